From an optimization exercise on the open Yosys and OpenROAD flow, aimed at small area; shortcuts taken in it are not production practice. The RTL was checked by simulation tests, not by an equivalence proof against the original design. Runs are listed by start time; runs that overlapped did not see each other's results, and the first one shown may already differ from the original design. The series may have gaps, and a smaller design here may also do less where the tests do not look. Power is estimated from default activity; no workload was simulated.

## flow/design.v

```verilog
module MUXI(input [32-1:0] sel, input [32*24-1:0] d, output reg [24-1:0] y);
	integer i;
	always @* begin
		y = {24{1'b0}};
		for (i = 0; i < 32; i = i + 1)
			y = y | (d[i*24 +: 24] & {24{sel[i]}});
	end
endmodule
module MUXR(input [35-1:0] sel, input [35*32-1:0] d, output reg [32-1:0] y);
	integer i;
	always @* begin
		y = {32{1'b0}};
		for (i = 0; i < 35; i = i + 1)
			y = y | (d[i*32 +: 32] & {32{sel[i]}});
	end
endmodule
module MUXD(input [33-1:0] sel, input [33*32-1:0] d, output reg [32-1:0] y);
	integer i;
	always @* begin
		y = {32{1'b0}};
		for (i = 0; i < 33; i = i + 1)
			y = y | (d[i*32 +: 32] & {32{sel[i]}});
	end
endmodule
module MULTI_CYCLE_RISC_V#(parameter INSTRUCTION_ADDR_SIZE = 5, DATA_LEN = 32)(input clk, input rst, input ins_write,input [(2**INSTRUCTION_ADDR_SIZE)-1:0] instruction_in, output [DATA_LEN-1:0] res);
	integer k;
	wire [6:0] in_op = instruction_in[6:0];
	wire [9:0] in_fn = {instruction_in[31:25], instruction_in[14:12]};
	wire in_r  = (in_op == 7'd51);
	wire in_ld = (in_op == 7'd3);
	wire in_st = (in_op == 7'd35);
	wire in_bq = (in_op == 7'd99);
	reg [2:0] in_aop;
	always @* begin
		case (in_fn)
			10'b0000000000: in_aop = 3'b000;
			10'b0100000000: in_aop = 3'b001;
			10'b0000000111: in_aop = 3'b010;
			10'b0000000110: in_aop = 3'b011;
			default:        in_aop = 3'b100;
		endcase
	end
	wire [1:0] in_typ = in_ld ? 2'b01 : in_st ? 2'b10 : in_bq ? 2'b11 : 2'b00;
	wire [6:0] in_hi  = (in_ld | in_st) ? instruction_in[31:25] : in_r ? {3'b000, 1'b1, in_aop} : 7'd0;
	wire [23:0] in_word = {in_typ, in_hi, instruction_in[24:20], instruction_in[19:15], instruction_in[11:7]};
	reg [23:0] imem [0:31];
	reg [4:0] imem_wptr;
	reg imem_wrap;
	reg [4:0] pc;
	always @(posedge clk or negedge rst) begin
		if (~rst) begin
			imem_wptr <= 5'd0;
			imem_wrap <= 1'b0;
		end else if (ins_write) begin
			imem_wptr <= imem_wptr + 1'b1;
			if (imem_wptr == 5'd31) imem_wrap <= 1'b1;
		end
	end
	always @(posedge clk) begin
		if (ins_write) imem[imem_wptr] <= in_word;
	end
	wire fetch_ok = ~ins_write & (imem_wrap | (pc < imem_wptr));
	reg [31:0] fetch_sel;
	reg [767:0] fetch_d;
	wire [23:0] fetch;
	always @* begin
		for (k = 0; k < 32; k = k + 1) begin
			fetch_sel[k] = fetch_ok && (pc == k);
			fetch_d[k*24 +: 24] = imem[k];
		end
	end
	MUXI fetch_mux(.sel(fetch_sel), .d(fetch_d), .y(fetch));
	reg [23:0] ifid_w;
	reg [4:0] ifid_ptr;
	reg [1:0] pstate;
	reg [4:0] idex_rs1, idex_rs2, idex_rd;
	reg [6:0] idex_hi;
	reg [2:0] idex_aop;
	reg idex_imm_ld, idex_imm_st, idex_imm_z;
	reg idex_mr, idex_mw, idex_rw, idex_m2r;
	reg idex_beq, idex_pred, idex_dz;
	reg [31:0] exmem_alu;
	reg [4:0] exmem_rd;
	reg exmem_rw, exmem_m2r, exmem_mr, exmem_z;
	reg exmem_upd, exmem_taken, exmem_misp;
	reg [31:0] memwb_val;
	reg [4:0] memwb_rd;
	reg memwb_rw, memwb_z;
	reg [31:0] wb_data;
	reg [4:0] wb_addr;
	reg wb_en;
	wire [1:0] d_typ = ifid_w[23:22];
	wire [6:0] d_hi  = ifid_w[21:15];
	wire [4:0] d_rs2 = ifid_w[14:10];
	wire [4:0] d_rs1 = ifid_w[9:5];
	wire [4:0] d_rd  = ifid_w[4:0];
	wire d_ld = (d_typ == 2'b01);
	wire d_st = (d_typ == 2'b10);
	wire d_bq = (d_typ == 2'b11);
	wire d_r  = (d_typ == 2'b00) & d_hi[3];
	wire d_df = (d_typ == 2'b00) & ~d_hi[3];
	wire stall = idex_mr & ((idex_rd == d_rs1) | (idex_rd == d_rs2));
	wire flush = exmem_misp;
	wire take_status = ~pstate[1] & d_bq;
	wire pc_src = d_bq & (flush ? exmem_taken : ~pstate[1]);
	wire [4:0] new_pc = {ifid_ptr[4:1] + d_rd[4:1], ifid_ptr[0]};
	wire [4:0] next_pc = pc_src ? new_pc : pc + 1'b1;
	always @(posedge clk or negedge rst) begin
		if (~rst) pc <= 5'd0;
		else if (ins_write) pc <= 5'd0;
		else if (~stall) pc <= next_pc;
	end
	always @(posedge clk or negedge rst) begin
		if (~rst) begin
			ifid_w <= 24'd0;
			ifid_ptr <= 5'd0;
		end else if (flush) begin
			ifid_w <= 24'd0;
		end else if (~stall) begin
			ifid_w <= fetch;
			ifid_ptr <= pc;
		end
	end
	always @(posedge clk or negedge rst) begin
		if (~rst) pstate <= 2'b01;
		else if (exmem_upd) begin
			if (exmem_taken) pstate <= (pstate == 2'b00) ? 2'b00 : pstate - 1'b1;
			else pstate <= (pstate == 2'b11) ? 2'b11 : pstate + 1'b1;
		end
	end
	always @(posedge clk) begin
		idex_rs1 <= d_rs1;
		idex_rs2 <= d_rs2;
		idex_rd <= d_rd;
		idex_hi <= d_hi;
	end
	wire ctl = ~flush & ~stall;
	always @(posedge clk or negedge rst) begin
		if (~rst) begin
			idex_aop <= 3'd0;
			idex_imm_ld <= 1'b0;
			idex_imm_st <= 1'b0;
			idex_imm_z <= 1'b0;
			idex_mr <= 1'b0;
			idex_mw <= 1'b0;
			idex_rw <= 1'b0;
			idex_m2r <= 1'b0;
			idex_beq <= 1'b0;
			idex_pred <= 1'b0;
			idex_dz <= 1'b1;
		end else begin
			idex_aop <= ~ctl ? 3'b000 : d_bq ? 3'b001 : d_r ? d_hi[2:0] : 3'b000;
			idex_imm_ld <= ctl & d_ld;
			idex_imm_st <= ctl & d_st;
			idex_imm_z <= ctl & d_df;
			idex_mr <= ctl & d_ld;
			idex_mw <= ctl & d_st;
			idex_rw <= ctl & (d_ld | d_r | d_df);
			idex_m2r <= ctl & (d_ld | d_df);
			idex_beq <= ~flush & d_bq;
			idex_pred <= take_status;
			idex_dz <= flush;
		end
	end
	reg [31:0] rf [0:31];
	reg [31:0] rf_v;
	always @(posedge clk) begin
		if (wb_en) rf[wb_addr] <= wb_data;
	end
	always @(posedge clk or negedge rst) begin
		if (~rst) rf_v <= 32'd0;
		else if (wb_en) rf_v[wb_addr] <= 1'b1;
	end
	wire exmem_fw = exmem_rw & (exmem_rd != 5'd0);
	wire memwb_fw = memwb_rw & (memwb_rd != 5'd0);
	wire fa_ex = exmem_fw & (exmem_rd == idex_rs1);
	wire fa_wb = ~fa_ex & memwb_fw & (memwb_rd == idex_rs1);
	wire fb_ex = exmem_fw & (exmem_rd == idex_rs2);
	wire fb_wb = ~fb_ex & memwb_fw & (memwb_rd == idex_rs2);
	wire rd_a = ~idex_dz & ~fa_ex & ~fa_wb;
	wire rd_b = ~idex_dz & ~fb_ex & ~fb_wb;
	reg [34:0] sel_a, sel_b;
	reg [1119:0] rf_d_a, rf_d_b;
	always @* begin
		for (k = 0; k < 32; k = k + 1) begin
			sel_a[k] = rd_a && (idex_rs1 == k) && rf_v[k];
			sel_b[k] = rd_b && (idex_rs2 == k) && rf_v[k];
			rf_d_a[k*32 +: 32] = rf[k];
			rf_d_b[k*32 +: 32] = rf[k];
		end
		sel_a[32] = fa_ex;
		sel_a[33] = fa_wb;
		sel_a[34] = rd_a & ~rf_v[idex_rs1];
		sel_b[32] = fb_ex;
		sel_b[33] = fb_wb;
		sel_b[34] = rd_b & ~rf_v[idex_rs2];
		rf_d_a[1024 +: 96] = {27'd0, idex_rs1, memwb_val, exmem_alu};
		rf_d_b[1024 +: 96] = {27'd0, idex_rs2, memwb_val, exmem_alu};
	end
	wire [31:0] op_a, op_b2;
	MUXR rf_mux_a(.sel(sel_a), .d(rf_d_a), .y(op_a));
	MUXR rf_mux_b(.sel(sel_b), .d(rf_d_b), .y(op_b2));
	wire [31:0] op_b = idex_imm_ld ? {20'd0, idex_hi, idex_rs2} :
	                   idex_imm_st ? {20'd0, idex_hi, idex_rd} :
	                   idex_imm_z ? 32'd0 : op_b2;
	reg [31:0] alu;
	always @* begin
		case (idex_aop)
			3'b000: alu = op_a + op_b;
			3'b001: alu = op_a - op_b;
			3'b010: alu = op_a & op_b;
			3'b011: alu = op_a | op_b;
			default: alu = 32'd0;
		endcase
	end
	wire [31:0] zx = op_a ^ op_b2;
	wire [31:0] zo = {op_a[30:0] | op_b2[30:0], 1'b0};
	wire alu_zero = ~|(zx ^ (zo & {32{~idex_aop[0]}}));
	reg [31:0] dmem [0:31];
	reg [31:0] dmem_v;
	wire st_en = idex_mw & ~flush;
	always @(posedge clk) begin
		if (st_en) dmem[alu[4:0]] <= op_b2;
	end
	always @(posedge clk or negedge rst) begin
		if (~rst) dmem_v <= 32'd0;
		else if (st_en) dmem_v[alu[4:0]] <= 1'b1;
	end
	always @(posedge clk) begin
		exmem_alu <= alu;
		exmem_rd <= idex_rd;
	end
	always @(posedge clk or negedge rst) begin
		if (~rst) begin
			exmem_rw <= 1'b0;
			exmem_m2r <= 1'b0;
			exmem_mr <= 1'b0;
			exmem_z <= 1'b1;
			exmem_upd <= 1'b0;
			exmem_taken <= 1'b0;
			exmem_misp <= 1'b0;
		end else begin
			exmem_rw <= ~flush & idex_rw;
			exmem_m2r <= ~flush & idex_m2r;
			exmem_mr <= ~flush & idex_mr;
			exmem_z <= flush;
			exmem_upd <= ~flush & idex_beq;
			exmem_taken <= ~flush & idex_beq & alu_zero;
			exmem_misp <= ~flush & idex_beq & (idex_pred ^ alu_zero);
		end
	end
	reg [32:0] mem_sel;
	reg [1055:0] mem_d;
	wire [31:0] mem_val;
	always @* begin
		for (k = 0; k < 32; k = k + 1) begin
			mem_sel[k] = exmem_m2r && exmem_mr && (exmem_alu[4:0] == k) && dmem_v[k];
			mem_d[k*32 +: 32] = dmem[k];
		end
		mem_sel[32] = ~exmem_m2r & ~exmem_z;
		mem_d[1024 +: 32] = exmem_alu;
	end
	MUXD mem_mux(.sel(mem_sel), .d(mem_d), .y(mem_val));
	always @(posedge clk) begin
		memwb_val <= mem_val;
		memwb_rd <= exmem_rd;
	end
	always @(posedge clk or negedge rst) begin
		if (~rst) begin
			memwb_rw <= 1'b0;
			memwb_z <= 1'b1;
		end else begin
			memwb_rw <= exmem_rw;
			memwb_z <= 1'b0;
		end
	end
	assign res = memwb_val & {32{~ins_write & ~memwb_z}};
	always @(posedge clk) begin
		wb_data <= memwb_val;
		wb_addr <= memwb_rd;
	end
	always @(posedge clk or negedge rst) begin
		if (~rst) wb_en <= 1'b0;
		else wb_en <= memwb_rw & ~ins_write;
	end
endmodule
```

## flow/constraint.sdc

```tcl
create_clock -name core_clock -period 10.0 [get_ports {clk}]
set_input_delay 2.0000 -clock core_clock [delete_from_list [all_inputs] [get_ports {clk}]]
set_output_delay 2.0000 -clock core_clock [all_outputs]
set_load 0.01 [all_outputs]
```

## flow/standard.sh

```bash
#!/bin/bash
# synth_recipe.tcl (not shown) runs the flow's synth.tcl, then flattens the netlist and writes it again
# the make line also repeats each setting of config.mk as NAME=value (left out here)
make -C /OpenROAD-flow-scripts/flow DESIGN_CONFIG=/design/flow/config.mk WORK_HOME=/design/flow/orfs CLKGATE_MAP_FILE= SYNTH_SCRIPT=/design/flow/synth_recipe.tcl "${@:-finish}"
```

## flow/config.mk

```make
export PLATFORM = sky130hd
export DESIGN_NAME = MULTI_CYCLE_RISC_V
export DESIGN_NICKNAME = MULTI_CYCLE_RISC_V
export VERILOG_FILES = /design/flow/design.v
export SDC_FILE = /design/flow/constraint.sdc
export NUM_CORES = 8
export LEC_CHECK = 0
export CAP_MARGIN = 20
export CORE_MARGIN = 2
export CORE_UTILIZATION = 60
export PLACE_DENSITY = 0.7
export SLEW_MARGIN = 20
```

## flow/flow/subst.py

```python
#!/usr/bin/env python3
"""Replace the behavioural read multiplexers in the design with structural ones.
usage: subst.py IN.v OUT.v   (muxgen.py must sit beside this script)"""
import re, sys, os
sys.path.insert(0, os.path.dirname(os.path.abspath(__file__)))
from muxgen import gen
MUXES = {'MUXI': (32, 24, {}), 'MUXR': (35, 32, {34: 5}), 'MUXD': (33, 32, {})}
src = open(sys.argv[1]).read()
for name, (n, w, nar) in MUXES.items():
    pat = re.compile(r'^\s*module\s+' + name + r'\b.*?^\s*endmodule\b', re.S | re.M)
    found = pat.findall(src)
    if len(found) != 1:
        sys.exit(f'module {name} found {len(found)} times')
    src = pat.sub('', src)
    src += '\n' + gen(name, n, w, nar)
    print(f'replaced {name} ({n} x {w}, narrow {nar})')
open(sys.argv[2], 'w').write(src)
```

## flow/flow/muxgen.py

```python
#!/usr/bin/env python3
"""Structural one-hot AND-OR multiplexer in sky130_fd_sc_hd cells.

y[b] = OR over i of (sel[i] & d[i*W + b]).  Same ports as the behavioural module.
usage: muxgen.py NAME N W [K:WIDTH ...]
  K:WIDTH marks input K as only WIDTH bits wide (its higher bits are zero and skipped).
"""
import sys

P = 'sky130_fd_sc_hd__'


def split(n, most):
    """Split n items into ceil(n/most) nearly equal chunks."""
    c = (n + most - 1) // most
    return [n // c + (1 if x < n % c else 0) for x in range(c)]


def gen(name, n, w, narrow):
    out = [f'module {name}(input [{n-1}:0] sel, input [{n*w-1}:0] d, output [{w-1}:0] y);']
    cnt = [0]

    def inst(cell, pins):
        cnt[0] += 1
        ps = ', '.join(f'.{p}({s})' for p, s in pins)
        out.append(f'  {P}{cell} u{cnt[0]} ({ps});')

    def wire(nm):
        out.append(f'  wire {nm};')
        return nm

    for b in range(w):
        idx = [i for i in range(n) if not (i in narrow and b >= narrow[i])]
        # first level: groups of up to 3 AND pairs, active-low outputs
        sizes = split(len(idx), 3)
        lows = []
        k = 0
        for gi, sz in enumerate(sizes):
            g = idx[k:k + sz]
            k += sz
            o = wire(f'g{b}_{gi}')
            if sz == 3:
                inst('a222oi_1', [('A1', f'sel[{g[0]}]'), ('A2', f'd[{g[0]*w+b}]'),
                                  ('B1', f'sel[{g[1]}]'), ('B2', f'd[{g[1]*w+b}]'),
                                  ('C1', f'sel[{g[2]}]'), ('C2', f'd[{g[2]*w+b}]'), ('Y', o)])
            elif sz == 2:
                inst('a22oi_1', [('A1', f'sel[{g[0]}]'), ('A2', f'd[{g[0]*w+b}]'),
                                 ('B1', f'sel[{g[1]}]'), ('B2', f'd[{g[1]*w+b}]'), ('Y', o)])
            else:
                inst('nand2_1', [('A', f'sel[{g[0]}]'), ('B', f'd[{g[0]*w+b}]'), ('Y', o)])
            lows.append(o)
        # second level: NAND of up to 4 active-low terms gives active-high ORs
        highs = []
        k = 0
        for j, sz in enumerate(split(len(lows), 4)):
            chunk = lows[k:k + sz]
            k += sz
            o = wire(f'h{b}_{j}')
            if sz == 1:
                inst('inv_1', [('A', chunk[0]), ('Y', o)])
            else:
                inst({2: 'nand2_1', 3: 'nand3_1', 4: 'nand4_1'}[sz], list(zip('ABCD', chunk)) + [('Y', o)])
            highs.append(o)
        assert len(highs) <= 4
        if len(highs) == 1:
            out.append(f'  assign y[{b}] = {highs[0]};')
        else:
            inst({2: 'or2_1', 3: 'or3_1', 4: 'or4_1'}[len(highs)], list(zip('ABCD', highs)) + [('X', f'y[{b}]')])
    out.append('endmodule')
    return '\n'.join(out) + '\n'


if __name__ == '__main__':
    nar = {}
    for a in sys.argv[4:]:
        k, v = a.split(':')
        nar[int(k)] = int(v)
    sys.stdout.write(gen(sys.argv[1], int(sys.argv[2]), int(sys.argv[3]), nar))
```

## flow/flow/run.sh

```bash
#!/bin/bash
# Own layout flow: the standard ORFS flow, except that
#  - the one-hot read multiplexers (modules MUXI, MUXR, MUXD) are given as
#    structural sky130 cells before synthesis, so that ABC does not remap them;
#  - clock tree synthesis uses larger sink clusters and no dummy loads.
set -euo pipefail
python3 flow/subst.py design.v design_mapped.v > subst.log 2>&1
bash standard.sh VERILOG_FILES="$PWD/design_mapped.v" \
  CTS_ARGS="-sink_clustering_enable -repair_clock_nets -sink_clustering_size 32 -sink_clustering_max_diameter 65 -dont_use_dummy_load" \
  finish > standard.log 2>&1
```

==> flow_metrics.tcl, run 1 <==
set metrics [dict create \
    nNetsFinal 6992 \
    coreArea_sq_um 193000 \
    hold_buffers 0 \
    via_per_inst 7.97 \
    async_flop_share_pct 4.10 \
    dieWidth_um 445 \
    clock-root-buffer "clkbuf_16" \
    final_common_cell "edfxtp_1" \
    syn-num-nets 6563 \
    synth_seq_area_share_pct 77.6 \
    floorplan.die_area_sq_um 198000 \
    cts_tree "done" \
    grt_pass1_wl_um 515000 \
    p_sw_mw 15.8 \
    synth_top_area_share_pct 72.6 \
    clk_pin_slew_ns 0.11 \
    vdd_drop_max_uv 488 \
    report.final.hold_viol_count 0 \
    synth.distinct_cells 94 \
    fin_area_sq_um 127000 \
    wl_per_cell_um 38.9 \
    startpoint_type "register" \
    fin_cells 9402 \
    wirelength_um 365000 \
    hpwlAfterDp_um 227000 \
    dpl_worst_slack_ns 0.729 \
    port_buffers 66 \
    synth_edf_count 2816 \
    num-fill-cells 13000 \
    clk-insertion-delay-late_ns 0.86 \
    rows 161 \
    start_util_pct 60.4 \
    multiInputGateArea_sq_um 26200 \
    post-route-drc-count 0 \
    drt_iter0_markers 18400 \
    drv_slew 0 \
    pwr-share-seq_pct 47.5 \
    synth_cells 6439 \
    cap_violations 0 \
    seqCellArea_sq_um 90400 \
    skew_ns 0.0846 \
    fin_util_pct 65.8 \
    htreeDepth 4 \
    cts_sinks 3075 \
    swShare_pct 39.0 \
    die_h_um 445 \
    layout_common_cells "edfxtp_1 (2816), a222oi_1 (1242), nand4_1 (314)" \
    ys_ff_latch 3075 \
    io_pins 67 \
    clock_path_buffers 3 \
    fin_crit_ns 9.73 \
    place_area_sq_um 123000 \
    worstSetupPathType "register to register" \
    drt_first_pass_iters 15 \
    p_int_mw 24.7 \
    status "timing/DRC/antenna clean" \
    grt_pass1_vias 71500 \
    p_leak_nw 41.0 \
    synth_area_leaders "edfxtp_1 (73%), a222oi_1 (11%), dfrtp_1 (2.6%), dfxtp_1 (2.3%), nand4_1 (1.7%)" \
    relSlewSlack_pct 17.9 \
    gp_congestion 0.980 \
    yosysWarnings 1 \
    setup_tns_ns 0 \
    tightest_slew_ns 1.23 \
    antenna_left 0 \
    path_max_fanout 34 \
    hold_class "register to register" \
    synth.avg_cell_area_sq_um 18.1 \
    dr_total_vias 75000 \
    cellPowerDensity_nw_per_um2 319 \
    comb_power_share_pct 36.4 \
    synth_ff_type "edfxtp_1" \
    cts_setup_buffers 0 \
    grt_overflow 0 \
    grt_max_degree 83 \
    cp.arrival_ns 10.45 \
    gr-usage-all-layers_pct 36.3 \
    rsz0062_at_grt "false" \
    p_clk_share_pct 16.1 \
    cts_buffers 155 \
    worst_slack_ns 0.272 \
    dp_cells 9234 \
    cp.required_ns 10.72 \
    fin_crit_sh_pct 97.3 \
    cp-end-kind "register" \
    cts_resized 0 \
    area_growth_pct 8.84 \
    antenna_found_initial 31 \
    drive_above_1_share_pct 9.70 \
    finalSetupViolations 0 \
    syn-cell-area_sq_um 117000 \
    synth_top_area_cell "edfxtp_1" \
    fmaxAchievable_ghz 0.103 \
]
cells in the mapped netlist, drive strengths merged (20+ instances only):
cell and instances:
xor2 39, mux4 20, edfxtp 2816, maj3 22, a211oi 23, and3 108
dfxtp 133, nor2b 32, ha 87, and2 54, clkbuf 57, a222oi 1242
nand3 86, xnor2 50, a21o 38, a21oi 73, nand4 314, nor2 223
a22o 29, dfrtp 123, a22oi 155, nand2 121, o21ai 68, inv 98
o31ai 20, nor3 28, or3 131, o21bai 35
registers in the layout (all words and copies together), names as in the netlist, 7 cells and up:
name       count
dmem        1024
rf          1024
imem         768
dmem_v        32
exmem_alu     32
memwb_val     32
rf_v          32
wb_data       32
ifid_w        24
idex_hi        7
cells by family after synthesis:
group | after synthesis | share of synthesized area, %
other | 1 | 0.00322
and+or+nand+nor | 1179 | 5.57
adders and majority gates | 111 | 1.16
buffers and inverters | 173 | 0.571
xor gates and xnor gates | 89 | 0.682
muxes | 27 | 0.447
DFF | 3075 | 77.6
AOI/OAI and AO/OA | 1784 | 14.0
critical path: stages (launching register included):
cell and delay, ns:
dfxtp_1 0.37, or4_1 0.51, o21ai_0 0.34, nor4_2 0.12, or3_1 0.41, or2_2 0.35
nor3_1 0.27, and3_1 0.95, buf_4 0.39, a222oi_1 0.14, nand4_1 0.26, or3_1 0.23
buf_4 0.41, or3b_1 0.42, a31o_2 0.29, and4_1 0.30, a21oi_1 0.73, xor2_1 0.15
ha_1 0.47, nand4_1 0.22, or4_1 0.55, a211oi_1 0.24, nand3b_1 0.28, o31ai_1 0.16
a31oi_1 0.43, a211oi_1 0.18, a311o_1 0.38
power groups by stage:
stage	clock network (mW)	registers, mW	logic, mW
2_1_floorplan	0	18.7	8.46
3_3_place_gp	0	19.4	14.0
3_5_place_dp	0	19.5	14.2
4_1_cts	6.54	19.2	14.2
5_1_grt	6.93	19.4	15.5
6_report	6.50	19.2	14.7
cell type report:
type | count | area share (%)
clock buffer | 155 | 3.06
multi-input combinational | 3191 | 20.7
inverter | 99 | 0.295
tap | 2526 | 2.49
sequential | 3075 | 71.3
antenna | 10 | 0.0197
timing repair buffer | 346 | 2.19
routing by layer:
layer	share of wire [%]	vias to the layer above	global-route usage [%]
met4	6.8	18	20.2
met5	0.033	-	0
met2	45	6494	54.2
li1	-	30100	-
met1	35	37400	50.2
met3	14	986	8.04
per-stage QoR:
| step | power, mW | hold WS [ns] |
|---|---|---|
| final | 40.5 | 0.386 |
| after global routing | 41.8 | 0.408 |
| after CTS | 40.0 | 0.384 |
| after detailed placement | 33.7 | 0.367 |
| after global placement | 33.4 | 0.363 |
| after floorplan | 27.2 | 0.348 |
worst paths after layout:
kind	end	start	cells after the start	slack, ns
min in group asynchronous	rf_v[19]	rst	1	1.08
setup reg to reg	exmem_alu[30]	exmem_rd[1]	26	0.27
max in group asynchronous	dmem_v[26]	rst	2	7.78
setup / recovery	exmem_alu[30]	exmem_rd[1]	26	0.27
hold reg to reg	wb_addr[0]	memwb_rd[0]	0	0.39
hold / removal	wb_addr[0]	memwb_rd[0]	0	0.39
==> run 2: changes to the inputs <==
==> flow/flow/run.sh (replaced) <==
#!/bin/bash
# Own layout flow: the standard ORFS flow, except that
#  - the one-hot read multiplexers (modules MUXI, MUXR, MUXD) are given as
#    structural sky130 cells before synthesis, so that ABC does not remap them;
#  - clock tree synthesis uses clkbuf_8 buffers, its own sink clusters and no dummy loads.
set -euo pipefail
python3 flow/subst.py design.v design_mapped.v > subst.log 2>&1
bash standard.sh VERILOG_FILES="$PWD/design_mapped.v" \
  CTS_ARGS="-sink_clustering_enable -repair_clock_nets -sink_clustering_size 20 -sink_clustering_max_diameter 60 -dont_use_dummy_load -buf_list sky130_fd_sc_hd__clkbuf_8" \
  finish > standard.log 2>&1
==> run 2 against run 1 <==
Synthesized cell count did not move. Wire length barely moved. Combinational power barely moved. Highest routed layer unchanged.
==> flow_metrics.tcl, run 2 <==
set metrics [dict create \
    status "timing/DRC/antenna clean" \
    cp.required_ns 10.88 \
    clk_pin_slew_ns 0.12 \
    p_leak_nw 40.5 \
    final_common_cell "edfxtp_1" \
    worstSetupPathType "register to register" \
    io_pins 67 \
    min_from "ifid_w[0]" \
    max_stage_delay_ns 0.95 \
    drt_iter0_markers 18400 \
    htreeDepth 4 \
    grt_max_degree 83 \
    worst_hold_slack_ns 0.401 \
    gp_congestion 0.980 \
    startpoint_type "register" \
    layout_common_cells "edfxtp_1 (2816), a222oi_1 (1242), nand4_1 (314)" \
    antenna_found_initial 27 \
    skew_ns 0.145 \
    syn-cell-area_sq_um 117000 \
    synth_edf_count 2816 \
    finalSetupViolations 0 \
    synth.most_common_cell "edfxtp_1" \
    netlist_top_cells_count "edfxtp_1 (2816), a222oi_1 (1242), nand4_1 (314), nor2_1 (223), a22oi_1 (155)" \
    cts_tree "done" \
    hpwlAfterDp_um 227000 \
    reg2reg_from "exmem_rd[1]" \
    post-route-drc-count 0 \
    path_max_fanout 34 \
    tightest_slew_ns 1.17 \
    report.final.hold_viol_count 0 \
    synth.avg_cell_area_sq_um 18.1 \
    drv_slew 0 \
    grt_pass1_wl_um 516000 \
    gr-usage-all-layers_pct 36.3 \
    fin_crit_ns 9.70 \
    multiInputGateArea_sq_um 26200 \
    fin_cells 9442 \
    cellPowerDensity_nw_per_um2 313 \
    cp.arrival_ns 10.59 \
    coreArea_sq_um 193000 \
    async_flop_share_pct 4.10 \
    dr_total_vias 75100 \
    hold_class "register to register" \
    yosysWarnings 1 \
    clock_path_buffers 3 \
    seqCellArea_sq_um 90400 \
    clock-root-buffer "clkbuf_8" \
    rows 161 \
    cp-startpoint "exmem_rd[1]" \
    synth.distinct_cells 94 \
    synth_area_leaders "edfxtp_1 (73%), a222oi_1 (11%), dfrtp_1 (2.6%), dfxtp_1 (2.3%), nand4_1 (1.7%)" \
    grt_overflow 0 \
    cp-end-kind "register" \
    ys_ff_latch 3075 \
    vdd_drop_max_uv 465 \
    dieWidth_um 445 \
    wl_per_cell_um 38.7 \
    dp_cells 9234 \
    wirelength_um 366000 \
    relSlewSlack_pct 21.7 \
    cts_sinks 3075 \
    nNetsFinal 7030 \
    cts_buffers 193 \
    grt_pass1_vias 71600 \
    synth_cells 6439 \
    area_growth_pct 7.79 \
    cap_violations 0 \
    port_buffers 66 \
    fmaxAchievable_ghz 0.103 \
    drt_first_pass_iters 15 \
    synth_top_area_cell "edfxtp_1" \
    floorplan.die_area_sq_um 198000 \
    synth_seq_area_share_pct 77.6 \
    setup_tns_ns 0 \
    drive_above_1_share_pct 10.2 \
    via_per_inst 7.95 \
    antenna_left 0 \
    fin_crit_sh_pct 97.0 \
    start_util_pct 60.4 \
    synth_top_area_share_pct 72.6 \
    syn-num-nets 6563 \
    die_h_um 445 \
    clk-insertion-delay-late_ns 1.06 \
    rsz0062_at_grt "false" \
    slowest_stage "and3_1" \
    synth_ff_type "edfxtp_1" \
    num-fill-cells 13100 \
]
[run 2: changes by cell type in the layout (fill, tap and decap cells not counted), moves of 2 or more]
cell and change:
diode_2 +2, dfxtp_1 -2, clkbuf_16 -155, clkbuf_8 +193, dfxtp_2 +2
[run 2: cell type report]
cell class | count | share of cell area, %
Tap cell | 2526 | 2.52
Antenna cell | 12 | 0.0239
Sequential cell | 3075 | 72.0
Inverter | 99 | 0.298
Clock buffer | 193 | 2.12
Multi-Input combinational cell | 3191 | 20.9
Timing Repair Buffer | 346 | 2.20
[run 2: stage by stage]
stage / util, % / cell area [sq um] / setup WS (ns) / power (mW)
after global placement: 63.7 / 123000 / 1.02 / 33.4
after detailed placement: 63.7 / 123000 / 0.729 / 33.7
final: 65.1 / 126000 / 0.298 / 39.3
after CTS: 65.1 / 125000 / 0.686 / 38.8
after floorplan: - / 117000 / 0.0818 / 27.2
after global routing: 65.1 / 126000 / 0.174 / 40.6
[run 2: worst paths after layout]
| path | to | slack, ns | cells past startpoint |
|---|---|---|---|
| max | exmem_alu[30] | 0.30 | 26 |
| max in group asynchronous | dmem_v[27] | 7.94 | 2 |
| max reg2reg | exmem_alu[30] | 0.30 | 26 |
| min in group asynchronous | rf_v[19] | 0.88 | 1 |
| min reg2reg | idex_rd[0] | 0.40 | 0 |
| min | idex_rd[0] | 0.40 | 0 |
[run 2: what timing repair did]
action                                 in CTS  in global routing
endpoints found under the hold margin       0                  0
gates resized for setup                     0                  1
hold buffers                                0                  0
setup buffers                               0                  0
setup endpoints to repair                   0                  1
[run 2: cells by family after synthesis]
| kind of cell | count (synthesis) | share of synthesized area [%] |
|---|---|---|
| DFF | 3075 | 77.6 |
| AOI/OAI and AO/OA | 1784 | 14.0 |
| adders and majority gates | 111 | 1.16 |
| xor gates and xnor gates | 89 | 0.682 |
| buffers and inverters | 173 | 0.571 |
| other | 1 | 0.00322 |
| and+or+nand+nor | 1179 | 5.57 |
| muxes | 27 | 0.447 |
[run 2: routing by layer]
metal | vias up | GRT usage [%] | part of all wire, %
met5 | - | 0 | 0.016
met4 | 8 | 20.0 | 6.6
met3 | 1028 | 7.46 | 14
met2 | 6484 | 54.2 | 45
met1 | 37400 | 50.7 | 35
li1 | 30100 | - | -
[run 2: power breakdown]
| group | internal, mW | switching, mW |
|---|---|---|
| clock network | 1.73 | 3.65 |
| registers | 17.7 | 1.50 |
| logic | 4.19 | 10.5 |
[run 2: worst max-delay path: cells and delay by family, from the launching register on]
kind	cells	cell delay (ns)
adders and majority gates	1	0.47
AOI/OAI and AO/OA	9	2.90
DFF	1	0.36
buffers and inverters	2	0.86
xor gates and xnor gates	1	0.15
and+or+nand+nor	13	4.77
==> run 3: changes to the inputs <==
--- a/flow/flow/run.sh
+++ b/flow/flow/run.sh
@@ -7,4 +7,4 @@
 python3 flow/subst.py design.v design_mapped.v > subst.log 2>&1
 bash standard.sh VERILOG_FILES="$PWD/design_mapped.v" \
-  CTS_ARGS="-sink_clustering_enable -repair_clock_nets -sink_clustering_size 20 -sink_clustering_max_diameter 60 -dont_use_dummy_load -buf_list sky130_fd_sc_hd__clkbuf_8" \
+  CTS_ARGS="-sink_clustering_enable -repair_clock_nets -sink_clustering_size 18 -sink_clustering_max_diameter 55 -dont_use_dummy_load -buf_list sky130_fd_sc_hd__clkbuf_8" \
   finish > standard.log 2>&1
==> run 3 against run 2 <==
Synthesized cell count unchanged. Synthesized area stayed put. Sequential share of layout area decreased by 0.17 points. Wire length grew 0.17%. Cell count up 0.23%. Sequential power is essentially flat. Critical path depth unchanged. First-iteration DRC count rose by 2.3%. Via count increased by 0.22%. Flip-flop and latch count stayed put. Hold slack worse by 0.0050 ns.
==> flow_metrics.tcl, run 3 <==
set metrics [dict create \
    synth.most_common_cell "edfxtp_1" \
    skew_ns 0.113 \
    synth_top_area_share_pct 72.6 \
    status "timing/DRC/antenna clean" \
    cts_sinks 3075 \
    synth_area_leaders "edfxtp_1 (73%), a222oi_1 (11%), dfrtp_1 (2.6%), dfxtp_1 (2.3%), nand4_1 (1.7%)" \
    antenna_left 0 \
    worstSetupPathType "register to register" \
    gp_congestion 0.980 \
    fin_total_pwr_mw 39.6 \
    cts_buffers 213 \
    post-route-drc-count 0 \
    dr_total_vias 75200 \
    clk-insertion-delay-late_ns 1.04 \
    layout_common_cells "edfxtp_1 (2816), a222oi_1 (1242), nand4_1 (314)" \
    num-fill-cells 13100 \
    clock_path_buffers 3 \
    cellPowerDensity_nw_per_um2 314 \
    syn-num-nets 6563 \
    synth_ff_type "edfxtp_1" \
    synth_cells 6439 \
    coreArea_sq_um 193000 \
    report.final.hold_viol_count 0 \
    vdd_drop_max_uv 524 \
    start_util_pct 60.4 \
    htreeDepth 4 \
    grt_overflow 0 \
    via_per_inst 7.95 \
    dp_cells 9234 \
    gr-usage-all-layers_pct 36.4 \
    grt_max_degree 83 \
    clk_pin_slew_ns 0.10 \
    fin_crit_sh_pct 96.7 \
    rows 161 \
    multiInputGateArea_sq_um 26200 \
    rsz0062_at_grt "false" \
    synth_edf_count 2816 \
    drt_first_pass_iters 13 \
    grt_pass1_vias 71900 \
    drt_iter0_markers 18800 \
    clock-root-buffer "clkbuf_8" \
    dieWidth_um 445 \
    synth_seq_area_share_pct 77.6 \
    nNetsFinal 7051 \
    synth.distinct_cells 94 \
    relSlewSlack_pct 21.9 \
    grt_pass1_wl_um 517000 \
    floorplan.die_area_sq_um 198000 \
    hpwlAfterDp_um 227000 \
    fin_area_sq_um 126000 \
    p_leak_nw 40.6 \
    path_max_fanout 34 \
    cp-end-kind "register" \
    async_flop_share_pct 4.10 \
    yosysWarnings 1 \
    drv_slew 0 \
    die_h_um 445 \
    fin_cells 9464 \
    antenna_found_initial 32 \
    synth_top_area_cell "edfxtp_1" \
    fmaxAchievable_ghz 0.103 \
    seqCellArea_sq_um 90400 \
    area_growth_pct 8.05 \
    cts_setup_buffers 0 \
    drive_above_1_share_pct 10.5 \
    startpoint_type "register" \
    hold_class "register to register" \
    netlist_top_cells_count "edfxtp_1 (2816), a222oi_1 (1242), nand4_1 (314), nor2_1 (223), a22oi_1 (155)" \
    cts_tree "done" \
    syn-cell-area_sq_um 117000 \
    wl_per_cell_um 38.7 \
    cap_violations 0 \
    cp.required_ns 10.91 \
    synth.avg_cell_area_sq_um 18.1 \
    io_pins 67 \
    fin_crit_ns 9.67 \
    finalSetupViolations 0 \
    port_buffers 66 \
    ys_ff_latch 3075 \
    hold_buffers 0 \
    final_common_cell "edfxtp_1" \
    tightest_slew_ns 1.17 \
    setup_tns_ns 0 \
    place_area_sq_um 123000 \
    cp.arrival_ns 10.58 \
    wirelength_um 366000 \
    cts_resized 0 \
]
-- run 3: worst paths after layout --
kind                             start             to  slack, ns  cells past startpoint
setup reg to reg           exmem_rd[1]  exmem_alu[30]       0.33                     26
hold reg to reg              ifid_w[0]     idex_rd[0]       0.40                      0
hold / removal               ifid_w[0]     idex_rd[0]       0.40                      0
max in group asynchronous          rst     dmem_v[24]       7.96                      2
setup / recovery           exmem_rd[1]  exmem_alu[30]       0.33                     26
min in group asynchronous          rst       rf_v[16]       0.87                      1
-- run 3: worst max-delay path: stages, from the launching register on --
cell	delay (ns)
dfxtp_1	0.36
or4_1	0.51
o21ai_0	0.34
nor4_2	0.11
or3_1	0.41
or2_2	0.35
nor3_1	0.27
and3_1	0.98
buf_4	0.39
a222oi_1	0.12
nand4_1	0.21
or3_1	0.22
buf_4	0.41
or3b_1	0.42
a31o_2	0.28
and4_1	0.31
a21oi_1	0.74
xor2_1	0.15
ha_1	0.47
nand4_1	0.22
or4_1	0.55
a211oi_1	0.25
nand3b_1	0.29
o31ai_1	0.16
a31oi_1	0.43
a211oi_1	0.18
a311o_1	0.38
-- run 3: report_power, final --
part,internal (mW),switching [mW]
clock network,1.90,3.71
registers,17.7,1.50
logic,4.19,10.5
total,23.8,15.7
-- run 3: cells by family (layout without fill, tap and decap cells) --
family,Yosys count,in the layout,share of synthesized area (%)
DFF,3075,3075,77.6
AOI/OAI and AO/OA,1784,1784,14.0
other,1,14,0.00322
adders and majority gates,111,111,1.16
muxes,27,27,0.447
xor gates and xnor gates,89,89,0.682
and+or+nand+nor,1179,1179,5.57
buffers and inverters,173,659,0.571
-- run 3: cell type report --
cell class	count	share of cell area, %
multi-input cells	3191	20.8
well taps	2526	2.51
repair buffers	347	2.21
inverters	99	0.297
flip-flops and latches	3075	71.8
clock buffers	213	2.33
diodes	13	0.0258
-- run 3: through the flow --
stage | util (%) | hold WS (ns) | setup WS, ns
after floorplan | - | 0.348 | 0.0818
after global placement | 63.7 | 0.363 | 1.02
after detailed placement | 63.7 | 0.367 | 0.729
after CTS | 65.2 | 0.392 | 0.740
after global routing | 65.3 | 0.407 | 0.0270
final | 65.3 | 0.396 | 0.330
-- run 3: per-layer routing --
layer,GRT usage [%],share of wire (%),up-vias
met1,50.5,35,37500
li1,-,-,30200
met4,20.3,6.7,20
met5,0,0.040,-
met3,7.90,13,1039
met2,54.3,45,6446
==> run 4: changes to the inputs <==
--- a/flow/design.v
+++ b/flow/design.v
@@ -172,10 +172,24 @@
 		else if (wb_en) rf_v[wb_addr] <= 1'b1;
 	end
+	reg fa_ex_r, fa_wb_r, fb_ex_r, fb_wb_r;
+	wire idex_fw = ~flush & idex_rw & (idex_rd != 5'd0);
 	wire exmem_fw = exmem_rw & (exmem_rd != 5'd0);
-	wire memwb_fw = memwb_rw & (memwb_rd != 5'd0);
-	wire fa_ex = exmem_fw & (exmem_rd == idex_rs1);
-	wire fa_wb = ~fa_ex & memwb_fw & (memwb_rd == idex_rs1);
-	wire fb_ex = exmem_fw & (exmem_rd == idex_rs2);
-	wire fb_wb = ~fb_ex & memwb_fw & (memwb_rd == idex_rs2);
+	always @(posedge clk or negedge rst) begin
+		if (~rst) begin
+			fa_ex_r <= 1'b0;
+			fa_wb_r <= 1'b0;
+			fb_ex_r <= 1'b0;
+			fb_wb_r <= 1'b0;
+		end else begin
+			fa_ex_r <= idex_fw & (idex_rd == d_rs1);
+			fa_wb_r <= exmem_fw & (exmem_rd == d_rs1);
+			fb_ex_r <= idex_fw & (idex_rd == d_rs2);
+			fb_wb_r <= exmem_fw & (exmem_rd == d_rs2);
+		end
+	end
+	wire fa_ex = fa_ex_r;
+	wire fa_wb = ~fa_ex_r & fa_wb_r;
+	wire fb_ex = fb_ex_r;
+	wire fb_wb = ~fb_ex_r & fb_wb_r;
 	wire rd_a = ~idex_dz & ~fa_ex & ~fa_wb;
 	wire rd_b = ~idex_dz & ~fb_ex & ~fb_wb;
--- a/flow/flow/run.sh
+++ b/flow/flow/run.sh
@@ -7,4 +7,4 @@
 python3 flow/subst.py design.v design_mapped.v > subst.log 2>&1
 bash standard.sh VERILOG_FILES="$PWD/design_mapped.v" \
-  CTS_ARGS="-sink_clustering_enable -repair_clock_nets -sink_clustering_size 18 -sink_clustering_max_diameter 55 -dont_use_dummy_load -buf_list sky130_fd_sc_hd__clkbuf_8" \
+  CTS_ARGS="-sink_clustering_enable -repair_clock_nets -sink_clustering_size 20 -sink_clustering_max_diameter 60 -dont_use_dummy_load -buf_list sky130_fd_sc_hd__clkbuf_8" \
   finish > standard.log 2>&1
==> run 4 against run 3 <==
Still clean on timing, DRC and antenna. Sequential power rose by 2%. Non-clock buffer count rose by 4. Core utilization fell by 0.22 points. Critical path type unchanged. Critical endpoint is now exmem_alu[29].
==> flow_metrics.tcl, run 4 <==
set metrics [dict create \
    vdd_drop_max_uv 932 \
    synth_ff_type "edfxtp_1" \
    async_flop_share_pct 4.22 \
    io_pins 67 \
    cap_violations 0 \
    synth_cells 6561 \
    clk_pin_slew_ns 0.10 \
    ys_ff_latch 3079 \
    cts_tree "done" \
    start_util_pct 60.2 \
    synth.avg_cell_area_sq_um 17.8 \
    via_per_inst 8.01 \
    p_leak_nw 40.9 \
    reg2reg_slack_ns 1.37 \
    floorplan.die_area_sq_um 199000 \
    die_h_um 446 \
    post-route-drc-count 0 \
    gp_congestion 1.01 \
    drv_slew 0 \
    synth.most_common_cell "edfxtp_1" \
    synth_seq_area_share_pct 77.4 \
    place_area_sq_um 123000 \
    final_common_cell "edfxtp_1" \
    antenna_left 0 \
    status "timing/DRC/antenna clean" \
    clk-insertion-delay-late_ns 1.05 \
    coreArea_sq_um 194000 \
    cts_buffers 196 \
    fin_cells 9599 \
    nNetsFinal 7152 \
    fin_crit_ns 8.63 \
    path_max_fanout 20 \
    clock_path_buffers 3 \
    grt_max_degree 72 \
    synth_top_area_cell "edfxtp_1" \
    cp-startpoint "idex_rs2[0]" \
    drive_above_1_share_pct 10.4 \
    hold_buffers 0 \
    layout_common_cells "edfxtp_1 (2816), a222oi_1 (1243), nand4_1 (315)" \
    port_buffers 66 \
    cp-end-kind "register" \
    dr_total_vias 76900 \
    netlist_top_cells_count "edfxtp_1 (2816), a222oi_1 (1243), nand4_1 (315), nor2_1 (232), a22oi_1 (158)" \
    wl_per_cell_um 39.9 \
    syn-num-nets 6685 \
    tightest_slew_ns 1.21 \
    setup_tns_ns 0 \
    startpoint_type "register" \
    yosysWarnings 1 \
    dp_cells 9360 \
    report.final.hold_viol_count 0 \
    cp.required_ns 10.95 \
    clock-root-buffer "clkbuf_8" \
    crit_end "exmem_alu[29]" \
    fin_util_pct 65.1 \
    grt_pass1_wl_um 532000 \
    reg2reg_from "idex_rs2[0]" \
    antenna_found_initial 42 \
    cellPowerDensity_nw_per_um2 332 \
    fmaxAchievable_ghz 0.116 \
    synth_top_area_share_pct 72.3 \
    reg2reg_to "exmem_alu[29]" \
    cts_sinks 3079 \
    gr-usage-all-layers_pct 37.8 \
    fin_area_sq_um 127000 \
    rows 162 \
    rsz0062_at_grt "false" \
    reg2reg_depth 22 \
    grt_overflow 0 \
    htreeDepth 4 \
    hpwlAfterDp_um 237000 \
    area_growth_pct 8.15 \
    drt_first_pass_iters 22 \
    num-fill-cells 13100 \
    synth_edf_count 2816 \
    synth_area_leaders "edfxtp_1 (72%), a222oi_1 (11%), dfrtp_1 (2.7%), dfxtp_1 (2.3%), nand4_1 (1.7%)" \
    wirelength_um 383000 \
    cts_setup_buffers 0 \
    finalSetupViolations 0 \
    skew_ns 0.127 \
    cts_resized 0 \
    syn-cell-area_sq_um 117000 \
    fin_crit_sh_pct 86.3 \
    grt_pass1_vias 73200 \
    relSlewSlack_pct 19.3 \
    cp.arrival_ns 9.58 \
    worstSetupPathType "register to register" \
    worst_hold_slack_ns 0.262 \
    dieWidth_um 446 \
    synth.distinct_cells 88 \
    hold_class "register to register" \
    drt_iter0_markers 19600 \
]
-- run 4: changes by cell type in the layout (fill, tap and decap cells not counted), moves of 12 or more --
cell,before,now
a21oi_1,68,81
buf_16,0,15
clkbuf_8,213,196
nand2b_1,15,34
diode_2,13,31
nand3_1,85,109
buf_4,274,260
nor2_1,92,104
o21bai_1,35,6
o21ai_0,64,92
and3_2,4,16
mux4_2,20,4
-- run 4: layout make-up --
class | instances | area [sq um] | area share (%)
antenna | 31 | 77.6 | 0.0613
multi-input combinational | 3291 | 26500 | 20.9
tap | 2542 | 3180 | 2.51
timing repair buffer | 351 | 3150 | 2.49
clock buffer | 196 | 2700 | 2.13
inverter | 109 | 409 | 0.323
sequential | 3079 | 90500 | 71.5
-- run 4: per-layer routing --
| metal | vias to the layer above | track usage (%) | routed length, um |
|---|---|---|---|
| met4 | 22 | 19.8 | 23900 |
| li1 | 30600 | - | - |
| met1 | 38300 | 50.8 | 132000 |
| met2 | 6779 | 56.8 | 171000 |
| met3 | 1184 | 10.5 | 55900 |
| met5 | - | 0 | 142 |
-- run 4: critical path: stages, from the launching register on --
cell	delay [ns]
dfxtp_1	0.91
nor3_1	0.27
and3_1	0.68
buf_4	0.42
a222oi_1	0.36
nand4_1	0.30
or3_1	0.60
nor3b_1	0.22
o21a_1	0.25
nor4_1	0.72
nand4b_1	0.50
nor2_1	0.51
nor2_1	0.21
a21oi_1	0.30
ha_1	0.38
a21o_1	0.24
a221o_1	0.34
a21oi_1	0.20
inv_1	0.07
a211oi_1	0.42
o31ai_1	0.20
a311o_1	0.39
o211ai_1	0.08
-- run 4: logic make-up (layout without fill, tap and decap cells) --
| family | Yosys count | in the layout | share of synthesized area [%] |
|---|---|---|---|
| flops | 3079 | 3079 | 77.4 |
| compound gates | 1834 | 1834 | 14.2 |
| simple gates | 1249 | 1249 | 5.83 |
| buf+inv | 191 | 656 | 0.636 |
| fa+ha+maj | 102 | 102 | 1.08 |
| xor+xnor | 75 | 75 | 0.568 |
| mux | 30 | 30 | 0.310 |
| other cells | 1 | 32 | 0.00321 |
-- run 4: through the flow --
stage / setup slack, ns / total power, mW
after global routing: 0.941 / 43.3
after CTS: 1.66 / 41.3
after floorplan: 1.88 / 28.3
after global placement: 1.70 / 35.7
final: 1.37 / 42.0
after detailed placement: 1.70 / 36.1
-- run 4: report_power, final --
part           internal, mW  leakage (nW)  switching (mW)
Sequential             18.0          28.6            1.54
Combinational          4.56          10.9            12.5
Clock                  1.75          1.41            3.64
-- run 4: how the worst min path moves through the flow --
| stage | to | start | depth (start not counted) |
|---|---|---|---|
| 2_1_floorplan | wb_addr[0] | memwb_rd[0] | 0 |
| 3_3_place_gp | wb_addr[2] | memwb_rd[2] | 0 |
| 3_5_place_dp | wb_addr[0] | memwb_rd[0] | 0 |
| 4_1_cts | wb_addr[4] | memwb_rd[4] | 0 |
| 5_1_grt | wb_addr[4] | memwb_rd[4] | 0 |
| 6_report | wb_addr[4] | memwb_rd[4] | 0 |
==> run 5: changes to the inputs <==
--- a/flow/design.v
+++ b/flow/design.v
@@ -218,9 +218,11 @@
 	                   idex_imm_st ? {20'd0, idex_hi, idex_rd} :
 	                   idex_imm_z ? 32'd0 : op_b2;
+	wire sub = idex_aop[0];
+	wire [31:0] bx = op_b ^ {32{sub}};
+	wire [32:0] sum33 = {op_a, sub} + {bx, sub};
 	reg [31:0] alu;
 	always @* begin
 		case (idex_aop)
-			3'b000: alu = op_a + op_b;
-			3'b001: alu = op_a - op_b;
+			3'b000, 3'b001: alu = sum33[32:1];
 			3'b010: alu = op_a & op_b;
 			3'b011: alu = op_a | op_b;
@@ -228,7 +230,7 @@
 		endcase
 	end
-	wire [31:0] zx = op_a ^ op_b2;
-	wire [31:0] zo = {op_a[30:0] | op_b2[30:0], 1'b0};
-	wire alu_zero = ~|(zx ^ (zo & {32{~idex_aop[0]}}));
+	wire [31:0] zp = op_a ^ bx;
+	wire [31:0] zo = op_a | bx;
+	wire alu_zero = sub ? &zp : ~|(zp ^ {zo[30:0], 1'b0});
 	reg [31:0] dmem [0:31];
 	reg [31:0] dmem_v;
--- a/flow/flow/run.sh
+++ b/flow/flow/run.sh
@@ -7,4 +7,4 @@
 python3 flow/subst.py design.v design_mapped.v > subst.log 2>&1
 bash standard.sh VERILOG_FILES="$PWD/design_mapped.v" \
-  CTS_ARGS="-sink_clustering_enable -repair_clock_nets -sink_clustering_size 20 -sink_clustering_max_diameter 60 -dont_use_dummy_load -buf_list sky130_fd_sc_hd__clkbuf_8" \
+  CTS_ARGS="-sink_clustering_enable -repair_clock_nets -sink_clustering_size 18 -sink_clustering_max_diameter 55 -dont_use_dummy_load -buf_list sky130_fd_sc_hd__clkbuf_8" \
   finish > standard.log 2>&1
==> run 5 against run 4 <==
Synthesized area shrank 0.63%. Via count shrank 3.2%. Critical path depth shrank 2. Design area shrank 0.84%. Hold slack gained 0.069 ns. Sequential share of layout area grew 0.59 points. Flip-flop and latch count is the same. Setup slack gained 0.028 ns. Clock skew shrank 0.017 ns. Combinational power shrank 29%. Register-to-register slack gained 0.03 ns. Core utilization grew 0.058 points. Critical path type unchanged. Largest power group unchanged.
==> flow_metrics.tcl, run 5 <==
set metrics [dict create \
    htreeDepth 4 \
    area_growth_pct 7.92 \
    hold_buffers 0 \
    fin_crit_ns 8.60 \
    synth.distinct_cells 86 \
    coreArea_sq_um 193000 \
    synth_area_leaders "edfxtp_1 (73%), a222oi_1 (11%), dfrtp_1 (2.7%), dfxtp_1 (2.3%), nand4_1 (1.8%)" \
    start_util_pct 60.4 \
    wirelength_um 369000 \
    relSlewSlack_pct 13.5 \
    io_pins 67 \
    ys_ff_latch 3079 \
    finalSetupViolations 0 \
    netlist_top_cells_count "edfxtp_1 (2816), a222oi_1 (1242), nand4_1 (328), nor2_1 (176), a22oi_1 (147)" \
    cp-end-kind "register" \
    drt_iter0_markers 18400 \
    syn-num-nets 6524 \
    cellPowerDensity_nw_per_um2 288 \
    final_common_cell "edfxtp_1" \
    cts_sinks 3079 \
    cp-startpoint "fb_ex_r" \
    clock-root-buffer "clkbuf_8" \
    async_flop_share_pct 4.22 \
    vdd_drop_max_uv 734 \
    setup_tns_ns 0 \
    synth_top_area_share_pct 72.7 \
    grt_pass1_vias 70400 \
    reg2reg_from "fb_ex_r" \
    synth.avg_cell_area_sq_um 18.2 \
    holdPathStages 0 \
    reg2reg_slack_ns 1.40 \
    dr_total_vias 74500 \
    gp_congestion 0.980 \
    synth_edf_count 2816 \
    drive_above_1_share_pct 10.6 \
    cap_violations 0 \
    skew_ns 0.110 \
    antenna_left 0 \
    fin_total_pwr_mw 36.2 \
    reg2reg_to "dmem[2][20]" \
    yosysWarnings 1 \
    syn-cell-area_sq_um 116000 \
    die_h_um 444 \
    report.final.hold_viol_count 0 \
    synth_top_area_cell "edfxtp_1" \
    drt_first_pass_iters 17 \
    rsz0062_at_grt "false" \
    cp.required_ns 10.63 \
    synth_cells 6399 \
    grt_overflow 0 \
    worstSetupPathType "register to register" \
    clock_path_buffers 3 \
    wl_per_cell_um 39.1 \
    fmaxAchievable_ghz 0.116 \
    port_buffers 66 \
    cts_resized 0 \
    dieWidth_um 444 \
    hold_class "register to register" \
    antenna_found_initial 53 \
    cts_buffers 211 \
    reg2reg_depth 20 \
    clk-insertion-delay-late_ns 1.07 \
    synth.most_common_cell "edfxtp_1" \
    startpoint_type "register" \
    cts_setup_buffers 0 \
    layout_common_cells "edfxtp_1 (2816), a222oi_1 (1242), nand4_1 (328)" \
    rows 161 \
    tightest_slew_ns 1.30 \
    cp.arrival_ns 9.23 \
    drv_slew 0 \
    clk_pin_slew_ns 0.09 \
    gr-usage-all-layers_pct 36.5 \
    status "timing/DRC/antenna clean" \
    floorplan.die_area_sq_um 197000 \
    grt_pass1_wl_um 512000 \
    p_leak_nw 40.7 \
    path_max_fanout 34 \
    via_per_inst 7.90 \
    hpwlAfterDp_um 230000 \
    nNetsFinal 6996 \
    synth_ff_type "edfxtp_1" \
    post-route-drc-count 0 \
    cts_tree "done" \
    crit_end "dmem[2][20]" \
    grt_max_degree 79 \
    synth_seq_area_share_pct 77.8 \
    fin_crit_sh_pct 86.0 \
]
run 5: changes by cell type in the layout (fill, tap and decap cells not counted), sizes merged, moves of 13 or more:
cell,delta
clkbuf,+15
o21ai,-48
nand4,+13
xor2,+19
nor3,+14
maj3,+13
nand3,-16
a31o,-31
o21bai,+29
nor2,-56
a21oi,-17
xnor2,+30
run 5: area by class of cell:
cell class,instances,area [sq um]
Sequential cell,3079,90500
Fill cell,13100,67100
Multi-Input combinational cell,3135,25700
Tap cell,2526,3160
Clock buffer,211,2900
Timing Repair Buffer,347,2770
Inverter,97,364
Antenna cell,27,67.6
run 5: worst min path at each step:
stage                 from          to  slack [ns]
2_1_floorplan  memwb_rd[0]  wb_addr[0]        0.31
3_3_place_gp   memwb_rd[3]  wb_addr[3]        0.31
3_5_place_dp   memwb_rd[0]  wb_addr[0]        0.31
4_1_cts        memwb_rd[0]  wb_addr[0]        0.34
5_1_grt        memwb_rd[3]  wb_addr[3]        0.35
6_report       memwb_rd[3]  wb_addr[3]        0.33
run 5: cell families after synthesis:
family	synth area share, %
flip-flops	77.8
buffers and inverters	0.615
other	0.00323
AO/OA/AOI/OAI	13.6
adder cells (fa/ha/maj)	1.20
AND/OR/NAND/NOR	5.50
multiplexers	0.312
XOR/XNOR	0.950
run 5: where the power goes:
part / leakage [nW] / internal [mW] / total, mW / switching, mW
Sequential: 28.6 / 17.3 / 18.6 / 1.27
Clock: 1.52 / 1.88 / 5.58 / 3.70
Combinational: 10.6 / 2.90 / 12.0 / 9.07
Total: 40.7 / 22.1 / 36.2 / 14.0
run 5: critical path, cell delays in order, from the launching register on:
cell      delay, ns
dfrtp_1        0.37
buf_4          0.28
nor3_1         0.55
nand2_1        0.21
nor2_1         0.27
and3_1         1.07
a222oi_1       0.28
nand4_1        0.28
or3_1          0.28
buf_4          0.42
or3b_2         0.49
a21oi_1        0.25
xnor2_1        0.19
ha_1           0.28
a21oi_1        0.38
or3_1          0.17
nand4_1        0.10
o21ai_2        0.49
nand4_1        0.68
nor2_4         0.81
buf_4          0.36
run 5: metal layers:
layer	GRT usage, %	routed length [um]	up-vias
met3	8.50	51200	1044
met4	19.7	25000	26
li1	-	-	29800
met2	55.5	165000	6253
met1	49.6	127000	37300
met5	0	184	-
run 5: per-stage QoR:
stage                     std cells  cell area [sq um]  hold slack [ns]  setup slack (ns)  util, %
after floorplan                6399             116000            0.310             0.480        -
after global placement         9181             122000            0.311              1.82     63.6
after detailed placement       9184             123000            0.312              1.67     63.6
after CTS                      9395             125000            0.335              1.61     65.1
after global routing           9406             125000            0.354              1.12     65.1
final                          9422             125000            0.332              1.40     65.1
==> run 6: changes to the inputs <==
--- a/flow/design.v
+++ b/flow/design.v
@@ -114,12 +114,13 @@
 		if (~rst) begin
 			ifid_w <= 24'd0;
-			ifid_ptr <= 5'd0;
 		end else if (flush) begin
 			ifid_w <= 24'd0;
 		end else if (~stall) begin
 			ifid_w <= fetch;
-			ifid_ptr <= pc;
 		end
 	end
+	always @(posedge clk) begin
+		if (~flush & ~stall) ifid_ptr <= pc;
+	end
 	always @(posedge clk or negedge rst) begin
 		if (~rst) pstate <= 2'b01;
@@ -129,5 +130,8 @@
 		end
 	end
+	wire ctl = ~flush & ~stall;
 	always @(posedge clk) begin
+		idex_aop <= ~ctl ? 3'b000 : d_bq ? 3'b001 : d_r ? d_hi[2:0] : 3'b000;
+		idex_pred <= take_status;
 		idex_rs1 <= d_rs1;
 		idex_rs2 <= d_rs2;
@@ -135,8 +139,6 @@
 		idex_hi <= d_hi;
 	end
-	wire ctl = ~flush & ~stall;
 	always @(posedge clk or negedge rst) begin
 		if (~rst) begin
-			idex_aop <= 3'd0;
 			idex_imm_ld <= 1'b0;
 			idex_imm_st <= 1'b0;
@@ -147,8 +149,6 @@
 			idex_m2r <= 1'b0;
 			idex_beq <= 1'b0;
-			idex_pred <= 1'b0;
 			idex_dz <= 1'b1;
 		end else begin
-			idex_aop <= ~ctl ? 3'b000 : d_bq ? 3'b001 : d_r ? d_hi[2:0] : 3'b000;
 			idex_imm_ld <= ctl & d_ld;
 			idex_imm_st <= ctl & d_st;
@@ -159,5 +159,4 @@
 			idex_m2r <= ctl & (d_ld | d_df);
 			idex_beq <= ~flush & d_bq;
-			idex_pred <= take_status;
 			idex_dz <= flush;
 		end
@@ -205,8 +204,8 @@
 		sel_a[32] = fa_ex;
 		sel_a[33] = fa_wb;
-		sel_a[34] = rd_a & ~rf_v[idex_rs1];
+		sel_a[34] = rd_a & ~|sel_a[31:0];
 		sel_b[32] = fb_ex;
 		sel_b[33] = fb_wb;
-		sel_b[34] = rd_b & ~rf_v[idex_rs2];
+		sel_b[34] = rd_b & ~|sel_b[31:0];
 		rf_d_a[1024 +: 96] = {27'd0, idex_rs1, memwb_val, exmem_alu};
 		rf_d_b[1024 +: 96] = {27'd0, idex_rs2, memwb_val, exmem_alu};
@@ -244,4 +243,5 @@
 	end
 	always @(posedge clk) begin
+		exmem_taken <= idex_beq & alu_zero;
 		exmem_alu <= alu;
 		exmem_rd <= idex_rd;
@@ -254,5 +254,4 @@
 			exmem_z <= 1'b1;
 			exmem_upd <= 1'b0;
-			exmem_taken <= 1'b0;
 			exmem_misp <= 1'b0;
 		end else begin
@@ -262,5 +261,4 @@
 			exmem_z <= flush;
 			exmem_upd <= ~flush & idex_beq;
-			exmem_taken <= ~flush & idex_beq & alu_zero;
 			exmem_misp <= ~flush & idex_beq & (idex_pred ^ alu_zero);
 		end
==> run 6 against run 5 <==
Still clean. Clock skew increased by 0.016 ns. Flip-flop and latch count unchanged. Total power increased by 1.1%. Largest cell class unchanged.
==> flow_metrics.tcl, run 6 <==
set metrics [dict create \
    skew_ns 0.126 \
    vdd_drop_max_uv 415 \
    nNetsFinal 7018 \
    crit_chain "nor3_1 -> nand2_1 -> nor3_1 -> and3_1 -> nor4_1 -> nand4b_1 -> a2111oi_0 -> buf_4 -> a22oi_1 -> nand4_1 -> or3_1 -> buf_4 -> a221oi_1 -> or2_2 -> xnor2_1 -> inv_1 -> ha_1 -> nand2_1 -> a21o_1 -> a21boi_0 -> o32a_1 -> and2_1 -> nand2_1 -> nor2_4" \
    synth_top_area_share_pct 73.0 \
    area_growth_pct 8.42 \
    reg2reg_from "fb_ex_r" \
    p_sw_mw 14.1 \
    fmaxAchievable_ghz 0.116 \
    setup_tns_ns 0 \
    hold_buffers 0 \
    cp_top_family "simple AND/OR/NAND/NOR gates" \
    via_per_inst 7.93 \
    grt_pass1_wl_um 519000 \
    fin_crit_ns 8.60 \
    clk_pin_slew_ns 0.10 \
    synth.most_common_cell "edfxtp_1" \
    synth.avg_cell_area_sq_um 18.1 \
    tightest_slew_ns 1.14 \
    num-fill-cells 13000 \
    syn-num-nets 6520 \
    cts_sinks 3079 \
    pwr-share-seq_pct 50.9 \
    wl_per_cell_um 39.3 \
    report.final.hold_viol_count 0 \
    die_h_um 444 \
    synth_cells 6395 \
    floorplan.die_area_sq_um 197000 \
    cts_tree "done" \
    path_common_cell "nand2_1" \
    antenna_found_initial 43 \
    cts_setup_buffers 0 \
    path_max_fanout 33 \
    start_util_pct 60.3 \
    cellPowerDensity_nw_per_um2 291 \
    slowest_stage "nor2_4" \
    clk-insertion-delay-late_ns 1.09 \
    cp.depth 24 \
    worstSetupPathType "register to register" \
    cts_buffers 212 \
    p_leak_nw 40.7 \
    gr-usage-all-layers_pct 37.0 \
    path_buf_inv 3 \
    clock-root-buffer "clkbuf_8" \
    drt_iter0_markers 19700 \
    async_flop_share_pct 3.90 \
    fin_total_pwr_mw 36.6 \
    p_clk_share_pct 15.2 \
    cp-end-kind "register" \
    layout_common_cells "edfxtp_1 (2821), a222oi_1 (1242), nand4_1 (321)" \
    cp.arrival_ns 9.28 \
    synth_area_leaders "edfxtp_1 (73%), a222oi_1 (11%), dfrtp_1 (2.5%), dfxtp_1 (2.4%), nand4_1 (1.7%)" \
    cts_resized 0 \
    synth_edf_count 2821 \
    swShare_pct 38.7 \
    hold_class "register to register" \
    coreArea_sq_um 192000 \
    cap_violations 0 \
    post-route-drc-count 0 \
    yosysWarnings 1 \
    clock_path_buffers 3 \
    p_int_mw 22.4 \
    htreeDepth 4 \
    comb_power_share_pct 33.9 \
    min_from "memwb_rd[3]" \
    startpoint_type "register" \
    dpl_worst_slack_ns 1.40 \
    rsz0062_at_grt "false" \
    ys_ff_latch 3079 \
    drv_slew 0 \
    drive_above_1_share_pct 10.5 \
    max_stage_delay_ns 0.94 \
    synth_top_area_cell "edfxtp_1" \
    netlist_top_cells_count "edfxtp_1 (2821), a222oi_1 (1242), nand4_1 (321), nor2_1 (220), a22oi_1 (148)" \
    io_pins 67 \
    grt_pass1_vias 70700 \
    final_common_cell "edfxtp_1" \
    reg2reg_depth 24 \
    gp_congestion 1.01 \
    syn-cell-area_sq_um 116000 \
    synth.distinct_cells 85 \
    antenna_left 0 \
    fin_cells 9463 \
    holdPathStages 0 \
    grt_overflow 0 \
    dieWidth_um 444 \
    dr_total_vias 75000 \
    synth_seq_area_share_pct 78.0 \
    cp-startpoint "fb_ex_r" \
    rows 161 \
    drt_first_pass_iters 22 \
    port_buffers 66 \
    synth_ff_type "edfxtp_1" \
    fin_crit_sh_pct 86.0 \
    worst_slack_ns 1.40 \
    finalSetupViolations 0 \
    status "timing/DRC/antenna clean" \
    relSlewSlack_pct 23.9 \
    reg2reg_slack_ns 1.40 \
    cp.required_ns 10.68 \
    grt_max_degree 80 \
    wirelength_um 372000 \
    dp_cells 9193 \
    hpwlAfterDp_um 231000 \
]
run 6: per-stage QoR:
step / hold slack [ns] / cell area, sq um / util (%)
6_report: 0.335 / 126000 / 65.4
5_1_grt: 0.347 / 126000 / 65.4
4_1_cts: 0.336 / 125000 / 65.2
3_5_place_dp: 0.312 / 122000 / 63.7
3_3_place_gp: 0.312 / 122000 / 63.6
2_1_floorplan: 0.310 / 116000 / -
run 6: cells by family after synthesis:
logic type | Yosys count | share of synthesized area [%]
muxes | 12 | 0.127
other | 1 | 0.00323
buffers and inverters | 180 | 0.590
AOI/OAI and AO/OA | 1708 | 13.6
DFF | 3079 | 78.0
xor gates and xnor gates | 117 | 0.899
and+or+nand+nor | 1185 | 5.60
adders and majority gates | 113 | 1.18
run 6: worst register-to-register path, stage by stage (launching register included):
cell and delay (ns):
dfrtp_1 0.39, nor3_1 0.67, nand2_1 0.23, nor3_1 0.65, and3_1 0.55, nor4_1 0.12, nand4b_1 0.15, a2111oi_0 0.10
buf_4 0.23, a22oi_1 0.14, nand4_1 0.11, or3_1 0.42, buf_4 0.30, a221oi_1 0.37, or2_2 0.19, xnor2_1 0.14
inv_1 0.07, ha_1 0.45, nand2_1 0.17, a21o_1 0.18, a21boi_0 0.22, o32a_1 0.85, and2_1 0.30, nand2_1 0.31
nor2_4 0.95
run 6: metal layers:
layer / share of wire [%] / GRT usage (%) / routed length, um / vias to the layer above
met5: 0.046 / 0 / 173 / -
met4: 6.5 / 19.4 / 24300 / 26
li1: - / - / - / 29900
met2: 44 / 55.3 / 165000 / 6663
met3: 15 / 9.52 / 55400 / 1089
met1: 34 / 50.7 / 128000 / 37300
run 6: area by class of cell:
type                    instances  area (sq um)  area share (%)
diodes                         46           115          0.0915
inverters                      98           370           0.294
multi-input cells            3136         25600            20.3
well taps                    2526          3160            2.51
clock buffers                 212          2920            2.32
flip-flops and latches       3079         90500            71.9
repair buffers                366          3170            2.52
run 6: worst paths after layout:
path / endpoint
max in group asynchronous: rf_v[11]
worst max-delay path: dmem[8][1]
min in group asynchronous: dmem_v[5]
worst min register to register: wb_addr[3]
worst max register to register: dmem[8][1]
worst min-delay path: wb_addr[3]
run 6: power groups by stage:
stage	clock [mW]	combinational, mW	sequential [mW]
after floorplan	0	6.38	18.4
after global placement	0	11.6	18.8
after detailed placement	0	11.8	18.8
after CTS	5.58	11.9	18.5
after global routing	6.01	12.8	18.7
final	5.57	12.4	18.6
==> run 7: changes to the inputs <==
--- a/flow/config.mk
+++ b/flow/config.mk
@@ -9,4 +9,4 @@
 export CORE_MARGIN = 2
 export CORE_UTILIZATION = 60
-export PLACE_DENSITY = 0.7
+export PLACE_DENSITY = 0.8
 export SLEW_MARGIN = 20
==> run 7 against run 6 <==
Still clean. Total power rose by 0.19%. Combinational power barely moved. Synthesized cell count did not move. Synthesized area did not move. Critical path depth fell by 5. Register-to-register slack got worse by 0.42 ns. Via count rose by 2.4%. Clock skew rose by 0.045 ns. Flip-flop and latch count did not move. Critical path type unchanged. Critical endpoint is now dmem[7][14]. Highest routed layer unchanged.
==> flow_metrics.tcl, run 7 <==
set metrics [dict create \
    status "timing/DRC/antenna clean" \
    reg2reg_from "exmem_z" \
    fin_util_pct 65.2 \
    multiInputGateArea_sq_um 25600 \
    seqCellArea_sq_um 90500 \
    dr_wl_met2_um 158000 \
    drt_iter0_markers 23000 \
    grt_overflow 0 \
    wl_met3_um 66100 \
    setup_tns_ns 0 \
    cts_tree "done" \
    dpl_worst_slack_ns 1.50 \
    synth_seq_area_share_pct 78.0 \
    path_max_fanout 33 \
    clk_pin_slew_ns 0.10 \
    synthSimpleGateAreaFrac_pct 5.60 \
    dp_cells 9165 \
    fin_crit_sh_pct 90.2 \
    num-fill-cells 12500 \
    synthAdderAreaFrac_pct 1.18 \
    drv_slew 0 \
    tightest_slew_ns 1.15 \
    synth.most_common_cell "edfxtp_1" \
    hold_buffers 0 \
    cellPowerDensity_nw_per_um2 292 \
    top_layer_used "met5" \
    drive_above_1_share_pct 9.89 \
    grt_max_degree 75 \
    crit_chain "nor3_1 -> nand2_1 -> nor3_1 -> and3_1 -> a222oi_1 -> nand4_1 -> or3_1 -> buf_4 -> or3b_2 -> a21oi_1 -> xnor2_1 -> inv_1 -> ha_1 -> nand3_1 -> a21o_1 -> a21boi_0 -> o32a_1 -> nand3_1 -> nor2_4" \
    synth_top_area_share_pct 73.0 \
    cts_resized 0 \
    synth_top_area_cell "edfxtp_1" \
    startpoint_type "register" \
    reg2reg_slack_ns 0.98 \
    reg2reg_depth 19 \
    htreeDepth 4 \
    hpwlAfterDp_um 226000 \
    start_util_pct 60.3 \
    finalSetupViolations 0 \
    layout_common_cells "edfxtp_1 (2821), a222oi_1 (1242), nand4_1 (321)" \
    post-route-drc-count 0 \
    synthMuxAreaShare_pct 0.127 \
    cp.arrival_ns 9.65 \
    worst_hold_slack_ns 0.345 \
    wl_per_cell_um 39.2 \
    fin_crit_ns 9.02 \
    synth_edf_count 2821 \
    floorplan.die_area_sq_um 197000 \
    worst_slack_ns 0.979 \
    rows 161 \
    synthXorXnorAreaFrac_pct 0.899 \
    fin_total_pwr_mw 36.6 \
    cap_violations 0 \
    min_to "wb_addr[1]" \
    coreArea_sq_um 192000 \
    netlist_top_cells_count "edfxtp_1 (2821), a222oi_1 (1242), nand4_1 (321), nor2_1 (220), a22oi_1 (148)" \
    gp_congestion 1.04 \
    wirelength_um 369000 \
    worstSetupPathType "register to register" \
    final_common_cell "edfxtp_1" \
    synth.distinct_cells 85 \
    ys_ff_latch 3079 \
    antenna_left 0 \
    antenna_found_initial 39 \
    grt_pass1_wl_um 518000 \
    report.final.hold_viol_count 0 \
    port_buffers 66 \
    grt_pass1_vias 72900 \
    syn-num-nets 6520 \
    holdPathStages 0 \
    fin_area_sq_um 125000 \
    via_per_inst 8.16 \
    skew_ns 0.171 \
    yosysWarnings 1 \
    synth_cells 6395 \
    p_leak_nw 40.5 \
    synth_top_family_by_area "compound AO/OA/AOI/OAI gates" \
    vdd_drop_max_uv 527 \
    relSlewSlack_pct 23.1 \
    area_growth_pct 8.06 \
    max_stage_delay_ns 1.02 \
    synth.avg_cell_area_sq_um 18.1 \
    hold_class "register to register" \
    slowest_stage "nor2_4" \
    path_buf_inv 2 \
    synth_area_leaders "edfxtp_1 (73%), a222oi_1 (11%), dfrtp_1 (2.5%), dfxtp_1 (2.4%), nand4_1 (1.7%)" \
    dieWidth_um 444 \
    dr_total_vias 76800 \
    clk-insertion-delay-late_ns 1.09 \
    cts_buffers 208 \
    fin_cells 9416 \
    synth_compound_area_share_pct 13.6 \
    io_pins 67 \
    syn-cell-area_sq_um 116000 \
    rsz0062_at_grt "false" \
    clock-root-buffer "clkbuf_8" \
    reg2reg_to "dmem[7][14]" \
    synth_ff_type "edfxtp_1" \
    cts_setup_buffers 0 \
    fmaxAchievable_ghz 0.111 \
    cp-end-kind "register" \
    gr-usage-all-layers_pct 36.6 \
    async_flop_share_pct 3.90 \
    nNetsFinal 6980 \
    cp.required_ns 10.63 \
    place_area_sq_um 122000 \
    min_from "memwb_rd[1]" \
    cp_top_family "simple AND/OR/NAND/NOR gates" \
    die_h_um 444 \
    drt_first_pass_iters 33 \
    clock_path_buffers 3 \
    cts_sinks 3079 \
    wl_met1_um 116000 \
]
-- run 7: cell counts after synthesis --
No cell type changed its count.
-- run 7: layer usage --
layer  up-vias  track usage, %
li1      29800               -
met2      8297            53.8
met3      1657            12.8
met4        20            20.5
met1     37000            47.9
met5         -               0
-- run 7: how the worst max path moves through the flow --
stage / endpoint / cells after the start / start / slack (ns)
finish: dmem[7][14] / 19 / exmem_z / 0.98
global route: dmem[7][28] / 19 / fb_ex_r / 0.68
CTS: dmem[7][28] / 21 / idex_rs2[1] / 1.44
detailed placement: dmem[6][14] / 19 / exmem_z / 1.50
global placement: dmem[7][26] / 19 / exmem_z / 1.65
floorplan: dmem[20][0] / 21 / fb_ex_r / 0.13
-- run 7: kinds of logic after synthesis --
kind of cell / count (synthesis)
flip-flops: 3079
AO/OA/AOI/OAI: 1708
AND/OR/NAND/NOR: 1185
buffers and inverters: 180
XOR/XNOR: 117
adder cells (fa/ha/maj): 113
multiplexers: 12
other: 1
-- run 7: cell type report --
class / count / share of cell area [%]
Sequential cell: 3079 / 72.2
Multi-Input combinational cell: 3136 / 20.4
Tap cell: 2526 / 2.52
Clock buffer: 208 / 2.28
Timing Repair Buffer: 332 / 2.22
Inverter: 98 / 0.295
Antenna cell: 37 / 0.0739
-- run 7: where the power goes --
part / switching [mW] / internal [mW]
Combinational: 9.28 / 3.05
Clock: 3.65 / 1.85
Sequential: 1.35 / 17.4

==> re-timing with driven ports <==
No port has a modelled driver above. Below, the same layouts with a new extraction and two added sets of constraints. Step 1, drivers: a clkbuf_16 drives clk and a buf_2 each remaining input, both assumed. Step 2 also shifts input and output timing later by t, the mid clock arrival at the registers, as if the neighbouring blocks saw the same clock. Three values: no drivers, after step 1, after step 2; two values: the first two.
run	t (ns)	slack for setup (ns)	worst setup path after step 2	slew at the worst register clock pin (ns)	pins driven straight from the clock port
run 1	0.911	0.272 / 0.272 / 0.272	register to register	0.11 / 0.11	1
run 2	1.078	0.298 / 0.298 / 0.298	register to register	0.12 / 0.12	1
run 3	1.080	0.330 / 0.330 / 0.330	register to register	0.12 / 0.12	1
run 4	1.067	1.373 / 1.373 / 1.373	register to register	0.12 / 0.12	1
run 5	1.095	1.401 / 1.401 / 1.401	register to register	0.12 / 0.12	1
run 6	1.116	1.398 / 1.398 / 1.398	register to register	0.12 / 0.12	1
run 7	1.092	0.979 / 0.979 / 0.979	register to register	0.12 / 0.12	1
After both steps every run listed still meets setup and hold.
